What follows belongs to an exercise in optimizing a design on an open flow for small area and a short achievable clock period; a production flow would make more cautious choices.
Where RTL was checked, it was by simulation tests only, not by an equivalence proof against the original.
Runs are listed by start time; runs that overlapped did not see each other's results, and the first one shown may already differ from the original design.
Some runs may be left out. An edit can pass the tests and still lose a function that they never use.
No functional check of the RTL was part of run 3.
Power is estimated from default activity; no workload was simulated.

--- design.v ---
module ALU (
	input logic[31:0] SrcA, 
	input logic [31:0] SrcB, 
	input logic [2:0] ALUControl, 
	output logic[31:0] ALUResult
); 
always_comb begin
	ALUResult = 32'b0; 
	if (ALUControl == 3'b010) begin 
		ALUResult = SrcA + SrcB; 
	end
	else if (ALUControl == 3'b110) begin 
		ALUResult = SrcA - SrcB;
	end
end
endmodule
module MUX_ALUSrc(
input logic ALUSrc, 
input logic [31:0] RegB, 
input logic [31:0] Imm,
output logic [31:0] ALUSrc_out
); 
assign ALUSrc_out = ALUSrc ? Imm : RegB; 
endmodule
module MUX_MemtoReg(
input logic MemtoReg, 
input logic [31:0] ALUResult,
input logic [31:0] RD, 
output logic [31:0] MemtoReg_out
); 
assign MemtoReg_out = MemtoReg ? RD : ALUResult; 
endmodule
module MUX_RegDst(
	input logic RegDst,
	input logic [4:0] rt, 
	input logic [4:0] rd,
	output logic [4:0] RegDst_out
); 
	assign RegDst_out = RegDst ? rd : rt; 
endmodule
module data_memory(
input logic clk, rst, 
input logic [31:0] A,  
input logic [31:0] WD,  
input logic WE,  
output logic [31:0] RD, 
output logic [31:0] prode  
); 
logic [31:0] mem [63:0];
assign RD = mem[A[5:0]];
assign prode = mem[A[5:0]]; 
always_ff @(posedge clk or negedge rst)
begin 
	if (!rst) begin 
		for (int i = 0; i < 64; i++) begin 
			mem[i] <= i; 
		end
	end
	else if (WE) begin
		mem[A[5:0]] <= WD; 
	end
end
endmodule
module display(
	input logic [3:0] data_in, 
	output logic [6:0] segments
); 
always_comb
begin 
	case(data_in)
		4'h0: segments = 7'b1000000;  
      4'h1: segments = 7'b1111001;  
      4'h2: segments = 7'b0100100;  
      4'h3: segments = 7'b0110000;  
      4'h4: segments = 7'b0011001;  
      4'h5: segments = 7'b0010010;  
      4'h6: segments = 7'b0000010;  
      4'h7: segments = 7'b1111000;  
      4'h8: segments = 7'b0000000;  
      4'h9: segments = 7'b0010000;  
      default: segments = 7'b1111111; 
    endcase
end
endmodule
module register_file(input logic clk, rst, 
		input logic[4:0] A1, A2, A3,  
		input logic[31:0] WD3,  
		input logic WE3,  
		output logic[31:0] RD1,  
		output logic[31:0] RD2,  
		output logic[31:0] prode  
); 
logic[31:0] rf_regs[31:0];
assign prode = rf_regs[A3];
assign RD1 = rf_regs[A1]; 
assign RD2 = rf_regs[A2];
always_ff @ (posedge clk or negedge rst)
begin 
	if (!rst) begin 
		for (int i = 0; i < 32; i++) begin 
			rf_regs[i] <= i;
		end 
	end
	else begin 
		if (WE3) begin 
			rf_regs[A3] <= WD3;  
		end
	end
end
endmodule
module sign_extend(
input logic [15:0] Imm,
output logic [31:0] SignImm
); 
assign SignImm = {{16{Imm[15]}}, Imm};
endmodule
module top(
    input logic clk, rst,
    input logic[31:0] inst,  
    output logic[31:0] ALUResult,
    output logic[31:0] RD1, RD2,
    output logic[31:0] prode_register_file,
    output logic[31:0] prode_data_memory,
    output logic[6:0] display_led
);
logic[31:0] inst_ex;
assign inst_ex = inst;
logic [31:0] SignImm, ALUSrc_out, MemtoReg_out, MemData;
logic [4:0] WriteReg;
logic MemtoReg, ALUSrc, RegDst, WE, WE3, RType;
logic [2:0] ALUControl;
assign RType = inst_ex[31];
assign MemtoReg = (inst_ex[31:26] == 6'b010101);  
assign WE = (inst_ex[31:26] == 6'b010100);  
assign RegDst = RType;
assign ALUSrc = !RType;
assign WE3 = (inst_ex[31:26] == 6'b010101) || RType;  
assign ALUControl = RType ? inst_ex[29:27] : 3'b010;
register_file r_f(
    .clk(clk),
    .rst(rst),
    .A1(inst_ex[25:21]),  
    .A2(inst_ex[20:16]),  
    .A3(WriteReg),  
    .WD3(MemtoReg_out),
    .WE3(WE3),
    .RD1(RD1),
    .RD2(RD2),
    .prode(prode_register_file)
);
ALU alu_inst(
    .SrcA(RD1),
    .SrcB(ALUSrc_out),
    .ALUControl(ALUControl),
    .ALUResult(ALUResult)
);
data_memory d_mem(
    .clk(clk),
    .rst(rst),
    .A(ALUResult),
    .WD(RD2),
    .WE(WE),
    .RD(MemData),
    .prode(prode_data_memory)
);
MUX_MemtoReg mux_memtoreg(
    .MemtoReg(MemtoReg),
    .ALUResult(ALUResult),
    .RD(MemData),
    .MemtoReg_out(MemtoReg_out)
);
MUX_RegDst mux_regdst(
    .RegDst(RegDst),
    .rt(inst_ex[20:16]),
    .rd(inst_ex[15:11]),
    .RegDst_out(WriteReg)
);
MUX_ALUSrc mux_alusrc(
    .ALUSrc(ALUSrc),
    .RegB(RD2),
    .Imm(SignImm),
    .ALUSrc_out(ALUSrc_out)
);
sign_extend sign_ext(
    .Imm(inst_ex[15:0]),
    .SignImm(SignImm)
);
display t2(
	.data_in(prode_register_file[3:0]),
	.segments(display_led)
);
endmodule
--- run.sh ---
#!/bin/bash
# synth_recipe.tcl (not shown) runs the flow's synth.tcl, then flattens the netlist and writes it again
# the make line also repeats each setting of config.mk as NAME=value (left out here)
make -C /OpenROAD-flow-scripts/flow DESIGN_CONFIG=/design/flow/config.mk WORK_HOME=/design/flow/orfs CLKGATE_MAP_FILE= SYNTH_SCRIPT=/design/flow/synth_recipe.tcl finish
--- config.mk ---
export PLATFORM = sky130hd
export DESIGN_NAME = top
export DESIGN_NICKNAME = top
export VERILOG_FILES = /design/flow/design.v
export SDC_FILE = /design/flow/constraint.sdc
export NUM_CORES = 8
export LEC_CHECK = 0
export CAP_MARGIN = 40
export CORE_MARGIN = 2
export CORE_UTILIZATION = 30
export SLEW_MARGIN = 40
--- constraint.sdc ---
create_clock -name core_clock -period 24.0 [get_ports {clk}]
set_input_delay 4.8000 -clock core_clock [delete_from_list [all_inputs] [get_ports {clk}]]
set_output_delay 4.8000 -clock core_clock [all_outputs]
set_load 0.01 [all_outputs]
==> results of run 1 <==
## cells by family after synthesis
logic type,Yosys count,share of synthesized area (%)
muxes,209,1.51
buffers and inverters,1656,4.54
AOI/OAI and AO/OA,5982,27.1
and+or+nand+nor,4351,12.7
DFF,3072,53.5
xor gates and xnor gates,10,0.0607
adders and majority gates,69,0.609
## through the flow
| step | area [um2] | cells | power, mW |
|---|---|---|---|
| global placement | 155000 | 20971 | 10.6 |
| detailed placement | 156000 | 21002 | 10.7 |
| finish | 168000 | 21702 | 16.4 |
| CTS | 167000 | 21584 | 16.0 |
| floorplan | 144000 | 15349 | 8.05 |
| global route | 168000 | 21621 | 16.6 |
## worst max path at each step
stage                   from                     to
finish              inst[20]  prode_data_memory[23]
global route        inst[17]  prode_data_memory[23]
CTS                 inst[17]  prode_data_memory[23]
detailed placement  inst[17]  prode_data_memory[23]
global placement    inst[17]  prode_data_memory[23]
floorplan           inst[19]  prode_data_memory[14]
## cell usage in the layout, fill, tap and decap left out, drive strengths merged, types with 259 or more instances in the layout
cell,instances
dfrtp,2800
nor2,259
buf,592
dfstp,272
clkbuf,469
o21ai,3053
a221oi,622
nand2,3273
a22oi,802
a22o,624
a21oi,281
nand4,315
## critical path: stages
cell and delay (ns):
clkdlybuf4s50_1 0.77, or3b_2 0.62, nor2_4 0.51, buf_4 0.83
a22oi_1 0.14, nand4_1 0.16, nand4b_1 0.19, o22ai_4 0.12
buf_4 0.31, o21a_1 0.33, fa_1 0.44, nor3b_2 0.20
nor3_2 0.43, o221ai_4 0.23, nand2_4 0.48, buf_4 0.81
nor3_2 0.12, buf_4 0.31, buf_4 0.41, a32oi_1 0.36
nand4_1 0.28, nor4_1 0.94, nand4_1 0.42, nor4_1 0.71
nor2_2 0.38, clkdlybuf4s50_1 0.58
## power by group through the flow
stage,Clock [mW],Sequential (mW),Combinational [mW]
after floorplan,0,6.25,1.80
after global placement,0,6.75,3.86
after detailed placement,0,6.73,3.96
after CTS,5.37,6.64,3.97
after global routing,5.59,6.71,4.32
final,5.39,6.76,4.29
## area by class of cell
| type | instances | area, um2 |
|---|---|---|
| inverter | 139 | 524 |
| sequential | 3072 | 77200 |
| antenna | 95 | 238 |
| clock buffer | 466 | 9510 |
| tap | 6400 | 8010 |
| timing repair buffer | 793 | 7410 |
| clock inverter | 116 | 1550 |
| fill | 48528 | 311000 |
| multi-input combinational | 10621 | 63700 |
## registers in the layout, summed over array words and instances, names as in the netlist
register / count
r_f.rf_regs: 1024
d_mem.mem: 2048
## layer usage
metal	up-vias	routed length [um]	global-route usage [%]
li1	55593	-	-
met1	70785	304000	40.8
met2	13815	334000	46.1
met3	4924	138000	17.6
met4	85	90300	27.5
met5	-	1820	2.13
==> out/qor.csv, run 1 <==
metric,value,unit
"Clk pin slew, worst setup/hold paths",0.05,ns
CTS resizes,0,
H-tree levels,5,
Syn Inst Count,15349,
Die Ht,698,um
final wirelength,868,mm
port bufs,200,
P_leak,70.7,nW
hold_ws,0.475,ns
die area,487000,um2
Yosys top cell by area,dfrtp_1,
cell with the most instances after synthesis,nand2_1,
Final Hold Vio Count,0,
Yosys reg bits,3072,
initial antenna violation count,85,
area grow syn2layout,16.5,%
via count,145202,
flop2flop setup slack,14.13,ns
YS warnings,6,
Crit Path Max Fanout,66,
post-synthesis cell type count,108,
Mapped Avg Cell Area,9.40,um2
hold depth,2,
share of cells above drive strength 1,12.4,%
status,timing/DRC/antenna clean,
unrepaired setup endpoints after global routing,false,
Routed Antenna Nets,0,
worst IR drop on VDD,80.6,uV
Worst EP arrival,16.14,ns
pre-CTS setup slack,3.79,ns
Worst-Margin Slew,1.11,ns
final count of pins violating max slew,0,
"top cells by area, synth","dfrtp_1 (49%), o21ai_0 (10%), nand2_1 (8.5%), dfstp_2 (5.0%), a22oi_1 (4.2%)",
first-pass GRT wire length,1170,mm
Finish-stage setup viols,0,
DR iter-0 viols,28378,
skew final,0.105,ns
Pre-antenna DRT Iters,15,
data required time of the worst path,19.20,ns
post-synthesis sequential area ratio,53.5,%
maxcap violations,0,
Critical Path Sink Type,output port,
final core occ,35.1,%
cell area after synthesis,144000,um2
CTS Buf Count,322,
sw power,6.56,mW
Initial Util,30.1,%
register share of total power,41.1,%
power share of the clock group,32.8,%
CTS Sinks,3072,
power density cells,97.8,nW/um2
Final Worst Setup Slack,3.06,ns
Avg Vias per Cell,6.69,
Worst Hold End,d_mem.mem[40][18]$_DFFE_PN0P_,
"Setup Fix Bufs, Post-CTS",0,
setup TNS,0,ns
Worst Reg-to-Reg Cells,24,
CP startpoint kind,input port,
Synth Flop Type,dfrtp_1,
relative slew slack,26.1,%
row cnt,254,
Max Clock Freq,47.8,MHz
r2r startpoint,r_f.rf_regs[30][0]$_DFFE_PN0P_,
Post-synth top cells,"nand2_1 (3271), o21ai_0 (2894), dfrtp_1 (2800), clkbuf_1 (1261), a22oi_1 (802)",
async set or reset register ratio after synthesis,100,%
crit share post-route,87.2,%
Longest Clk Path Bufs,4,
grt ovf,0,
Synth top area share,48.5,%
post-detail-place hpwl,535,mm
HP Class,reg -> reg,
Cell Int Power,9.87,mW
WS Path Type,in -> out,
largest net degree at the start of global routing,154,
Sw Ratio,39.9,%
Overall Global Routing Usage,34.4,%
"Clk Latency, worst-skew pair",1.05,ns
Die X,698,um
Boundary Pins,201,
clk root buf,clkbuf_16,
hold buffers post-CTS,0,
worst r2r dst,r_f.rf_regs[2][23]$_DFFE_PN0P_,
core area,479000,um2
number of enable flip-flop cells after synthesis,0,
fin crit period,20.94,ns
Logic pwr share,26.1,%
TritonCTS clock tree,built,
number of global-route vias before repair,132653,
nets,15052,
hold_sp,d_mem.mem[40][18]$_DFFE_PN0P_,
drt drc,0,
average routed wire per standard cell,40.0,um
gpl congestion,1.06,
==> inputs of run 2 (changes only) <==
--- a/design.v
+++ b/design.v
@@ -5,13 +5,10 @@
 	output logic[31:0] ALUResult
 ); 
-always_comb begin
-	ALUResult = 32'b0; 
-	if (ALUControl == 3'b010) begin 
-		ALUResult = SrcA + SrcB; 
-	end
-	else if (ALUControl == 3'b110) begin 
-		ALUResult = SrcA - SrcB;
-	end
-end
+logic sub, valid;
+logic [31:0] sum;
+assign sub = (ALUControl == 3'b110);
+assign valid = (ALUControl == 3'b010) | sub;
+assign sum = SrcA + (SrcB ^ {32{sub}}) + {31'b0, sub};
+assign ALUResult = sum & {32{valid}};
 endmodule
 module MUX_ALUSrc(
@@ -40,24 +37,37 @@
 endmodule
 module data_memory(
-input logic clk, rst, 
-input logic [31:0] A,  
+input logic clk, rst,
+input logic [5:0] A,  
 input logic [31:0] WD,  
 input logic WE,  
-output logic [31:0] RD, 
-output logic [31:0] prode  
-); 
-logic [31:0] mem [63:0];
-assign RD = mem[A[5:0]];
-assign prode = mem[A[5:0]]; 
-always_ff @(posedge clk or negedge rst)
-begin 
-	if (!rst) begin 
-		for (int i = 0; i < 64; i++) begin 
-			mem[i] <= i; 
-		end
-	end
-	else if (WE) begin
-		mem[A[5:0]] <= WD; 
-	end
+output logic [31:0] RD
+);
+logic [2047:0] q;    
+logic [63:0] v;      
+logic [63:0] dec;
+always_comb begin
+	for (int i = 0; i < 64; i++) dec[i] = (A == i);
+end
+genvar g;
+generate
+	for (g = 0; g < 64; g++) begin : word
+		logic we;
+		assign we = WE & dec[g];
+		always_ff @(posedge clk) begin
+			q[32*g +: 32] <= (q[32*g +: 32] & ~{32{we}}) | (WD & {32{we}});
+		end
+		always_ff @(posedge clk or negedge rst) begin
+			if (!rst) v[g] <= 1'b0;
+			else      v[g] <= v[g] | we;
+		end
+	end
+endgenerate
+logic [63:0] s;
+logic n;
+assign s = dec & v;
+assign n = |(dec & ~v);
+always_comb begin
+	RD = {26'b0, A & {6{n}}};
+	for (int i = 0; i < 64; i++) RD = RD | (q[32*i +: 32] & {32{s[i]}});
 end
 endmodule
@@ -83,5 +93,5 @@
 end
 endmodule
-module register_file(input logic clk, rst, 
+module register_file(input logic clk, rst,
 		input logic[4:0] A1, A2, A3,  
 		input logic[31:0] WD3,  
@@ -90,20 +100,45 @@
 		output logic[31:0] RD2,  
 		output logic[31:0] prode  
-); 
-logic[31:0] rf_regs[31:0];
-assign prode = rf_regs[A3];
-assign RD1 = rf_regs[A1]; 
-assign RD2 = rf_regs[A2];
-always_ff @ (posedge clk or negedge rst)
-begin 
-	if (!rst) begin 
-		for (int i = 0; i < 32; i++) begin 
-			rf_regs[i] <= i;
-		end 
-	end
-	else begin 
-		if (WE3) begin 
-			rf_regs[A3] <= WD3;  
-		end
+);
+logic [1023:0] q;    
+logic [31:0] v;      
+logic [31:0] dec1, dec2, dec3;
+always_comb begin
+	for (int i = 0; i < 32; i++) begin
+		dec1[i] = (A1 == i);
+		dec2[i] = (A2 == i);
+		dec3[i] = (A3 == i);
+	end
+end
+genvar g;
+generate
+	for (g = 0; g < 32; g++) begin : word
+		logic we;
+		assign we = WE3 & dec3[g];
+		always_ff @(posedge clk) begin
+			q[32*g +: 32] <= (q[32*g +: 32] & ~{32{we}}) | (WD3 & {32{we}});
+		end
+		always_ff @(posedge clk or negedge rst) begin
+			if (!rst) v[g] <= 1'b0;
+			else      v[g] <= v[g] | we;
+		end
+	end
+endgenerate
+logic [31:0] s1, s2, s3;
+logic n1, n2, n3;
+assign s1 = dec1 & v;
+assign s2 = dec2 & v;
+assign s3 = dec3 & v;
+assign n1 = |(dec1 & ~v);
+assign n2 = |(dec2 & ~v);
+assign n3 = |(dec3 & ~v);
+always_comb begin
+	RD1 = {27'b0, A1 & {5{n1}}};
+	RD2 = {27'b0, A2 & {5{n2}}};
+	prode = {27'b0, A3 & {5{n3}}};
+	for (int i = 0; i < 32; i++) begin
+		RD1 = RD1 | (q[32*i +: 32] & {32{s1[i]}});
+		RD2 = RD2 | (q[32*i +: 32] & {32{s2[i]}});
+		prode = prode | (q[32*i +: 32] & {32{s3[i]}});
 	end
 end
@@ -158,10 +193,10 @@
     .clk(clk),
     .rst(rst),
-    .A(ALUResult),
+    .A(ALUResult[5:0]),
     .WD(RD2),
     .WE(WE),
-    .RD(MemData),
-    .prode(prode_data_memory)
-);
+    .RD(MemData)
+);
+assign prode_data_memory = MemData;
 MUX_MemtoReg mux_memtoreg(
     .MemtoReg(MemtoReg),
==> run 2 against run 1 <==
Net effect: final cell count down 30%; die area is 9.1% lower; fmax is 1.7% higher; critical endpoint is now prode_data_memory[7]; largest cell class unchanged.
==> out/qor.csv, run 2 <==
metric,value,unit,change
status,timing/DRC/antenna clean,,
Critical Path Sink Type,output port,,
WS Path Type,in -> out,,
HP Class,reg -> reg,,
data required time of the worst path,19.20,ns,about the same
Yosys reg bits,3168,,+3.1%
power density cells,96.6,nW/um2,-1.2%
die area,442000,um2,-9.1%
initial antenna violation count,75,,-12%
share of cells above drive strength 1,16.0,%,+3.6 points
Yosys top cell by area,edfxtp_1,,
Cell Int Power,10.1,mW,+2.8%
CTS Sinks,3168,,+3.1%
Synth top area share,70.4,%,+22 points
Overall Global Routing Usage,33.3,%,-1.1 points
skew final,0.113,ns,+0.00836 ns
post-synthesis cell type count,104,,-3.7%
average routed wire per standard cell,50.7,um,+27%
H-tree levels,5,,unchanged
Post-synth top cells,"edfxtp_1 (3072), a22oi_1 (1381), clkbuf_1 (437), nand4_1 (387), a22o_1 (362)",,
Die X,665,um,-4.7%
cell with the most instances after synthesis,edfxtp_1,,
via count,108810,,-25%
async set or reset register ratio after synthesis,3.03,%,-97 points
Routed Antenna Nets,0,,unchanged
Logic pwr share,20.9,%,-5.2 points
final count of pins violating max slew,0,,unchanged
Max Clock Freq,48.6,MHz,+1.7%
YS warnings,3,,-3
power share of the clock group,34.9,%,+2.1 points
DR iter-0 viols,27469,,-3.2%
Finish-stage setup viols,0,,unchanged
placement-stage cell area,144000,um2,-8.0%
first-pass GRT wire length,984,mm,-16%
grt ovf,0,,unchanged
setup TNS,0,ns,unchanged
max incr delay on CP,1.01,ns,+0.07 ns
Boundary Pins,201,,unchanged
cell area after synthesis,131000,um2,-9.2%
crit share post-route,85.8,%,-1.5 points
CTS Buf Count,328,,+1.9%
core area,435000,um2,-9.2%
port bufs,200,,unchanged
post-detail-place hpwl,457,mm,-15%
Longest Clk Path Bufs,4,,unchanged
Worst EP arrival,15.79,ns,-0.35 ns
"commonest non-fill, non-tap cells in the layout","edfxtp_1 (3072), a22oi_1 (1381), buf_4 (445), nand4_1 (387), a22o_1 (362)",,
maxcap violations,0,,unchanged
Synth Flop Type,edfxtp_1,,
"Setup Fix Bufs, Post-CTS",0,,unchanged
Most common cell on crit path,buf_4,,
TritonCTS clock tree,built,,
worst IR drop on VDD,60.5,uV,-25%
number of global-route vias before repair,98023,,-26%
relative slew slack,27.7,%,+1.6 points
CTS resizes,0,,unchanged
CP startpoint kind,input port,,
nets,9136,,-39%
Syn Inst Count,8658,,-44%
"Clk Latency, worst-skew pair",1.01,ns,-0.04 ns
final instance area,155000,um2,-8.0%
Pre-antenna DRT Iters,15,,unchanged
drt drc,0,,unchanged
area grow syn2layout,18.0,%,
sw power,4.80,mW,-27%
P_leak,50.0,nW,-29%
Crit-path slowest cell,or4_2,,
"Clk pin slew, worst setup/hold paths",0.07,ns,+0.02 ns
gpl congestion,1.03,,-3.1%
Final Hold Vio Count,0,,unchanged
Sw Ratio,32.1,%,-7.8 points
Mapped Avg Cell Area,15.1,um2,+61%
post-synthesis sequential area ratio,72.2,%,+19 points
Avg Vias per Cell,7.19,,+7.4%
unrepaired setup endpoints after global routing,false,,
register share of total power,44.2,%,+3.1 points
row cnt,242,,-4.7%
hold buffers post-CTS,0,,unchanged
clk root buf,clkbuf_16,,
"top cells by area, synth","edfxtp_1 (70%), a22oi_1 (7.9%), a22o_1 (2.4%), a221oi_1 (2.0%), nand4_1 (1.8%)",,
Initial Util,30.1,%,about the same
number of enable flip-flop cells after synthesis,3072,,+3072
Die Ht,665,um,-4.7%
largest net degree at the start of global routing,67,,-56%
Crit Path Max Fanout,28,,-58%
fin crit period,20.59,ns,-0.348 ns
Worst-Margin Slew,1.08,ns,-0.0241 ns
"most common cell after layout, fill and taps aside",edfxtp_1,,
final wirelength,767,mm,-12%
[run 2: cell count changes after synthesis, moves of 325 or more]
cell	previous run	this run
o21ai_0	2894	72
a22oi_1	802	1381
clkbuf_1	1261	437
a221oi_1	619	294
dfrtp_1	2800	96
nand2_1	3271	329
edfxtp_1	0	3072
[run 2: worst paths after layout]
path / startpoint / end / slack [ns] / cells past startpoint
max: inst[16] / prode_data_memory[7] / 3.41 / 25
min: r_f.v[28]$_DFF_PN0_ / r_f.v[28]$_DFF_PN0_ / 0.48 / 1
max reg2reg: r_f.v[17]$_DFF_PN0_ / flip-flop / 13.37 / 21
min reg2reg: r_f.v[28]$_DFF_PN0_ / r_f.v[28]$_DFF_PN0_ / 0.48 / 1
max in group asynchronous: rst / d_mem.v[29]$_DFF_PN0_ / 18.79 / 2
min in group asynchronous: rst / r_f.v[19]$_DFF_PN0_ / 3.92 / 1
[run 2: cell type report]
type | count | area, um2
fill | 41044 | 280000
sequential | 3168 | 94700
multi-input combinational | 4744 | 35200
clock buffer | 386 | 8550
tap | 5734 | 7170
timing repair buffer | 732 | 6600
clock inverter | 215 | 2090
inverter | 92 | 345
antenna | 68 | 170
[run 2: per-layer routing]
| metal | vias up | wire length (um) | GRT usage (%) |
|---|---|---|---|
| li1 | 37592 | - | - |
| met1 | 54902 | 265000 | 42.0 |
| met2 | 13115 | 297000 | 44.4 |
| met3 | 3165 | 137000 | 15.9 |
| met4 | 36 | 68600 | 23.1 |
| met5 | - | 439 | 0.271 |
[run 2: critical path, delay by kind of cell]
| family | cells | cell delay, ns |
|---|---|---|
| AND/OR/NAND/NOR | 8 | 4.41 |
| AO/OA/AOI/OAI | 8 | 2.92 |
| buffers and inverters | 6 | 2.79 |
| adder cells (fa/ha/maj) | 1 | 0.39 |
| multiplexers | 1 | 0.29 |
| XOR/XNOR | 1 | 0.08 |
[run 2: power by group through the flow]
stage                     sequential [mW]  combinational (mW)  clock [mW]
final                                6.61                3.12        5.22
after global routing                 6.60                3.09        5.40
after CTS                            6.59                2.93        5.19
after detailed placement             6.71                2.92           0
after global placement               6.72                2.86           0
after floorplan                      6.67                1.06           0
[run 2: kinds of logic (layout without fill, tap and decap cells)]
kind of cell / Yosys count / count (layout) / synth area share [%]
DFF: 3168 / 3168 / 72.2
AOI/OAI and AO/OA: 2626 / 2626 / 16.1
and+or+nand+nor: 1966 / 1966 / 8.18
buffers and inverters: 746 / 1425 / 2.27
muxes: 61 / 61 / 0.573
xor gates and xnor gates: 55 / 55 / 0.367
adders and majority gates: 36 / 36 / 0.349
other: 0 / 68 / 0
[run 2: per-stage QoR]
step | hold slack [ns] | setup WS, ns | std cells | total power, mW | util, %
final | 0.480 | 3.41 | 15139 | 14.9 | 35.6
after global routing | 0.518 | 3.64 | 15084 | 15.1 | 35.6
after CTS | 0.475 | 4.08 | 15061 | 14.7 | 35.5
after detailed placement | 0.459 | 4.15 | 14460 | 9.64 | 33.0
after global placement | 0.457 | 3.10 | 14428 | 9.58 | 32.8
after floorplan | 0.436 | 7.46 | 8658 | 7.74 | -
==> inputs of run 3 (changes only) <==
==> design.v (replaced) <==
module ALU (
	input logic[31:0] SrcA, 
	input logic [31:0] RD2, 
	input logic [31:0] Imm, 
	input logic rtype,
	input logic cin,
	input logic valid,
	output logic[31:0] ALUResult
); 
logic [31:0] y;
assign y = rtype ? (RD2 ^ {32{cin}}) : Imm;
assign ALUResult = (SrcA + y + {31'b0, cin}) & {32{valid}};
endmodule
module MUX_ALUSrc(
input logic ALUSrc, 
input logic [31:0] RegB, 
input logic [31:0] Imm,
output logic [31:0] ALUSrc_out
); 
assign ALUSrc_out = ALUSrc ? Imm : RegB; 
endmodule
module MUX_MemtoReg(
input logic MemtoReg, 
input logic [31:0] ALUResult,
input logic [31:0] RD, 
output logic [31:0] MemtoReg_out
); 
assign MemtoReg_out = MemtoReg ? RD : ALUResult; 
endmodule
module MUX_RegDst(
	input logic RegDst,
	input logic [4:0] rt, 
	input logic [4:0] rd,
	output logic [4:0] RegDst_out
); 
	assign RegDst_out = RegDst ? rd : rt; 
endmodule
module data_memory(
input logic clk, rst,
input logic [5:0] x,  
input logic [5:0] r2, imm,  
input logic rtype,
input logic cin,
input logic en,
input logic [31:0] WD,  
input logic WE,  
output logic [31:0] RD
);
logic [2047:0] q;    
logic [63:0] v;      
logic [63:0] wen, s, u;
logic [31:0] wdn;
assign wdn = ~WD;
sum_decoder sdec(.x(x), .r2(r2), .imm(imm), .rtype(rtype), .cin(cin), .en(en),
	.v(v), .we(WE), .s(s), .u(u), .wen(wen));
genvar g;
generate
	for (g = 0; g < 64; g++) begin : word
		store_word sw(.clk(clk), .rst(rst), .wen(wen[g]), .wdn(wdn), .q(q[32*g +: 32]), .v(v[g]));
	end
endgenerate
mem_read rd(.q(q), .s(s), .u(u), .d(RD));
endmodule
module mem_read(
	input logic [2047:0] q,
	input logic [63:0] s, u,
	output logic [31:0] d
);
genvar b, k;
generate
	for (b = 0; b < 32; b++) begin : bit_
		logic [63:0] qb;
		logic [7:0] y;
		logic [3:0] w;
		for (k = 0; k < 64; k++) begin : w_
			assign qb[k] = q[32*k + b];
		end
		for (k = 0; k < 8; k++) begin : grp
			ao8 a(.q(qb[8*k +: 8]), .s(s[8*k +: 8]), .y(y[k]));
		end
		nor2 n0(.a(y[0]), .b(y[1]), .y(w[0]));
		nor2 n1(.a(y[2]), .b(y[3]), .y(w[1]));
		nor2 n2(.a(y[4]), .b(y[5]), .y(w[2]));
		if (b < 6) begin : lo
			logic [31:0] ub;
			logic uo;
			for (k = 0; k < 32; k++) begin : w_
				assign ub[k] = u[((k >> b) << (b + 1)) | (1 << b) | (k & ((1 << b) - 1))];
			end
			or32 o(.a(ub), .y(uo));
			nor3 n3(.a(y[6]), .b(y[7]), .c(uo), .y(w[3]));
		end else begin : hi
			nor2 n3(.a(y[6]), .b(y[7]), .y(w[3]));
		end
		nand4 n4(.a(w[0]), .b(w[1]), .c(w[2]), .d(w[3]), .y(d[b]));
	end
endgenerate
endmodule
module sum_decoder(
	input logic [5:0] x, r2, imm,
	input logic rtype,
	input logic cin,
	input logic en,
	input logic [63:0] v,
	input logic we,
	output logic [63:0] s, u, wen
);
logic [5:0] y, p, g, t;
assign y = rtype ? (r2 ^ {6{cin}}) : imm;
assign p = x ^ y;
assign g = x & y;
assign t = x | y;
logic [1:0] z0;
logic [3:0] z [0:4];
assign z0[0] = ~(p[0] ^ cin);
assign z0[1] = p[0] ^ cin;
genvar j;
generate
	for (j = 0; j < 5; j++) begin : pos
		assign z[j][0] = ~(p[j+1] ^ t[j]);    
		assign z[j][1] = ~(p[j+1] ^ g[j]);    
		assign z[j][2] =  (p[j+1] ^ t[j]);    
		assign z[j][3] =  (p[j+1] ^ g[j]);    
	end
endgenerate
logic [63:0] e;
always_comb begin
	for (int k = 0; k < 64; k++) begin
		e[k] = en & z0[k & 1]
			& z[0][(k >> 0) & 3] & z[1][(k >> 1) & 3] & z[2][(k >> 2) & 3]
			& z[3][(k >> 3) & 3] & z[4][(k >> 4) & 3];
		if (k == 0) e[k] = e[k] | ~en;
	end
end
assign s = e & v;
assign u = e & ~v;
assign wen = ~(e & {64{we}});
endmodule
module display(
	input logic [3:0] data_in, 
	output logic [6:0] segments
); 
always_comb
begin 
	case(data_in)
		4'h0: segments = 7'b1000000;  
      4'h1: segments = 7'b1111001;  
      4'h2: segments = 7'b0100100;  
      4'h3: segments = 7'b0110000;  
      4'h4: segments = 7'b0011001;  
      4'h5: segments = 7'b0010010;  
      4'h6: segments = 7'b0000010;  
      4'h7: segments = 7'b1111000;  
      4'h8: segments = 7'b0000000;  
      4'h9: segments = 7'b0010000;  
      default: segments = 7'b1111111; 
    endcase
end
endmodule
module register_file(input logic clk, rst,
		input logic [31:0] s1, s2, s3,  
		input logic [31:0] u1, u2, u3,  
		input logic [31:0] wen,  
		input logic [31:0] WD,  
		output logic [31:0] v,  
		output logic [31:0] RD1, RD2, RD3
);
logic [1023:0] q;    
logic [31:0] wdn;
assign wdn = ~WD;
genvar g;
generate
	for (g = 0; g < 32; g++) begin : word
		store_word sw(.clk(clk), .rst(rst), .wen(wen[g]), .wdn(wdn), .q(q[32*g +: 32]), .v(v[g]));
	end
endgenerate
rf_read rd1(.q(q), .s(s1), .u(u1), .d(RD1));
rf_read rd2(.q(q), .s(s2), .u(u2), .d(RD2));
rf_read rd3(.q(q), .s(s3), .u(u3), .d(RD3));
endmodule
module store_word(
	input logic clk, rst,
	input logic wen,  
	input logic [31:0] wdn,  
	output logic [31:0] q,
	output logic v
);
logic [31:0] d;
genvar b;
generate
	for (b = 0; b < 32; b++) begin : bit_
		hold_bit hb(.q(q[b]), .wdn(wdn[b]), .wen(wen), .d(d[b]));
	end
endgenerate
always_ff @(posedge clk) q <= d;
always_ff @(posedge clk or negedge rst) begin
	if (!rst) v <= 1'b0;
	else      v <= v | ~wen;
end
endmodule
module hold_bit(input logic q, wdn, wen, output logic d);
assign d = ~((wdn | wen) & ~(q & wen));
endmodule
module rf_read(
	input logic [1023:0] q,
	input logic [31:0] s, u,
	output logic [31:0] d
);
genvar b, k;
generate
	for (b = 0; b < 32; b++) begin : bit_
		logic [31:0] qb;
		logic [3:0] y;
		for (k = 0; k < 32; k++) begin : w
			assign qb[k] = q[32*k + b];
		end
		for (k = 0; k < 4; k++) begin : grp
			ao8 a(.q(qb[8*k +: 8]), .s(s[8*k +: 8]), .y(y[k]));
		end
		logic w0, w1;
		nor2 n0(.a(y[0]), .b(y[1]), .y(w0));
		if (b < 5) begin : lo
			logic [15:0] ub;
			logic uo;
			for (k = 0; k < 16; k++) begin : w
				assign ub[k] = u[((k >> b) << (b + 1)) | (1 << b) | (k & ((1 << b) - 1))];
			end
			or16 o(.a(ub), .y(uo));
			nor3 n1(.a(y[2]), .b(y[3]), .c(uo), .y(w1));
		end else begin : hi
			nor2 n1(.a(y[2]), .b(y[3]), .y(w1));
		end
		nand2 n2(.a(w0), .b(w1), .y(d[b]));
	end
endgenerate
endmodule
module ao8(input logic [7:0] q, s, output logic y);
assign y = |(q & s);
endmodule
module or16(input logic [15:0] a, output logic y);
assign y = |a;
endmodule
module or32(input logic [31:0] a, output logic y);
assign y = |a;
endmodule
module nor2(input logic a, b, output logic y);
assign y = ~(a | b);
endmodule
module nor3(input logic a, b, c, output logic y);
assign y = ~(a | b | c);
endmodule
module nand2(input logic a, b, output logic y);
assign y = ~(a & b);
endmodule
module nand4(input logic a, b, c, d, output logic y);
assign y = ~(a & b & c & d);
endmodule
module read_select #(parameter AW = 5) (
	input logic [AW-1:0] a,
	input logic [(1<<AW)-1:0] v,
	output logic [(1<<AW)-1:0] s, u
);
logic [(1<<AW)-1:0] dec;
always_comb begin
	for (int i = 0; i < (1<<AW); i++) dec[i] = (a == i);
end
assign s = dec & v;
assign u = dec & ~v;
endmodule
module write_select #(parameter AW = 5) (
	input logic [AW-1:0] a,
	input logic en,
	output logic [(1<<AW)-1:0] wen
);
always_comb begin
	for (int i = 0; i < (1<<AW); i++) wen[i] = ~(en & (a == i));
end
endmodule
module sign_extend(
input logic [15:0] Imm,
output logic [31:0] SignImm
); 
assign SignImm = {{16{Imm[15]}}, Imm};
endmodule
module top(
    input logic clk, rst,
    input logic[31:0] inst,  
    output logic[31:0] ALUResult,
    output logic[31:0] RD1, RD2,
    output logic[31:0] prode_register_file,
    output logic[31:0] prode_data_memory,
    output logic[6:0] display_led
);
logic [4:0] rs, rt, rd, WriteReg;
logic [31:0] SignImm, MemData, WD3;
logic RType, MemtoReg, WE, WE3, sub, valid;
assign rs = inst[25:21];
assign rt = inst[20:16];
assign rd = inst[15:11];
assign RType = inst[31];
assign MemtoReg = (inst[31:26] == 6'b010101);  
assign WE = (inst[31:26] == 6'b010100);  
assign WE3 = MemtoReg || RType;  
assign sub = RType && (inst[29:27] == 3'b110);
assign valid = !RType || (inst[29:27] == 3'b010) || (inst[29:27] == 3'b110);
MUX_RegDst mux_regdst(
    .RegDst(RType),
    .rt(rt),
    .rd(rd),
    .RegDst_out(WriteReg)
);
sign_extend sign_ext(
    .Imm(inst[15:0]),
    .SignImm(SignImm)
);
logic [31:0] v, s1, s2, s3, u1, u2, u3, wen3;
read_select #(.AW(5)) rsel1(.a(rs), .v(v), .s(s1), .u(u1));
read_select #(.AW(5)) rsel2(.a(rt), .v(v), .s(s2), .u(u2));
read_select #(.AW(5)) rsel3(.a(WriteReg), .v(v), .s(s3), .u(u3));
write_select #(.AW(5)) wsel(.a(WriteReg), .en(WE3), .wen(wen3));
register_file r_f(
    .clk(clk),
    .rst(rst),
    .s1(s1),
    .s2(s2),
    .s3(s3),
    .u1(u1),
    .u2(u2),
    .u3(u3),
    .wen(wen3),
    .WD(WD3),
    .v(v),
    .RD1(RD1),
    .RD2(RD2),
    .RD3(prode_register_file)
);
ALU alu_inst(
    .SrcA(RD1),
    .RD2(RD2),
    .Imm(SignImm),
    .rtype(RType),
    .cin(sub),
    .valid(valid),
    .ALUResult(ALUResult)
);
data_memory d_mem(
    .clk(clk),
    .rst(rst),
    .x(RD1[5:0]),
    .r2(RD2[5:0]),
    .imm(inst[5:0]),
    .rtype(RType),
    .cin(sub),
    .en(valid),
    .WD(RD2),
    .WE(WE),
    .RD(MemData)
);
assign prode_data_memory = MemData;
assign WD3 = MemtoReg ? MemData : ALUResult;
display t2(
	.data_in(prode_register_file[3:0]),
	.segments(display_led)
);
endmodule
==> flow/run.sh (new file) <==
#!/bin/bash
# The standard ORFS layout (standard.sh), with more timing effort:
# - repair_timing treats any path with less than SETUP_SLACK_MARGIN ns of
#   slack as violating, so it keeps shortening the input-to-output paths
#   past the 24 ns clock;
# - MATCH_CELL_FOOTPRINT=0 lets it resize cells across footprints;
set -e
bash standard.sh SETUP_SLACK_MARGIN=${MARGIN:-11} MATCH_CELL_FOOTPRINT=0 \
  "BUFFER_PORTS_ARGS=-buffer_cell sky130_fd_sc_hd__buf_4" finish > standard.log 2>&1
==> standard.sh (new file) <==
#!/bin/bash
# synth_recipe.tcl (not shown) runs the flow's synth.tcl, then flattens the netlist and writes it again
# the make line also repeats each setting of config.mk as NAME=value (left out here)
make -C /OpenROAD-flow-scripts/flow DESIGN_CONFIG=/design/flow/config.mk WORK_HOME=/design/flow/orfs CLKGATE_MAP_FILE= SYNTH_SCRIPT=/design/flow/synth_recipe.tcl "${@:-finish}"
--- a/config.mk
+++ b/config.mk
@@ -8,4 +8,5 @@
 export CAP_MARGIN = 40
 export CORE_MARGIN = 2
-export CORE_UTILIZATION = 30
+export CORE_UTILIZATION = 50
 export SLEW_MARGIN = 40
+export SYNTH_HIERARCHICAL = 1
removed: run.sh
==> run 3 against run 2 <==
Net effect: clock skew down 0.018 ns; clock-buffer cell count grew 97; fmax increased by 37%; setup slack improved by 5.6 ns; flip-flop and latch count stayed put; die area shrank 42%; combinational power down 2%; total power rose by 0.44%; design area rose by 2.7%; sequential power down 3%; largest cell class is now multi-input gates.
==> out/qor.csv, run 3 <==
metric,value,unit,change
Global Route met3 Usage,16.0,%,+0.041 points
Avg Vias per Cell,6.88,,-4.3%
Longest Clk Path Bufs,4,,unchanged
grt met1 use,56.5,%,+15 points
H-tree levels,5,,unchanged
sequential cell area,63900,um2,-32%
Die Ht,506,um,-24%
via count,134056,,+23%
nets,15925,,+74%
row cnt,184,,-24%
Mapped Avg Cell Area,8.69,um2,-43%
WS Path Type,in -> out,,
unrepaired setup endpoints after global routing,true,,
cell area after synthesis,126000,um2,-3.8%
Routed Antenna Nets,0,,unchanged
area of the multi-input gates,67100,um2,+91%
Initial Util,50.2,%,+20 points
TritonCTS clock tree,built,,
fin crit period,15.02,ns,-5.57 ns
die area,256000,um2,-42%
Sw Ratio,33.4,%,+1.3 points
drt drc,0,,unchanged
skew final,0.0947,ns,-0.0184 ns
status,timing/DRC/antenna clean,,
placement-stage cell area,135000,um2,-6.1%
DR iter-0 viols,20893,,-24%
leading registers by flop count,"d_mem.word.sw.q x2048, r_f.word.sw.q x1024, d_mem.word.sw.v x64",,
final count of pins violating max slew,0,,unchanged
share of cells above drive strength 1,17.4,%,+1.4 points
final wirelength,652,mm,-15%
Layout Cells excl Fill,19487,,+29%
worst IR drop on VDD,66.3,uV,+9.6%
hold depth,2,,+1
largest reg by FF count,d_mem.word.sw.q,,
initial antenna violation count,36,,-52%
Overall Global Routing Usage,48.1,%,+15 points
YS warnings,12,,+9
post-detail-place hpwl,375,mm,-18%
flop2flop setup slack,16.70,ns,+3.33 ns
Final Hold Vio Count,0,,unchanged
Boundary Pins,201,,unchanged
M2 GR Usage,69.2,%,+25 points
area grow syn2layout,26.1,%,
worst r2r dst,r_f.word[22].sw.q[17]$_DFF_P_,,
hold_ws,0.446,ns,-0.0337 ns
data required time of the worst path,19.20,ns,about the same
Logic pwr share,20.3,%,-0.6 points
crit share post-route,62.6,%,-23 points
Die X,506,um,-24%
maxcap violations,0,,unchanged
Worst EP arrival,10.22,ns,-5.57 ns
clk root buf,clkbuf_16,,
Max Clock Freq,66.6,MHz,+37%
relative slew slack,31.8,%,+4.1 points
"commonest non-fill, non-tap cells in the layout","nand2_1 (3161), o21ai_1 (3081), dfxtp_1 (3072), a22oi_1 (2416), nand4_1 (708)",,
Worst Reg-to-Reg Cells,24,,+14%
grt ovf,0,,unchanged
Finish-stage setup viols,0,,unchanged
placed insts,18248,,+26%
port bufs,200,,unchanged
first-pass GRT wire length,899,mm,-8.7%
hold_sp,d_mem.word[22].sw.q[21]$_DFF_P_,,
final instance area,159000,um2,+2.7%
Worst-Margin Slew,1.02,ns,-0.0616 ns
largest net degree at the start of global routing,66,,-1.5%
CP startpoint kind,input port,,
CTS Buf Count,341,,+4.0%
Cell Int Power,9.99,mW,-1.5%
Critical Path Sink Type,output port,,
setup TNS,0,ns,unchanged
register share of total power,42.9,%,-1.3 points
gpl congestion,1.04,,+1.6%
max reg flops,2048,,
r2r startpoint,r_f.word[30].sw.v$_DFF_PN0_,,
sw power,5.02,mW,+4.5%
power density cells,94.4,nW/um2,-2.2%
P_leak,55.7,nW,+11%
power share of the clock group,36.8,%,+1.9 points
average routed wire per standard cell,33.4,um,-34%
Pre-antenna DRT Iters,13,,-2
"most common cell after layout, fill and taps aside",nand2_1,,
CTS Sinks,3168,,unchanged
Worst Hold End,d_mem.word[22].sw.q[21]$_DFF_P_,,
Crit Path Max Fanout,16,,-43%
GR peak layer,met2,,
number of global-route vias before repair,121894,,+24%
"Clk pin slew, worst setup/hold paths",0.06,ns,about the same
Syn Inst Count,14505,,+68%
fill count,21217,,-48%
HP Class,reg -> reg,,
"Clk Latency, worst-skew pair",0.95,ns,-0.06 ns
core area,251000,um2,-42%
run 3: worst max path at each step:
stage / startpoint / to / slack (ns) / cells after the start
after floorplan: inst[18] / prode_data_memory[0] / 10.64 / 21
after global placement: inst[16] / prode_data_memory[30] / 7.65 / 20
after detailed placement: inst[16] / prode_data_memory[17] / 7.77 / 21
after CTS: inst[16] / prode_data_memory[17] / 9.45 / 22
after global routing: inst[18] / prode_data_memory[0] / 9.00 / 25
final: inst[18] / prode_data_memory[0] / 8.98 / 24
run 3: stage by stage:
step | power, mW | setup WS (ns) | util [%]
floorplan | 7.44 | 10.64 | -
CTS | 14.6 | 9.45 | 62.1
finish | 15.0 | 8.98 | 63.3
global route | 15.3 | 9.00 | 63.3
global placement | 8.61 | 7.65 | 53.6
detailed placement | 8.71 | 7.77 | 53.7
run 3: layer usage:
metal	up-vias	routed length [um]	part of all wire, %
met5	-	396	0.061
met4	24	76200	12
met3	3201	83600	13
met2	10070	266000	41
met1	62455	226000	35
li1	58306	-	-
run 3: layout make-up:
class	instances	share of cell area, %
clock inverters	129	1.13
flip-flops and latches	3168	40.2
clock buffers	483	6.21
repair buffers	1059	7.32
well taps	3348	2.64
inverters	95	0.240
diodes	26	0.0409
multi-input cells	11179	42.2
run 3: power by group through the flow:
| stage | clock network [mW] | logic [mW] | registers, mW |
|---|---|---|---|
| 5_1_grt | 5.75 | 3.09 | 6.47 |
| 2_1_floorplan | 0 | 1.17 | 6.27 |
| 3_5_place_dp | 0 | 2.25 | 6.46 |
| 3_3_place_gp | 0 | 2.18 | 6.42 |
| 4_1_cts | 5.53 | 2.73 | 6.37 |
| 6_report | 5.53 | 3.05 | 6.44 |
run 3: worst max-delay path, stage by stage:
cell and delay, ns:
clkbuf_16 0.14, buf_6 0.13, nand3_4 0.11, nor4_2 0.08, nor4_2 0.43, nand4_1 0.51, nor3_2 0.30, nand2_2 0.16
xnor2_2 0.17, a21oi_2 0.25, inv_2 0.07, ha_4 0.43, xor2_4 0.21, buf_12 0.17, nor3_4 0.06, and2_4 0.16
and3_4 0.19, buf_12 0.16, a22oi_1 0.18, nand4_1 0.40, nor3_4 0.55, nand4_1 0.18, buf_6 0.18, buf_8 0.14
run 3: repair_timing:
action / in CTS / in global routing
pin swaps: 372 / 282
hold buffers: 0 / 0
buffers inserted: 373 / 95
gates resized for setup: 1199 / 276
gates cloned: 93 / 20
endpoints found under the setup margin: 103 / 91
==> inputs of run 4 (changes only) <==
--- a/design.v
+++ b/design.v
@@ -8,7 +8,68 @@
 	output logic[31:0] ALUResult
 ); 
-logic [31:0] y;
-assign y = rtype ? (RD2 ^ {32{cin}}) : Imm;
-assign ALUResult = (SrcA + y + {31'b0, cin}) & {32{valid}};
+logic [31:0] y, p, g, cn;
+alu_srcb #(.W(32)) sb(.r2(RD2), .imm(Imm), .rtype(rtype), .sub(cin), .y(y));
+vec_xor #(.W(32)) px(.a(SrcA), .b(y), .y(p));
+vec_and #(.W(32)) ga(.a(SrcA), .b(y), .y(g));
+ks_carry kc(.p(p), .g(g), .cin(cin), .cn(cn));
+alu_sum su(.p(p), .cn(cn), .valid(valid), .s(ALUResult));
+endmodule
+module alu_srcb #(parameter W = 32) (
+	input logic [W-1:0] r2, imm,
+	input logic rtype, sub,
+	output logic [W-1:0] y
+);
+assign y = rtype ? (r2 ^ {W{sub}}) : imm;
+endmodule
+module vec_xor #(parameter W = 32) (input logic [W-1:0] a, b, output logic [W-1:0] y);
+assign y = a ^ b;
+endmodule
+module vec_and #(parameter W = 32) (input logic [W-1:0] a, b, output logic [W-1:0] y);
+assign y = a & b;
+endmodule
+module ks_carry (
+	input logic [31:0] p, g,
+	input logic cin,
+	output logic [31:0] cn
+);
+logic [31:0] G [0:5];
+logic [31:0] P [0:5];
+assign G[0] = {g[31:1], g[0] | (p[0] & cin)};
+assign P[0] = p;
+genvar k, i;
+generate
+	for (k = 0; k < 5; k++) begin : lvl
+		for (i = 0; i < 32; i++) begin : b
+			if (i >= (1 << k)) begin : m
+				if (k % 2 == 0) begin : t
+					prefix_node_t n(.gh(G[k][i]), .ph(P[k][i]), .gl(G[k][i - (1 << k)]), .pl(P[k][i - (1 << k)]),
+						.gn(G[k+1][i]), .pn(P[k+1][i]));
+				end else begin : f
+					prefix_node_f n(.ghn(G[k][i]), .phn(P[k][i]), .gln(G[k][i - (1 << k)]), .pln(P[k][i - (1 << k)]),
+						.g(G[k+1][i]), .p(P[k+1][i]));
+				end
+			end else begin : c
+				assign G[k+1][i] = ~G[k][i];
+				assign P[k+1][i] = ~P[k][i];
+			end
+		end
+	end
+endgenerate
+assign cn = {G[5][30:0], ~cin};
+endmodule
+module prefix_node_t(input logic gh, ph, gl, pl, output logic gn, pn);
+assign gn = ~(gh | (ph & gl));
+assign pn = ~(ph & pl);
+endmodule
+module prefix_node_f(input logic ghn, phn, gln, pln, output logic g, p);
+assign g = ~(ghn & (phn | gln));
+assign p = ~(phn | pln);
+endmodule
+module alu_sum (
+	input logic [31:0] p, cn,
+	input logic valid,
+	output logic [31:0] s
+);
+assign s = ~(p ^ cn) & {32{valid}};
 endmodule
 module MUX_ALUSrc(
@@ -107,8 +168,8 @@
 );
 logic [5:0] y, p, g, t;
-assign y = rtype ? (r2 ^ {6{cin}}) : imm;
-assign p = x ^ y;
-assign g = x & y;
-assign t = x | y;
+alu_srcb #(.W(6)) sb(.r2(r2), .imm(imm), .rtype(rtype), .sub(cin), .y(y));
+vec_xor #(.W(6)) px(.a(x), .b(y), .y(p));
+vec_and #(.W(6)) ga(.a(x), .b(y), .y(g));
+vec_or #(.W(6)) to(.a(x), .b(y), .y(t));
 logic [1:0] z0;
 logic [3:0] z [0:4];
@@ -137,4 +198,7 @@
 assign wen = ~(e & {64{we}});
 endmodule
+module vec_or #(parameter W = 32) (input logic [W-1:0] a, b, output logic [W-1:0] y);
+assign y = a | b;
+endmodule
 module display(
 	input logic [3:0] data_in, 
==> flow/run.sh (replaced) <==
#!/bin/bash
# The standard ORFS layout (standard.sh) with these changes:
# - repair_timing treats any path with less than SETUP_SLACK_MARGIN ns of
#   slack as violating, so it keeps shortening the input-to-output paths
#   past the 24 ns clock; MATCH_CELL_FOOTPRINT=0 lets it resize cells across
#   footprints;
# - the port buffers start as buf_2 cells (resizable) instead of delay cells;
set -e
bash standard.sh SETUP_SLACK_MARGIN=9.5 MATCH_CELL_FOOTPRINT=0 \
  "BUFFER_PORTS_ARGS=-buffer_cell sky130_fd_sc_hd__buf_2" \
  "CTS_ARGS=-sink_clustering_enable -repair_clock_nets -dont_use_dummy_load -buf_list sky130_fd_sc_hd__clkbuf_8 -sink_clustering_size 14 -sink_clustering_max_diameter 50" \
  finish > standard.log 2>&1
--- a/config.mk
+++ b/config.mk
@@ -6,7 +6,7 @@
 export NUM_CORES = 8
 export LEC_CHECK = 0
-export CAP_MARGIN = 40
+export CAP_MARGIN = 25
 export CORE_MARGIN = 2
 export CORE_UTILIZATION = 50
-export SLEW_MARGIN = 40
+export SLEW_MARGIN = 25
 export SYNTH_HIERARCHICAL = 1
==> run 4 against run 3 <==
Net effect: die area grew 0.38%; first-iteration DRC count shrank 2.8%; non-clock buffer count shrank 199; design area shrank 7.6%; synthesized cell count grew 0.52%; hold slack gained 0.0016 ns.
==> out/qor.csv, run 4 <==
metric,value,unit,change
relative slew slack,11.3,%,-20 points
port bufs,200,,unchanged
Final Worst Setup Slack,8.96,ns,-0.0216 ns
gpl congestion,1.05,,+0.47%
Max Clock Freq,66.5,MHz,-0.14%
average routed wire per standard cell,32.6,um,-2.4%
H-tree levels,5,,unchanged
Longest Clk Path Bufs,4,,unchanged
Finish-stage setup viols,0,,unchanged
Pre-antenna DRT Iters,22,,+9
DR iter-0 viols,20303,,-2.8%
P_leak,50.1,nW,-10%
nets,15713,,-1.3%
Most common cell on crit path,buf_12,,
data required time of the worst path,19.20,ns,about the same
CP endpoint,prode_data_memory[5],,
worst IR drop on VDD,56.9,uV,-14%
"most common cell after layout, fill and taps aside",nand2_1,,
area grow syn2layout,16.1,%,
Crit-path slowest cell,nand4_1,,
"Clk pin slew, worst setup/hold paths",0.07,ns,about the same
Worst-Margin Slew,1.33,ns,+0.307 ns
final count of pins violating max slew,0,,unchanged
drt drc,0,,unchanged
Crit path depth,26,,+8.3%
Initial Util,50.3,%,+0.053 points
initial antenna violation count,36,,unchanged
CTS Sinks,3168,,unchanged
skew final,0.136,ns,+0.0409 ns
die area,257000,um2,+0.38%
Die Ht,507,um,+0.19%
Overall Global Routing Usage,45.6,%,-2.5 points
worst r2r dst,r_f.word[20].sw.q[26]$_DFF_P_,,
setup TNS,0,ns,unchanged
status,timing/DRC/antenna clean,,
Final Hold Vio Count,0,,unchanged
clk root buf,clkbuf_8,,
unrepaired setup endpoints after global routing,true,,
number of global-route vias before repair,117971,,-3.2%
power share of the clock group,25.5,%,-11 points
largest net degree at the start of global routing,66,,unchanged
"Clk Latency, worst-skew pair",1.07,ns,+0.12 ns
Top delay family on crit path,simple AND/OR/NAND/NOR gates,,
YS warnings,17,,+5
placement-stage cell area,134000,um2,-0.40%
Avg Vias per Cell,6.86,,-0.31%
Sw Ratio,36.5,%,+3.0 points
sw power,4.49,mW,-11%
worst path bufs/invs,10,,+3
largest reg by FF count,d_mem.word.sw.q,,
critical path launch point,inst[16],,
HP Class,reg -> reg,,
hold buffers post-CTS,0,,unchanged
row cnt,184,,unchanged
Crit Path Max Fanout,24,,+8
Worst Reg-to-Reg Cells,25,,+4.2%
pre-CTS setup slack,6.73,ns,-1.04 ns
final core occ,58.4,%,-4.9 points
Worst EP arrival,10.24,ns,+0.02 ns
TritonCTS clock tree,built,,
Syn Inst Count,14581,,+0.52%
final instance area,147000,um2,-7.6%
max incr delay on CP,0.57,ns,+0.02 ns
WS Path Type,in -> out,,
cell area after synthesis,127000,um2,+0.38%
crit share post-route,62.7,%,+0.090 points
Die X,507,um,+0.19%
register share of total power,52.0,%,+9.1 points
max reg flops,2048,,unchanged
power density cells,83.8,nW/um2,-11%
via count,130577,,-2.6%
Overall Power,12.3,mW,-18%
maxcap violations,0,,unchanged
Boundary Pins,201,,unchanged
share of cells above drive strength 1,13.3,%,-4.0 points
CTS Buf Count,349,,+2.3%
Cell Int Power,7.82,mW,-22%
grt ovf,0,,unchanged
final wirelength,621,mm,-4.7%
Critical Path Sink Type,output port,,
Mapped Avg Cell Area,8.68,um2,-0.14%
Logic pwr share,22.6,%,+2.3 points
leading registers by flop count,"d_mem.word.sw.q x2048, r_f.word.sw.q x1024, d_mem.word.sw.v x64",,
Routed Antenna Nets,0,,unchanged
flop2flop setup slack,17.09,ns,+0.39 ns
first-pass GRT wire length,856,mm,-4.8%
core area,252000,um2,+0.27%
fin crit period,15.04,ns,+0.0216 ns
CP startpoint kind,input port,,
post-detail-place hpwl,376,mm,+0.38%
r2r startpoint,r_f.word[10].sw.v$_DFF_PN0_,,
"commonest non-fill, non-tap cells in the layout","nand2_1 (3236), o21ai_1 (3072), dfxtp_1 (3072), a22oi_1 (2450), nand4_1 (726)",,
-- run 4: area by class of cell --
cell class,instances,area (um2)
antenna,20,50.0
tap,3348,4190
timing repair buffer,860,8790
fill,22537,105000
inverter,102,410
multi-input combinational,11193,64800
clock buffer,349,4800
sequential,3168,63900
-- run 4: what timing repair did --
action / in CTS / in global routing
buffers inserted: 156 / 106
pin swaps: 157 / 156
gates cloned: 43 / 22
gates resized for setup: 678 / 285
setup endpoints to repair: 61 / 52
-- run 4: how the worst min path moves through the flow --
stage,cells after the start,to,startpoint,slack (ns)
after global routing,2,d_mem.word[25].sw.q[4]$_DFF_P_,d_mem.word[25].sw.q[4]$_DFF_P_,0.46
after floorplan,2,d_mem.word[12].sw.q[0]$_DFF_P_,d_mem.word[12].sw.q[0]$_DFF_P_,0.43
after CTS,2,d_mem.word[43].sw.q[23]$_DFF_P_,d_mem.word[43].sw.q[23]$_DFF_P_,0.45
after global placement,2,d_mem.word[9].sw.q[27]$_DFF_P_,d_mem.word[9].sw.q[27]$_DFF_P_,0.43
after detailed placement,2,d_mem.word[39].sw.q[18]$_DFF_P_,d_mem.word[39].sw.q[18]$_DFF_P_,0.44
final,2,d_mem.word[33].sw.q[11]$_DFF_P_,d_mem.word[33].sw.q[11]$_DFF_P_,0.45
-- run 4: worst min-delay path: stages (launching register included) --
cell	delay, ns
dfxtp_1	0.31
nand2_1	0.05
o21ai_1	0.05
-- run 4: stage by stage --
step,cells,hold WS [ns]
floorplan,14581,0.429
global placement,18337,0.435
detailed placement,18341,0.441
CTS,18889,0.447
global route,19030,0.462
finish,19040,0.447
-- run 4: per-layer routing --
metal | GRT usage (%) | share of wire, % | vias up | wire [um]
li1 | - | - | 57460 | -
met3 | 13.9 | 13 | 2681 | 80200
met1 | 56.8 | 37 | 61170 | 228000
met5 | 0 | 0.059 | - | 368
met2 | 65.1 | 41 | 9234 | 252000
met4 | 37.0 | 9.8 | 32 | 60600
-- run 4: power by group through the flow --
stage	clock network (mW)	logic [mW]	registers (mW)
2_1_floorplan	0	1.18	6.27
3_3_place_gp	0	2.19	6.44
3_5_place_dp	0	2.24	6.47
4_1_cts	3.14	2.51	6.36
5_1_grt	3.34	2.83	6.45
6_report	3.14	2.78	6.40
==> inputs of run 5 (changes only) <==
--- a/design.v
+++ b/design.v
@@ -167,34 +167,91 @@
 	output logic [63:0] s, u, wen
 );
-logic [5:0] y, p, g, t;
-alu_srcb #(.W(6)) sb(.r2(r2), .imm(imm), .rtype(rtype), .sub(cin), .y(y));
-vec_xor #(.W(6)) px(.a(x), .b(y), .y(p));
-vec_and #(.W(6)) ga(.a(x), .b(y), .y(g));
-vec_or #(.W(6)) to(.a(x), .b(y), .y(t));
-logic [1:0] z0;
-logic [3:0] z [0:4];
-assign z0[0] = ~(p[0] ^ cin);
-assign z0[1] = p[0] ^ cin;
-genvar j;
+logic [21:0] zi, za, zs, z;
+logic [5:0] p, g, t, pa, ga, ta, ps, gs, ts;
+vec_xor #(.W(6)) pxi(.a(x), .b(imm), .y(p));
+vec_and #(.W(6)) gai(.a(x), .b(imm), .y(g));
+vec_or #(.W(6)) toi(.a(x), .b(imm), .y(t));
+sad_conditions ci(.p(p), .g(g), .t(t), .cin(1'b0), .z(zi));
+vec_xor #(.W(6)) pxa(.a(x), .b(r2), .y(pa));
+vec_and #(.W(6)) gaa(.a(x), .b(r2), .y(ga));
+vec_or #(.W(6)) toa(.a(x), .b(r2), .y(ta));
+sad_conditions ca(.p(pa), .g(ga), .t(ta), .cin(1'b0), .z(za));
+vec_xnor #(.W(6)) pxs(.a(x), .b(r2), .y(ps));
+vec_andn #(.W(6)) gas(.a(x), .b(r2), .y(gs));
+vec_orn #(.W(6)) tos(.a(x), .b(r2), .y(ts));
+sad_conditions cs(.p(ps), .g(gs), .t(ts), .cin(1'b1), .z(zs));
+logic sel_i, sel_a, sel_s;
+assign sel_i = ~rtype;
+assign sel_a = rtype & ~cin;
+assign sel_s = rtype & cin;
+genvar j, k;
 generate
-	for (j = 0; j < 5; j++) begin : pos
-		assign z[j][0] = ~(p[j+1] ^ t[j]);    
-		assign z[j][1] = ~(p[j+1] ^ g[j]);    
-		assign z[j][2] =  (p[j+1] ^ t[j]);    
-		assign z[j][3] =  (p[j+1] ^ g[j]);    
+	for (j = 0; j < 22; j++) begin : zs_
+		select3 m(.a(zi[j]), .b(za[j]), .c(zs[j]), .sa(sel_i), .sb(sel_a), .sc(sel_s), .y(z[j]));
+	end
+endgenerate
+logic [7:0] an;
+logic [15:0] bn;
+logic [63:0] vn;
+logic wen_n;
+assign vn = ~v;
+generate
+	for (k = 0; k < 8; k++) begin : grpa
+		nand4 n(.a(en), .b(z[k & 1]), .c(z[2 + (k & 3)]), .d(z[6 + ((k >> 1) & 3)]), .y(an[k]));
+	end
+	for (k = 0; k < 16; k++) begin : grpb
+		nand3 n(.a(z[10 + (k & 3)]), .b(z[14 + ((k >> 1) & 3)]), .c(z[18 + ((k >> 2) & 3)]), .y(bn[k]));
+	end
+	for (k = 1; k < 64; k++) begin : sel
+		nor3 ns(.a(an[k & 7]), .b(bn[k >> 2]), .c(vn[k]), .y(s[k]));
+		nor3 nu(.a(an[k & 7]), .b(bn[k >> 2]), .c(v[k]), .y(u[k]));
 	end
 endgenerate
+sel_word0 s0(.an(an[0]), .bn(bn[0]), .en(en), .v(v[0]), .s(s[0]), .u(u[0]));
 logic [63:0] e;
 always_comb begin
-	for (int k = 0; k < 64; k++) begin
-		e[k] = en & z0[k & 1]
-			& z[0][(k >> 0) & 3] & z[1][(k >> 1) & 3] & z[2][(k >> 2) & 3]
-			& z[3][(k >> 3) & 3] & z[4][(k >> 4) & 3];
-		if (k == 0) e[k] = e[k] | ~en;
-	end
+	for (int kk = 0; kk < 64; kk++) e[kk] = ~an[kk & 7] & ~bn[kk >> 2];
+	e[0] = e[0] | ~en;
 end
+assign wen = ~(e & {64{we}});
+endmodule
+module sad_conditions(
+	input logic [5:0] p, g, t,
+	input logic cin,
+	output logic [21:0] z
+);
+assign z[0] = ~(p[0] ^ cin);
+assign z[1] = p[0] ^ cin;
+genvar j;
+generate
+	for (j = 0; j < 5; j++) begin : pos
+		assign z[2 + 4*j + 0] = ~(p[j+1] ^ t[j]);
+		assign z[2 + 4*j + 1] = ~(p[j+1] ^ g[j]);
+		assign z[2 + 4*j + 2] =  (p[j+1] ^ t[j]);
+		assign z[2 + 4*j + 3] =  (p[j+1] ^ g[j]);
+	end
+endgenerate
+endmodule
+module select3(input logic a, b, c, sa, sb, sc, output logic y);
+logic an, bn, cn;
+nand2 na(.a(a), .b(sa), .y(an));
+nand2 nb(.a(b), .b(sb), .y(bn));
+nand2 nc(.a(c), .b(sc), .y(cn));
+nand3 no(.a(an), .b(bn), .c(cn), .y(y));
+endmodule
+module sel_word0(input logic an, bn, en, v, output logic s, u);
+logic e;
+assign e = ~en | (~an & ~bn);
 assign s = e & v;
 assign u = e & ~v;
-assign wen = ~(e & {64{we}});
+endmodule
+module vec_xnor #(parameter W = 32) (input logic [W-1:0] a, b, output logic [W-1:0] y);
+assign y = ~(a ^ b);
+endmodule
+module vec_andn #(parameter W = 32) (input logic [W-1:0] a, b, output logic [W-1:0] y);
+assign y = a & ~b;
+endmodule
+module vec_orn #(parameter W = 32) (input logic [W-1:0] a, b, output logic [W-1:0] y);
+assign y = a | ~b;
 endmodule
 module vec_or #(parameter W = 32) (input logic [W-1:0] a, b, output logic [W-1:0] y);
@@ -224,4 +281,5 @@
 module register_file(input logic clk, rst,
 		input logic [31:0] s1, s2, s3,  
+		input logic [31:0] s1lo, s2lo,  
 		input logic [31:0] u1, u2, u3,  
 		input logic [31:0] wen,  
@@ -239,7 +297,7 @@
 	end
 endgenerate
-rf_read rd1(.q(q), .s(s1), .u(u1), .d(RD1));
-rf_read rd2(.q(q), .s(s2), .u(u2), .d(RD2));
-rf_read rd3(.q(q), .s(s3), .u(u3), .d(RD3));
+rf_read rd1(.q(q), .s(s1), .slo(s1lo), .u(u1), .d(RD1));
+rf_read rd2(.q(q), .s(s2), .slo(s2lo), .u(u2), .d(RD2));
+rf_read rd3(.q(q), .s(s3), .slo(s3), .u(u3), .d(RD3));
 endmodule
 module store_word(
@@ -268,5 +326,5 @@
 module rf_read(
 	input logic [1023:0] q,
-	input logic [31:0] s, u,
+	input logic [31:0] s, slo, u,
 	output logic [31:0] d
 );
@@ -280,5 +338,5 @@
 		end
 		for (k = 0; k < 4; k++) begin : grp
-			ao8 a(.q(qb[8*k +: 8]), .s(s[8*k +: 8]), .y(y[k]));
+			ao8 a(.q(qb[8*k +: 8]), .s(b < 6 ? slo[8*k +: 8] : s[8*k +: 8]), .y(y[k]));
 		end
 		logic w0, w1;
@@ -317,4 +375,7 @@
 assign y = ~(a & b);
 endmodule
+module nand3(input logic a, b, c, output logic y);
+assign y = ~(a & b & c);
+endmodule
 module nand4(input logic a, b, c, d, output logic y);
 assign y = ~(a & b & c & d);
@@ -332,4 +393,13 @@
 assign u = dec & ~v;
 endmodule
+module read_select_s #(parameter AW = 5) (
+	input logic [AW-1:0] a,
+	input logic [(1<<AW)-1:0] v,
+	output logic [(1<<AW)-1:0] s
+);
+always_comb begin
+	for (int i = 0; i < (1<<AW); i++) s[i] = (a == i) & v[i];
+end
+endmodule
 module write_select #(parameter AW = 5) (
 	input logic [AW-1:0] a,
@@ -378,7 +448,9 @@
     .SignImm(SignImm)
 );
-logic [31:0] v, s1, s2, s3, u1, u2, u3, wen3;
+logic [31:0] v, s1, s2, s3, s1lo, s2lo, u1, u2, u3, wen3;
 read_select #(.AW(5)) rsel1(.a(rs), .v(v), .s(s1), .u(u1));
+read_select_s #(.AW(5)) rsel1lo(.a(rs), .v(v), .s(s1lo));
 read_select #(.AW(5)) rsel2(.a(rt), .v(v), .s(s2), .u(u2));
+read_select_s #(.AW(5)) rsel2lo(.a(rt), .v(v), .s(s2lo));
 read_select #(.AW(5)) rsel3(.a(WriteReg), .v(v), .s(s3), .u(u3));
 write_select #(.AW(5)) wsel(.a(WriteReg), .en(WE3), .wen(wen3));
@@ -389,4 +461,6 @@
     .s2(s2),
     .s3(s3),
+    .s1lo(s1lo),
+    .s2lo(s2lo),
     .u1(u1),
     .u2(u2),
--- a/config.mk
+++ b/config.mk
@@ -8,5 +8,6 @@
 export CAP_MARGIN = 25
 export CORE_MARGIN = 2
-export CORE_UTILIZATION = 50
+export CORE_UTILIZATION = 58
+export PLACE_DENSITY = 0.72
 export SLEW_MARGIN = 25
 export SYNTH_HIERARCHICAL = 1
==> run 5 against run 4 <==
Net effect: still clean; first-iteration DRC count is 24% higher; sequential share of layout area rose by 0.81 points; utilization grew 7.2 points; hold slack got worse by 0.0016 ns; clock power shrank 6%; critical path type unchanged; critical endpoint is now ALUResult[30]; highest routed layer unchanged.
==> out/qor.csv, run 5 <==
metric,value,unit,change
status,timing/DRC/antenna clean,,
relative slew slack,22.2,%,+11 points
P_leak,49.9,nW,-0.23%
crit share post-route,61.3,%,-1.3 points
hold_sp,d_mem.word[52].sw.q[21]$_DFF_P_,,
CTS Buf Count,317,,-9.2%
WS Path Type,in -> out,,
Mapped Avg Cell Area,8.68,um2,about the same
placement-stage cell area,136000,um2,+1.1%
gpl congestion,1.10,,+4.5%
Worst-Margin Slew,1.17,ns,-0.164 ns
"most common cell after layout, fill and taps aside",nand2_1,,
Die Ht,475,um,-6.4%
power density cells,82.4,nW/um2,-1.6%
TritonCTS clock tree,built,,
largest net degree at the start of global routing,66,,unchanged
die area,225000,um2,-12%
average routed wire per standard cell,31.7,um,-2.8%
leading registers by flop count,"d_mem.word.sw.q x2048, r_f.word.sw.q x1024, d_mem.word.sw.v x64",,
clk root buf,clkbuf_8,,
Worst Reg-to-Reg Cells,21,,-16%
hold depth,2,,unchanged
Final Hold Vio Count,0,,unchanged
maxcap violations,0,,unchanged
"Clk Latency, worst-skew pair",1.13,ns,+0.06 ns
final instance area,144000,um2,-1.8%
DR iter-0 viols,25125,,+24%
"Clk pin slew, worst setup/hold paths",0.05,ns,-0.02 ns
Finish-stage setup viols,0,,unchanged
Pre-antenna DRT Iters,15,,-32%
unrepaired setup endpoints after global routing,true,,
data required time of the worst path,19.20,ns,about the same
core area,220000,um2,-13%
fin crit period,14.72,ns,-0.320 ns
number of global-route vias before repair,122316,,+3.7%
max reg flops,2048,,unchanged
post-detail-place hpwl,365,mm,-3.1%
Die X,475,um,-6.4%
via count,133870,,+2.5%
pre-CTS setup slack,7.58,ns,+0.842 ns
Final Worst Setup Slack,9.28,ns,+0.320 ns
Max Clock Freq,67.9,MHz,+2.2%
cell area after synthesis,129000,um2,+1.6%
Worst EP arrival,9.92,ns,-0.32 ns
Initial Util,58.4,%,+8.1 points
YS warnings,17,,unchanged
skew final,0.143,ns,+0.00722 ns
share of cells above drive strength 1,11.9,%,-1.4 points
final count of pins violating max slew,0,,unchanged
sequential cell area,63900,um2,unchanged
initial antenna violation count,53,,+47%
Critical Path Sink Type,output port,,
r2r startpoint,r_f.word[31].sw.v$_DFF_PN0_,,
CP startpoint kind,input port,,
first-pass GRT wire length,835,mm,-2.5%
area grow syn2layout,12.2,%,
final wirelength,593,mm,-4.5%
port bufs,200,,unchanged
Boundary Pins,201,,unchanged
row cnt,172,,-6.5%
fill count,18099,,-20%
Longest Clk Path Bufs,4,,unchanged
largest reg by FF count,d_mem.word.sw.q,,
hold buffers post-CTS,0,,unchanged
drt drc,0,,unchanged
grt ovf,0,,unchanged
worst IR drop on VDD,77.2,uV,+36%
H-tree levels,5,,unchanged
Overall Global Routing Usage,50.4,%,+4.8 points
"commonest non-fill, non-tap cells in the layout","nand2_1 (3264), o21ai_1 (3072), dfxtp_1 (3072), a22oi_1 (2542), nand4_1 (707)",,
CTS Sinks,3168,,unchanged
Crit Path Max Fanout,26,,+8.3%
area of the multi-input gates,66000,um2,+1.9%
Avg Vias per Cell,7.15,,+4.3%
critical path launch point,inst[18],,
HP Class,reg -> reg,,
nets,15767,,+0.34%
setup TNS,0,ns,unchanged
Routed Antenna Nets,0,,unchanged
Syn Inst Count,14799,,+1.5%
[run 5: cell count changes in the layout (fill, tap and decap cells not counted), sizes merged, moves of 22 or more]
| cell | delta |
|---|---|
| buf | -117 |
| clkbuf | -87 |
| nor3 | +70 |
| nand2b | +66 |
| inv | +62 |
| and3 | +61 |
| nor4 | -47 |
| nand2 | +46 |
| and4 | -31 |
| xor2 | +27 |
| xnor2 | +22 |
[run 5: layout make-up]
class / instances / share of cell area [%]
clock buffers: 317 / 3.02
diodes: 32 / 0.0555
well taps: 2958 / 2.57
flip-flops and latches: 3168 / 44.3
repair buffers: 688 / 3.90
inverters: 148 / 0.385
multi-input cells: 11405 / 45.8
[run 5: per-stage QoR]
stage	util, %	hold WS, ns	total power [mW]	std cells
after global placement	61.7	0.435	8.50	18200
after global routing	65.6	0.455	12.1	18694
after CTS	64.7	0.448	11.5	18597
after floorplan	-	0.425	7.39	14803
after detailed placement	61.8	0.441	8.61	18206
final	65.6	0.446	11.9	18716
[run 5: repair_timing]
action / in CTS / in global routing
setup buffers: 73 / 79
resized for setup: 296 / 229
endpoints found under the hold margin: 0 / 0
pin swaps: 65 / 94
cloned: 1 / 4
setup endpoints to repair: 62 / 59
[run 5: routing by layer]
layer	routed length, um	vias up	share of wire [%]	global-route usage [%]
met1	213000	62100	36	63.3
met3	98400	3112	17	23.4
li1	-	57615	-	-
met4	53400	48	9.0	35.6
met5	857	-	0.14	2.16
met2	228000	10995	38	67.2
[run 5: where the power goes]
part	total [mW]	leakage, nW	internal (mW)	switching [mW]
Sequential	6.42	26.2	5.75	0.668
Clock	2.96	2.28	1.18	1.78
Combinational	2.51	21.5	0.656	1.85
Total	11.9	49.9	7.59	4.30
[run 5: final timing paths]
| check | to | slack (ns) |
|---|---|---|
| worst max-delay path | ALUResult[30] | 9.28 |
| worst min-delay path | d_mem.word[52].sw.q[21]$_DFF_P_ | 0.45 |
| worst max register to register | r_f.word[26].sw.q[28]$_DFF_P_ | 16.91 |
| worst min register to register | d_mem.word[52].sw.q[21]$_DFF_P_ | 0.45 |
| max in group asynchronous | d_mem.word[51].sw.v$_DFF_PN0_ | 18.72 |
| min in group asynchronous | r_f.word[26].sw.v$_DFF_PN0_ | 3.53 |
[run 5: worst max-delay path, cell delays in order]
cell	delay (ns)
buf_12	0.17
and3b_1	0.24
and3_1	0.19
buf_4	0.32
a22oi_1	0.31
nand4_1	0.23
nor2_1	0.52
nand2_4	0.33
xnor2_1	0.21
a21oi_1	0.31
xor2_2	0.39
nand2_1	0.18
nor2_1	0.26
nand2_1	0.15
nor2_1	0.15
a21oi_2	0.11
xnor2_1	0.40
and2_2	0.38
buf_2	0.19
==> inputs of run 6 (changes only) <==
--- a/design.v
+++ b/design.v
@@ -8,10 +8,10 @@
 	output logic[31:0] ALUResult
 ); 
-logic [31:0] y, p, g, cn;
+logic [31:0] y, pn, gn, c;
 alu_srcb #(.W(32)) sb(.r2(RD2), .imm(Imm), .rtype(rtype), .sub(cin), .y(y));
-vec_xor #(.W(32)) px(.a(SrcA), .b(y), .y(p));
-vec_and #(.W(32)) ga(.a(SrcA), .b(y), .y(g));
-ks_carry kc(.p(p), .g(g), .cin(cin), .cn(cn));
-alu_sum su(.p(p), .cn(cn), .valid(valid), .s(ALUResult));
+vec_xnor #(.W(32)) px(.a(SrcA), .b(y), .y(pn));
+vec_nand #(.W(32)) ga(.a(SrcA), .b(y), .y(gn));
+ks_carry kc(.pn(pn), .gn(gn), .cin(cin), .c(c));
+alu_sum su(.pn(pn), .c(c), .valid(valid), .s(ALUResult));
 endmodule
 module alu_srcb #(parameter W = 32) (
@@ -25,16 +25,19 @@
 assign y = a ^ b;
 endmodule
-module vec_and #(parameter W = 32) (input logic [W-1:0] a, b, output logic [W-1:0] y);
-assign y = a & b;
+module vec_xnor #(parameter W = 32) (input logic [W-1:0] a, b, output logic [W-1:0] y);
+assign y = ~(a ^ b);
+endmodule
+module vec_nand #(parameter W = 32) (input logic [W-1:0] a, b, output logic [W-1:0] y);
+assign y = ~(a & b);
 endmodule
 module ks_carry (
-	input logic [31:0] p, g,
+	input logic [31:0] pn, gn,
 	input logic cin,
-	output logic [31:0] cn
+	output logic [31:0] c
 );
 logic [31:0] G [0:5];
 logic [31:0] P [0:5];
-assign G[0] = {g[31:1], g[0] | (p[0] & cin)};
-assign P[0] = p;
+assign G[0] = {gn[31:1], gn[0] & (pn[0] | ~cin)};
+assign P[0] = pn;
 genvar k, i;
 generate
@@ -42,5 +45,5 @@
 		for (i = 0; i < 32; i++) begin : b
 			if (i >= (1 << k)) begin : m
-				if (k % 2 == 0) begin : t
+				if (k % 2 == 1) begin : t
 					prefix_node_t n(.gh(G[k][i]), .ph(P[k][i]), .gl(G[k][i - (1 << k)]), .pl(P[k][i - (1 << k)]),
 						.gn(G[k+1][i]), .pn(P[k+1][i]));
@@ -56,5 +59,5 @@
 	end
 endgenerate
-assign cn = {G[5][30:0], ~cin};
+assign c = {G[5][30:0], cin};
 endmodule
 module prefix_node_t(input logic gh, ph, gl, pl, output logic gn, pn);
@@ -67,9 +70,9 @@
 endmodule
 module alu_sum (
-	input logic [31:0] p, cn,
+	input logic [31:0] pn, c,
 	input logic valid,
 	output logic [31:0] s
 );
-assign s = ~(p ^ cn) & {32{valid}};
+assign s = ~(pn ^ c) & {32{valid}};
 endmodule
 module MUX_ALUSrc(
@@ -168,17 +171,17 @@
 );
 logic [21:0] zi, za, zs, z;
-logic [5:0] p, g, t, pa, ga, ta, ps, gs, ts;
+logic [5:0] p, gn, tn, pa, gan, tan, ps, gsn, tsn;
 vec_xor #(.W(6)) pxi(.a(x), .b(imm), .y(p));
-vec_and #(.W(6)) gai(.a(x), .b(imm), .y(g));
-vec_or #(.W(6)) toi(.a(x), .b(imm), .y(t));
-sad_conditions ci(.p(p), .g(g), .t(t), .cin(1'b0), .z(zi));
+vec_nand #(.W(6)) gai(.a(x), .b(imm), .y(gn));
+vec_nor #(.W(6)) toi(.a(x), .b(imm), .y(tn));
+sad_conditions ci(.p(p), .gn(gn), .tn(tn), .cin(1'b0), .z(zi));
 vec_xor #(.W(6)) pxa(.a(x), .b(r2), .y(pa));
-vec_and #(.W(6)) gaa(.a(x), .b(r2), .y(ga));
-vec_or #(.W(6)) toa(.a(x), .b(r2), .y(ta));
-sad_conditions ca(.p(pa), .g(ga), .t(ta), .cin(1'b0), .z(za));
+vec_nand #(.W(6)) gaa(.a(x), .b(r2), .y(gan));
+vec_nor #(.W(6)) toa(.a(x), .b(r2), .y(tan));
+sad_conditions ca(.p(pa), .gn(gan), .tn(tan), .cin(1'b0), .z(za));
 vec_xnor #(.W(6)) pxs(.a(x), .b(r2), .y(ps));
-vec_andn #(.W(6)) gas(.a(x), .b(r2), .y(gs));
-vec_orn #(.W(6)) tos(.a(x), .b(r2), .y(ts));
-sad_conditions cs(.p(ps), .g(gs), .t(ts), .cin(1'b1), .z(zs));
+vec_nandb #(.W(6)) gas(.a(x), .b(r2), .y(gsn));
+vec_norb #(.W(6)) tos(.a(x), .b(r2), .y(tsn));
+sad_conditions cs(.p(ps), .gn(gsn), .tn(tsn), .cin(1'b1), .z(zs));
 logic sel_i, sel_a, sel_s;
 assign sel_i = ~rtype;
@@ -217,5 +220,5 @@
 endmodule
 module sad_conditions(
-	input logic [5:0] p, g, t,
+	input logic [5:0] p, gn, tn,
 	input logic cin,
 	output logic [21:0] z
@@ -226,8 +229,8 @@
 generate
 	for (j = 0; j < 5; j++) begin : pos
-		assign z[2 + 4*j + 0] = ~(p[j+1] ^ t[j]);
-		assign z[2 + 4*j + 1] = ~(p[j+1] ^ g[j]);
-		assign z[2 + 4*j + 2] =  (p[j+1] ^ t[j]);
-		assign z[2 + 4*j + 3] =  (p[j+1] ^ g[j]);
+		assign z[2 + 4*j + 0] =  (p[j+1] ^ tn[j]);
+		assign z[2 + 4*j + 1] =  (p[j+1] ^ gn[j]);
+		assign z[2 + 4*j + 2] = ~(p[j+1] ^ tn[j]);
+		assign z[2 + 4*j + 3] = ~(p[j+1] ^ gn[j]);
 	end
 endgenerate
@@ -246,15 +249,12 @@
 assign u = e & ~v;
 endmodule
-module vec_xnor #(parameter W = 32) (input logic [W-1:0] a, b, output logic [W-1:0] y);
-assign y = ~(a ^ b);
-endmodule
-module vec_andn #(parameter W = 32) (input logic [W-1:0] a, b, output logic [W-1:0] y);
-assign y = a & ~b;
+module vec_nandb #(parameter W = 32) (input logic [W-1:0] a, b, output logic [W-1:0] y);
+assign y = ~(a & ~b);
 endmodule
-module vec_orn #(parameter W = 32) (input logic [W-1:0] a, b, output logic [W-1:0] y);
-assign y = a | ~b;
+module vec_norb #(parameter W = 32) (input logic [W-1:0] a, b, output logic [W-1:0] y);
+assign y = ~(a | ~b);
 endmodule
-module vec_or #(parameter W = 32) (input logic [W-1:0] a, b, output logic [W-1:0] y);
-assign y = a | b;
+module vec_nor #(parameter W = 32) (input logic [W-1:0] a, b, output logic [W-1:0] y);
+assign y = ~(a | b);
 endmodule
 module display(
==> run 6 against run 5 <==
Net effect: non-clock buffer count fell by 47; critical path depth stayed put; final cell count down 0.25%; highest routed layer unchanged; still clean; register-to-register slack better by 0.04 ns.
==> out/qor.csv, run 6 <==
metric,value,unit,change
port bufs,200,,unchanged
via count,133447,,-0.32%
share of cells above drive strength 1,11.5,%,-0.45 points
max incr delay on CP,0.59,ns,+0.07 ns
drt drc,0,,unchanged
Layout Cells excl Fill,18670,,-0.25%
Final Worst Setup Slack,9.27,ns,-0.0132 ns
Syn Inst Count,14801,,+0.014%
H-tree levels,5,,unchanged
Worst EP arrival,9.93,ns,about the same
clk root buf,clkbuf_8,,
CP endpoint,ALUResult[31],,
final core occ,65.1,%,-0.48 points
crit share post-route,61.4,%,about the same
max reg flops,2048,,unchanged
"critical path, cell by cell",buf_12 > and3b_1 > and3_2 > buf_4 > a22oi_1 > nand4_1 > nor2_1 > nand2_1 > xnor2_1 > a21oi_1 > xnor2_1 > nor2_1 > nand2_1 > nor2_1 > a21oi_2 > o21ai_2 > xnor2_1 > and2_2 > buf_2,,
CP startpoint kind,input port,,
power density cells,82.9,nW/um2,+0.62%
first-pass GRT wire length,838,mm,+0.41%
critical path launch point,inst[18],,
r2r startpoint,r_f.word[2].sw.v$_DFF_PN0_,,
hold buffers post-CTS,0,,unchanged
maxcap violations,0,,unchanged
TritonCTS clock tree,built,,
grt ovf,0,,unchanged
final wirelength,595,mm,+0.30%
"most common cell after layout, fill and taps aside",nand2_1,,
gpl congestion,1.06,,-3.4%
placed insts,18206,,unchanged
YS warnings,17,,unchanged
Die Ht,475,um,about the same
largest reg by FF count,d_mem.word.sw.q,,
average routed wire per standard cell,31.9,um,+0.54%
Longest Clk Path Bufs,4,,unchanged
largest net degree at the start of global routing,66,,unchanged
final instance area,143000,um2,-0.73%
hold_ws,0.449,ns,+0.00304 ns
unrepaired setup endpoints after global routing,true,,
data required time of the worst path,19.20,ns,about the same
nets,15728,,-0.25%
WS Path Type,in -> out,,
Initial Util,58.4,%,about the same
CTS Buf Count,322,,+1.6%
die area,225000,um2,about the same
"Clk Latency, worst-skew pair",1.12,ns,about the same
Avg Vias per Cell,7.15,,about the same
Finish-stage setup viols,0,,unchanged
Mapped Avg Cell Area,8.68,um2,-0.10%
Overall Global Routing Usage,50.6,%,+0.24 points
Crit Path Max Fanout,26,,unchanged
leading registers by flop count,"d_mem.word.sw.q x2048, r_f.word.sw.q x1024, d_mem.word.sw.v x64",,
worst IR drop on VDD,79.1,uV,+2.5%
Final Hold Vio Count,0,,unchanged
HP Class,reg -> reg,,
core area,220000,um2,unchanged
row cnt,172,,unchanged
flop2flop setup slack,16.95,ns,+0.04 ns
number of global-route vias before repair,122791,,+0.39%
setup TNS,0,ns,unchanged
CTS Sinks,3168,,unchanged
cell area after synthesis,128000,um2,about the same
worst r2r dst,r_f.word[19].sw.q[31]$_DFF_P_,,
area grow syn2layout,11.5,%,
placement-stage cell area,136000,um2,about the same
Pre-antenna DRT Iters,22,,+7
post-detail-place hpwl,366,mm,+0.44%
Die X,475,um,about the same
"commonest non-fill, non-tap cells in the layout","nand2_1 (3305), o21ai_1 (3074), dfxtp_1 (3072), a22oi_1 (2553), nand4_1 (707)",,
final count of pins violating max slew,0,,unchanged
Crit-path slowest cell,xnor2_1,,
fin crit period,14.73,ns,+0.0132 ns
Max Clock Freq,67.9,MHz,about the same
DR iter-0 viols,24304,,-3.3%
initial antenna violation count,42,,-21%
P_leak,49.4,nW,-1.1%
status,timing/DRC/antenna clean,,
relative slew slack,19.8,%,-2.4 points
Routed Antenna Nets,0,,unchanged
Worst-Margin Slew,1.20,ns,+0.0355 ns
Worst Reg-to-Reg Cells,20,,-4.8%
"Clk pin slew, worst setup/hold paths",0.06,ns,about the same
Critical Path Sink Type,output port,,
Overall Power,11.9,mW,-0.12%
skew final,0.108,ns,-0.0344 ns
Boundary Pins,201,,unchanged
pre-CTS setup slack,7.53,ns,-0.0506 ns
[run 6: area by class of cell]
type | count | area [um2]
antenna | 25 | 62.6
tap | 2958 | 3700
multi-input combinational | 11407 | 65500
fill | 18531 | 76700
sequential | 3168 | 63900
inverter | 149 | 559
timing repair buffer | 641 | 5020
clock buffer | 322 | 4430
[run 6: how the worst min path moves through the flow]
stage / from / endpoint / slack [ns] / cells after the start
6_report: d_mem.word[22].sw.q[30]$_DFF_P_ / d_mem.word[22].sw.q[30]$_DFF_P_ / 0.45 / 2
5_1_grt: d_mem.word[35].sw.q[13]$_DFF_P_ / d_mem.word[35].sw.q[13]$_DFF_P_ / 0.46 / 2
4_1_cts: d_mem.word[51].sw.q[20]$_DFF_P_ / d_mem.word[51].sw.q[20]$_DFF_P_ / 0.45 / 2
3_5_place_dp: d_mem.word[30].sw.q[29]$_DFF_P_ / d_mem.word[30].sw.q[29]$_DFF_P_ / 0.44 / 2
3_3_place_gp: d_mem.word[1].sw.q[29]$_DFF_P_ / d_mem.word[1].sw.q[29]$_DFF_P_ / 0.43 / 2
2_1_floorplan: d_mem.word[0].sw.v$_DFF_PN0_ / d_mem.word[0].sw.v$_DFF_PN0_ / 0.43 / 1
[run 6: worst max-delay path: cells and delay by family]
family	cells	cell delay [ns]
compound gates	4	0.68
xor+xnor	3	1.28
buf+inv	3	0.71
simple gates	9	2.39
[run 6: per-layer routing]
metal / wire length (um) / track usage, % / share of wire [%]
met1: 212000 / 63.2 / 36
met2: 230000 / 68.5 / 39
met5: 480 / 0.952 / 0.081
met3: 97100 / 21.9 / 16
met4: 55600 / 37.7 / 9.3
[run 6: what timing repair did]
item,4_1_cts,5_1_grt
cloned,2,7
endpoints found under the setup margin,59,59
setup buffers,40,62
resized for setup,268,149
pin swaps,40,54
[run 6: power by group]
group	total [mW]	switching [mW]	internal (mW)
Clock	2.97	1.78	1.20
Sequential	6.43	0.678	5.75
Combinational	2.47	1.85	0.624
Total	11.9	4.30	7.57

[separate check: timing with driven ports]
How much do the figures lean on ideal ports? The routed layouts below were timed once more, with nothing changed but the port constraints.
Step 1 (the two cells are an assumption about what drives the block):
set clk [get_ports {clk}]
set_driving_cell -lib_cell sky130_fd_sc_hd__clkbuf_16 $clk
set_driving_cell -lib_cell sky130_fd_sc_hd__buf_2 [delete_from_list [all_inputs] $clk]
Step 2 times the ports against the registers' clock, not the clock port: input delays grow and output delays shrink by t, the midpoint of the rising clock arrivals with the driver on.
Slacks: ideal ports / drivers / drivers and shift; pairs: ideal ports / drivers.
run	t, ns	slack for setup (ns)	worst setup path after step 2	worst register clock-pin slew, ns	cell pins on the clock port's net
run 1	1.121	3.062 / 2.983 / 2.983	input to output	0.08 / 0.08	1
run 2	1.086	3.410 / 3.373 / 3.373	input to output	0.07 / 0.07	1
run 3	1.006	8.984 / 8.729 / 8.729	input to output	0.07 / 0.07	1
run 4	1.104	8.962 / 8.659 / 8.659	input to output	0.10 / 0.10	1
run 5	1.168	9.282 / 9.186 / 9.186	input to output	0.10 / 0.10	1
run 6	1.155	9.269 / 9.121 / 9.121	input to output	0.10 / 0.10	1
After both steps setup and hold are still met in every run listed. For run 4, which loses most, drivers alone change the setup slack by -0.303 ns; drivers and shift together by -0.303 ns.
